Source: an optimization exercise on an open RTL-to-GDS flow (aim: small area). Production flows keep margins and buffers that such runs may drop. Where RTL was checked, it was by simulation tests only, not by an equivalence proof against the original. The runs stand in the order in which they began. Some may have run side by side, so a run need not build on the results above it, and the first need not be the original design. Not every run is shown, and edits may drop behaviour that the tests do not exercise. Function not checked in run 2: the RTL went through the layout flow alone. Power and IR drop assume default switching activity.

==> flow/design.v <==
module button_conditioner (
    input wire clk,
    input wire raw_button,
    output reg conditioned_button,
    output wire conditioned_button_edge
);
    parameter integer DEBOUNCE_THRESHOLD = 50000;
    parameter integer COUNTER_WIDTH = 16;
    reg sync_ff1;
    reg sync_ff2;
    reg debounced_state;
    reg [COUNTER_WIDTH-1:0] debounce_counter;
    reg conditioned_button_prev;
    always @(posedge clk) begin
        sync_ff1 <= raw_button;
        sync_ff2 <= sync_ff1;
    end
    always @(posedge clk) begin
        if (sync_ff2 != debounced_state) begin
            if (debounce_counter < DEBOUNCE_THRESHOLD) begin
                debounce_counter <= debounce_counter + 1;
            end else begin
                debounced_state <= sync_ff2;
                debounce_counter <= 0;
            end
        end else begin
            debounce_counter <= 0;
        end
        conditioned_button <= debounced_state;
    end
    always @(posedge clk) begin
        conditioned_button_prev <= conditioned_button;
    end
    assign conditioned_button_edge = conditioned_button && ~conditioned_button_prev;
endmodule
module clock_divider #(
    parameter DIV_FACTOR = 50_000_000
) (
    input   wire    reset,
    input   wire    clk_in,
    output  reg    clk_out,
    output  wire   rise_next     
);
    reg [25:0] counter;
    assign rise_next = (counter == DIV_FACTOR - 1) && !clk_out;
    always @(posedge clk_in or posedge reset) begin
        if (reset) begin
            counter <= 0;
            clk_out <= 0;
        end else begin
            counter <= counter + 1;
            if(counter == DIV_FACTOR - 1) begin
                clk_out <= ~clk_out;
                counter <= 0;
            end
        end
    end
endmodule
module digit_to_7seg (
    input [3:0] digit,
    output reg [6:0] seg7
);
    always @(*) begin
        case (digit)
            4'b0000: seg7 = 7'b1000000;  
            4'b0001: seg7 = 7'b1111001;  
            4'b0010: seg7 = 7'b0100100;  
            4'b0011: seg7 = 7'b0110000;  
            4'b0100: seg7 = 7'b0011001;  
            4'b0101: seg7 = 7'b0010010;  
            4'b0110: seg7 = 7'b0000010;  
            4'b0111: seg7 = 7'b1111000;  
            4'b1000: seg7 = 7'b0000000;  
            4'b1001: seg7 = 7'b0010000;  
            default: seg7 = 7'b1111111;  
        endcase
    end
endmodule
module seg7_display (
    input clk,
    input reset,
    input [7:0] number,
    output reg [6:0] seg7,
    output reg [3:0] select
);
    reg[3:0] hundreds, tens, ones;
    wire [6:0] seg_ones, seg_tens, seg_hundreds;
    reg [1:0] mux_counter;
    digit_to_7seg u_ones (
        .digit(ones),
        .seg7(seg_ones)
    );
    digit_to_7seg u_tens (
        .digit(tens),
        .seg7(seg_tens)
    );
    digit_to_7seg u_hundreds (
        .digit(hundreds),
        .seg7(seg_hundreds)
    );
    wire slow_clk;
    wire slow_tick;
    clock_divider #(
        .DIV_FACTOR(500)
    ) clk_div (
        .reset(reset),
        .clk_in(clk),
        .clk_out(slow_clk),
        .rise_next(slow_tick)
    );
    always @(*) begin
        hundreds = number / 100;
        tens = (number - hundreds * 100) / 10;
        ones = number - hundreds * 100 - tens * 10;    
    end
    always @(posedge clk or posedge reset) begin
        if (reset) begin
            mux_counter <= 2'b00;
        end else if (slow_tick) begin
            if (mux_counter == 2'b10) begin
                mux_counter <= 2'b00;
            end else begin
                mux_counter <= mux_counter + 1;
            end
        end
    end
    always @(*) begin
        case (mux_counter) 
            2'b00: begin
                select = ~4'b0001;
                seg7 = seg_ones;
            end
            2'b01: begin
                select = ~4'b0010;
                seg7 = seg_tens;
            end
            2'b10: begin
                select = ~4'b0100;
                seg7 = seg_hundreds;
            end
            default: begin
                select = 4'b1111;
                seg7 = 7'b1111111;
            end
        endcase
    end
endmodule
module midi_uart_tx #(
    parameter integer CLK_FREQ = 100_000_000,                  
    parameter BAUD_RATE = 115200            
) (
    input clk,                              
    input reset,                            
    input send,                             
    input [7:0] data,                       
    output reg tx,                          
    output reg busy                         
);
    localparam integer CLKS_PER_BIT = CLK_FREQ / BAUD_RATE;      
    reg [9:0] shift_reg;               
    reg [3:0] bit_index;               
    reg [15:0] clk_count;              
    always @(posedge clk or posedge reset) begin
        if (reset) begin
            tx <= 1;                   
            busy <= 0;                 
            clk_count <= 0;            
            bit_index <= 0;            
        end else begin
            if (!busy) begin            
                if (send) begin         
                    shift_reg <= {1'b1, data, 1'b0};
                    busy <= 1;           
                    bit_index <= 0;      
                    clk_count <= 0;      
                end
            end else begin                
                clk_count <= clk_count + 1;  
                if (clk_count == CLKS_PER_BIT - 1) begin
                    tx <= shift_reg[bit_index];   
                    bit_index <= bit_index + 1;    
                    clk_count <= 0;                 
                    if (bit_index == 9) begin      
                        busy <= 0;                  
                        tx <= 1;                    
                    end
                end
            end
        end
    end
endmodule
module midi_note_sender (
    input clk,
    input reset,
    input trigger,
    input [3:0] channel,
    input [6:0] note,
    input [6:0] velocity,
    output tx,
    output busy
);
    localparam  IDLE = 2'd0,
                SEND_STATUS = 2'd1,
                SEND_NOTE = 2'd2,
                SEND_VELOCITY = 2'd3;    
    reg [1:0] state;
    reg uart_send;
    reg uart_send_d;  
    reg [7:0] uart_data;
    midi_uart_tx #(
        .CLK_FREQ(1_000_000),
        .BAUD_RATE(31_250)
    ) uart (
        .clk(clk),
        .reset(reset),
        .send(uart_send),
        .data(uart_data),
        .tx(tx),
        .busy(busy)
    );
    always @(posedge clk or posedge reset) begin
        if(reset) begin
            uart_send <= 0;
            uart_send_d <= 0;
            uart_data <= 0;
            state <= IDLE;
        end else begin
            uart_send_d <= 0;   
            uart_send <= uart_send_d;
            case (state) 
                IDLE: begin
                    if(trigger) begin
                        state <= SEND_STATUS;
                    end
                end
                SEND_STATUS: begin
                    if(!busy && !uart_send_d && !uart_send) begin
                        uart_data <= { 4'h9, channel[3:0] };  
                        uart_send_d <= 1;
                        state <= SEND_NOTE;
                    end
                end 
                SEND_NOTE: begin
                    if(!busy && !uart_send_d && !uart_send) begin
                        uart_data <= { 1'b0, note[6:0] };
                        uart_send_d <= 1;
                        state <= SEND_VELOCITY;
                    end
                end
                SEND_VELOCITY: begin
                    if(!busy && !uart_send_d && !uart_send) begin
                        uart_data <= { 1'b0, velocity[6:0] };
                        uart_send_d <= 1;
                        state <= IDLE;
                    end
                end
            endcase
        end
    end
endmodule
module note_counter #(
    parameter COUNT_IDX = 3'b011,
    parameter MAX = 4'b1000
)(
    input  wire clk,
    input  wire rst,
    input  wire enable,        
    output reg [COUNT_IDX-1:0] count
);
    always @(posedge clk) begin
        if (rst) begin
            count <= 0;
        end else begin
            if (enable) begin
                if (count == MAX - 1)
                    count <=0;      
                else 
                    count <= count + 1;
            end
        end
    end
endmodule
module note_sequence #(
    parameter INDEX_WIDTH = 3'b011   
)(
    input  wire         clk,
    input  wire [INDEX_WIDTH-1:0] index,
    output reg  [6:0]   note,
    output reg  [6:0]  velocity
);
    always @(*) begin
    case (index)
            3'b000: begin
                note <= 7'd60;  
                velocity <= 7'd100;
            end
            3'b001: begin
                note <= 7'd62;  
                velocity <= 7'd80;
            end
            3'b010:  begin
                note <= 7'd63;  
                velocity <= 7'd70;
                end
            3'b011:  begin
                note <= 7'd65;  
                velocity <= 7'd100;
            end
            3'b100:  begin
                note <= 7'd67;  
                velocity <= 7'd100;
            end
            3'b101:  begin
                note <= 7'd68;  
                velocity <= 7'd80;
            end
            3'b110:  begin
                note <= 7'd70;  
                velocity <= 7'd70;
            end
            3'b111:  begin
                note <= 7'd72;  
                velocity <= 7'd100;
            end
            default: begin
                note <= 7'd0;
                velocity <= 7'd100;
            end
        endcase
    end
endmodule
module seq_player #(
    parameter STEP_IDX_WIDTH = 3'b011
)(
    input clk,
    input rst,
    input pulse_choose_note,
    input busy,
    output reg pulse_send_note,
    output [6:0] midi_note,
    output [6:0] midi_velocity,
    output [STEP_IDX_WIDTH-1:0] step_idx  
);
    localparam WAIT_FOR_TICK = 2'd0,
               SEND_NOTE = 2'd1;
    reg [1:0] state;
    note_counter u_note_counter (
        .clk(clk),
        .rst(rst),
        .enable(pulse_choose_note),
        .count(step_idx)
    );
    note_sequence #( .INDEX_WIDTH(STEP_IDX_WIDTH) ) u_note_sequence (
        .clk(clk),
        .index(step_idx),
        .note(midi_note),
        .velocity(midi_velocity)
    );
    always @(posedge clk or posedge rst) begin
        if(rst) begin
            pulse_send_note <=0;
            state <= WAIT_FOR_TICK;
        end else begin
            case (state)
                WAIT_FOR_TICK: begin
                    pulse_send_note <= 0;  
                    if (!busy && pulse_choose_note)
                        state <= SEND_NOTE;
                end
                SEND_NOTE: begin
                    pulse_send_note <= 1;  
                    state <= WAIT_FOR_TICK;
                end
            endcase
        end
    end
endmodule
module bpm_clock #(
    parameter BPM = 120,
    parameter CLOCK_FREQ = 1_000_000  
) (
    input clk,
    input reset,
    input bpm_inc, 
    input bpm_dec,
    output reg [4:0] beats,
    output reg [4:0] beat_triggers,
    output reg [7:0] o_bpm
);
    localparam MIN_BPM = 40;
    localparam MAX_BPM = 200;
    localparam BPM_RANGE_SIZE = MAX_BPM - MIN_BPM + 1;
    localparam QN_WIDTH = $clog2( (CLOCK_FREQ * 60 ) / MIN_BPM );
    localparam EN_WIDTH = $clog2( ((CLOCK_FREQ * 60 ) / MIN_BPM ) / 2);
    localparam SN_WIDTH = $clog2( ((CLOCK_FREQ * 60 ) / MIN_BPM ) / 4);
    reg [7:0] bpm_current;
    reg [QN_WIDTH - 1:0] qn_counter;
    reg [EN_WIDTH - 1:0] en_counter;
    reg [SN_WIDTH - 1:0] sn_counter;
    function [QN_WIDTH-1:0] quarter_cycles_LUT;
        input [7:0] idx;
        begin
            case (idx)
                8'd0: quarter_cycles_LUT = 1500000;
                8'd1: quarter_cycles_LUT = 1463414;
                8'd2: quarter_cycles_LUT = 1428571;
                8'd3: quarter_cycles_LUT = 1395348;
                8'd4: quarter_cycles_LUT = 1363636;
                8'd5: quarter_cycles_LUT = 1333333;
                8'd6: quarter_cycles_LUT = 1304347;
                8'd7: quarter_cycles_LUT = 1276595;
                8'd8: quarter_cycles_LUT = 1250000;
                8'd9: quarter_cycles_LUT = 1224489;
                8'd10: quarter_cycles_LUT = 1200000;
                8'd11: quarter_cycles_LUT = 1176470;
                8'd12: quarter_cycles_LUT = 1153846;
                8'd13: quarter_cycles_LUT = 1132075;
                8'd14: quarter_cycles_LUT = 1111111;
                8'd15: quarter_cycles_LUT = 1090909;
                8'd16: quarter_cycles_LUT = 1071428;
                8'd17: quarter_cycles_LUT = 1052631;
                8'd18: quarter_cycles_LUT = 1034482;
                8'd19: quarter_cycles_LUT = 1016949;
                8'd20: quarter_cycles_LUT = 1000000;
                8'd21: quarter_cycles_LUT = 983606;
                8'd22: quarter_cycles_LUT = 967741;
                8'd23: quarter_cycles_LUT = 952380;
                8'd24: quarter_cycles_LUT = 937500;
                8'd25: quarter_cycles_LUT = 923076;
                8'd26: quarter_cycles_LUT = 909090;
                8'd27: quarter_cycles_LUT = 895522;
                8'd28: quarter_cycles_LUT = 882352;
                8'd29: quarter_cycles_LUT = 869565;
                8'd30: quarter_cycles_LUT = 857142;
                8'd31: quarter_cycles_LUT = 845070;
                8'd32: quarter_cycles_LUT = 833333;
                8'd33: quarter_cycles_LUT = 821917;
                8'd34: quarter_cycles_LUT = 810810;
                8'd35: quarter_cycles_LUT = 800000;
                8'd36: quarter_cycles_LUT = 789473;
                8'd37: quarter_cycles_LUT = 779220;
                8'd38: quarter_cycles_LUT = 769230;
                8'd39: quarter_cycles_LUT = 759493;
                8'd40: quarter_cycles_LUT = 750000;
                8'd41: quarter_cycles_LUT = 740740;
                8'd42: quarter_cycles_LUT = 731707;
                8'd43: quarter_cycles_LUT = 722891;
                8'd44: quarter_cycles_LUT = 714285;
                8'd45: quarter_cycles_LUT = 705882;
                8'd46: quarter_cycles_LUT = 697674;
                8'd47: quarter_cycles_LUT = 689655;
                8'd48: quarter_cycles_LUT = 681818;
                8'd49: quarter_cycles_LUT = 674157;
                8'd50: quarter_cycles_LUT = 666666;
                8'd51: quarter_cycles_LUT = 659340;
                8'd52: quarter_cycles_LUT = 652173;
                8'd53: quarter_cycles_LUT = 645161;
                8'd54: quarter_cycles_LUT = 638297;
                8'd55: quarter_cycles_LUT = 631578;
                8'd56: quarter_cycles_LUT = 625000;
                8'd57: quarter_cycles_LUT = 618556;
                8'd58: quarter_cycles_LUT = 612244;
                8'd59: quarter_cycles_LUT = 606060;
                8'd60: quarter_cycles_LUT = 600000;
                8'd61: quarter_cycles_LUT = 594059;
                8'd62: quarter_cycles_LUT = 588235;
                8'd63: quarter_cycles_LUT = 582524;
                8'd64: quarter_cycles_LUT = 576923;
                8'd65: quarter_cycles_LUT = 571428;
                8'd66: quarter_cycles_LUT = 566037;
                8'd67: quarter_cycles_LUT = 560747;
                8'd68: quarter_cycles_LUT = 555555;
                8'd69: quarter_cycles_LUT = 550458;
                8'd70: quarter_cycles_LUT = 545454;
                8'd71: quarter_cycles_LUT = 540540;
                8'd72: quarter_cycles_LUT = 535714;
                8'd73: quarter_cycles_LUT = 530973;
                8'd74: quarter_cycles_LUT = 526315;
                8'd75: quarter_cycles_LUT = 521739;
                8'd76: quarter_cycles_LUT = 517241;
                8'd77: quarter_cycles_LUT = 512820;
                8'd78: quarter_cycles_LUT = 508474;
                8'd79: quarter_cycles_LUT = 504201;
                8'd80: quarter_cycles_LUT = 500000;
                8'd81: quarter_cycles_LUT = 495867;
                8'd82: quarter_cycles_LUT = 491803;
                8'd83: quarter_cycles_LUT = 487804;
                8'd84: quarter_cycles_LUT = 483870;
                8'd85: quarter_cycles_LUT = 480000;
                8'd86: quarter_cycles_LUT = 476190;
                8'd87: quarter_cycles_LUT = 472440;
                8'd88: quarter_cycles_LUT = 468750;
                8'd89: quarter_cycles_LUT = 465116;
                8'd90: quarter_cycles_LUT = 461538;
                8'd91: quarter_cycles_LUT = 458015;
                8'd92: quarter_cycles_LUT = 454545;
                8'd93: quarter_cycles_LUT = 451127;
                8'd94: quarter_cycles_LUT = 447761;
                8'd95: quarter_cycles_LUT = 444444;
                8'd96: quarter_cycles_LUT = 441176;
                8'd97: quarter_cycles_LUT = 437956;
                8'd98: quarter_cycles_LUT = 434782;
                8'd99: quarter_cycles_LUT = 431654;
                8'd100: quarter_cycles_LUT = 428571;
                8'd101: quarter_cycles_LUT = 425531;
                8'd102: quarter_cycles_LUT = 422535;
                8'd103: quarter_cycles_LUT = 419580;
                8'd104: quarter_cycles_LUT = 416666;
                8'd105: quarter_cycles_LUT = 413793;
                8'd106: quarter_cycles_LUT = 410958;
                8'd107: quarter_cycles_LUT = 408163;
                8'd108: quarter_cycles_LUT = 405405;
                8'd109: quarter_cycles_LUT = 402684;
                8'd110: quarter_cycles_LUT = 400000;
                8'd111: quarter_cycles_LUT = 397350;
                8'd112: quarter_cycles_LUT = 394736;
                8'd113: quarter_cycles_LUT = 392156;
                8'd114: quarter_cycles_LUT = 389610;
                8'd115: quarter_cycles_LUT = 387096;
                8'd116: quarter_cycles_LUT = 384615;
                8'd117: quarter_cycles_LUT = 382165;
                8'd118: quarter_cycles_LUT = 379746;
                8'd119: quarter_cycles_LUT = 377358;
                8'd120: quarter_cycles_LUT = 375000;
                8'd121: quarter_cycles_LUT = 372670;
                8'd122: quarter_cycles_LUT = 370370;
                8'd123: quarter_cycles_LUT = 368098;
                8'd124: quarter_cycles_LUT = 365853;
                8'd125: quarter_cycles_LUT = 363636;
                8'd126: quarter_cycles_LUT = 361445;
                8'd127: quarter_cycles_LUT = 359281;
                8'd128: quarter_cycles_LUT = 357142;
                8'd129: quarter_cycles_LUT = 355029;
                8'd130: quarter_cycles_LUT = 352941;
                8'd131: quarter_cycles_LUT = 350877;
                8'd132: quarter_cycles_LUT = 348837;
                8'd133: quarter_cycles_LUT = 346820;
                8'd134: quarter_cycles_LUT = 344827;
                8'd135: quarter_cycles_LUT = 342857;
                8'd136: quarter_cycles_LUT = 340909;
                8'd137: quarter_cycles_LUT = 338983;
                8'd138: quarter_cycles_LUT = 337078;
                8'd139: quarter_cycles_LUT = 335195;
                8'd140: quarter_cycles_LUT = 333333;
                8'd141: quarter_cycles_LUT = 331491;
                8'd142: quarter_cycles_LUT = 329670;
                8'd143: quarter_cycles_LUT = 327868;
                8'd144: quarter_cycles_LUT = 326086;
                8'd145: quarter_cycles_LUT = 324324;
                8'd146: quarter_cycles_LUT = 322580;
                8'd147: quarter_cycles_LUT = 320855;
                8'd148: quarter_cycles_LUT = 319148;
                8'd149: quarter_cycles_LUT = 317460;
                8'd150: quarter_cycles_LUT = 315789;
                8'd151: quarter_cycles_LUT = 314136;
                8'd152: quarter_cycles_LUT = 312500;
                8'd153: quarter_cycles_LUT = 310880;
                8'd154: quarter_cycles_LUT = 309278;
                8'd155: quarter_cycles_LUT = 307692;
                8'd156: quarter_cycles_LUT = 306122;
                8'd157: quarter_cycles_LUT = 304568;
                8'd158: quarter_cycles_LUT = 303030;
                8'd159: quarter_cycles_LUT = 301507;
                8'd160: quarter_cycles_LUT = 300000;
                default: quarter_cycles_LUT = 0;
            endcase
        end
    endfunction
    function [EN_WIDTH-1:0] eighth_cycles_LUT;
        input [7:0] idx;
        begin
            case (idx)
                8'd0: eighth_cycles_LUT = 750000;
                8'd1: eighth_cycles_LUT = 731707;
                8'd2: eighth_cycles_LUT = 714285;
                8'd3: eighth_cycles_LUT = 697674;
                8'd4: eighth_cycles_LUT = 681818;
                8'd5: eighth_cycles_LUT = 666666;
                8'd6: eighth_cycles_LUT = 652173;
                8'd7: eighth_cycles_LUT = 638297;
                8'd8: eighth_cycles_LUT = 625000;
                8'd9: eighth_cycles_LUT = 612244;
                8'd10: eighth_cycles_LUT = 600000;
                8'd11: eighth_cycles_LUT = 588235;
                8'd12: eighth_cycles_LUT = 576923;
                8'd13: eighth_cycles_LUT = 566037;
                8'd14: eighth_cycles_LUT = 555555;
                8'd15: eighth_cycles_LUT = 545454;
                8'd16: eighth_cycles_LUT = 535714;
                8'd17: eighth_cycles_LUT = 526315;
                8'd18: eighth_cycles_LUT = 517241;
                8'd19: eighth_cycles_LUT = 508474;
                8'd20: eighth_cycles_LUT = 500000;
                8'd21: eighth_cycles_LUT = 491803;
                8'd22: eighth_cycles_LUT = 483870;
                8'd23: eighth_cycles_LUT = 476190;
                8'd24: eighth_cycles_LUT = 468750;
                8'd25: eighth_cycles_LUT = 461538;
                8'd26: eighth_cycles_LUT = 454545;
                8'd27: eighth_cycles_LUT = 447761;
                8'd28: eighth_cycles_LUT = 441176;
                8'd29: eighth_cycles_LUT = 434782;
                8'd30: eighth_cycles_LUT = 428571;
                8'd31: eighth_cycles_LUT = 422535;
                8'd32: eighth_cycles_LUT = 416666;
                8'd33: eighth_cycles_LUT = 410958;
                8'd34: eighth_cycles_LUT = 405405;
                8'd35: eighth_cycles_LUT = 400000;
                8'd36: eighth_cycles_LUT = 394736;
                8'd37: eighth_cycles_LUT = 389610;
                8'd38: eighth_cycles_LUT = 384615;
                8'd39: eighth_cycles_LUT = 379746;
                8'd40: eighth_cycles_LUT = 375000;
                8'd41: eighth_cycles_LUT = 370370;
                8'd42: eighth_cycles_LUT = 365853;
                8'd43: eighth_cycles_LUT = 361445;
                8'd44: eighth_cycles_LUT = 357142;
                8'd45: eighth_cycles_LUT = 352941;
                8'd46: eighth_cycles_LUT = 348837;
                8'd47: eighth_cycles_LUT = 344827;
                8'd48: eighth_cycles_LUT = 340909;
                8'd49: eighth_cycles_LUT = 337078;
                8'd50: eighth_cycles_LUT = 333333;
                8'd51: eighth_cycles_LUT = 329670;
                8'd52: eighth_cycles_LUT = 326086;
                8'd53: eighth_cycles_LUT = 322580;
                8'd54: eighth_cycles_LUT = 319148;
                8'd55: eighth_cycles_LUT = 315789;
                8'd56: eighth_cycles_LUT = 312500;
                8'd57: eighth_cycles_LUT = 309278;
                8'd58: eighth_cycles_LUT = 306122;
                8'd59: eighth_cycles_LUT = 303030;
                8'd60: eighth_cycles_LUT = 300000;
                8'd61: eighth_cycles_LUT = 297029;
                8'd62: eighth_cycles_LUT = 294117;
                8'd63: eighth_cycles_LUT = 291262;
                8'd64: eighth_cycles_LUT = 288461;
                8'd65: eighth_cycles_LUT = 285714;
                8'd66: eighth_cycles_LUT = 283018;
                8'd67: eighth_cycles_LUT = 280373;
                8'd68: eighth_cycles_LUT = 277777;
                8'd69: eighth_cycles_LUT = 275229;
                8'd70: eighth_cycles_LUT = 272727;
                8'd71: eighth_cycles_LUT = 270270;
                8'd72: eighth_cycles_LUT = 267857;
                8'd73: eighth_cycles_LUT = 265486;
                8'd74: eighth_cycles_LUT = 263157;
                8'd75: eighth_cycles_LUT = 260869;
                8'd76: eighth_cycles_LUT = 258620;
                8'd77: eighth_cycles_LUT = 256410;
                8'd78: eighth_cycles_LUT = 254237;
                8'd79: eighth_cycles_LUT = 252100;
                8'd80: eighth_cycles_LUT = 250000;
                8'd81: eighth_cycles_LUT = 247933;
                8'd82: eighth_cycles_LUT = 245901;
                8'd83: eighth_cycles_LUT = 243902;
                8'd84: eighth_cycles_LUT = 241935;
                8'd85: eighth_cycles_LUT = 240000;
                8'd86: eighth_cycles_LUT = 238095;
                8'd87: eighth_cycles_LUT = 236220;
                8'd88: eighth_cycles_LUT = 234375;
                8'd89: eighth_cycles_LUT = 232558;
                8'd90: eighth_cycles_LUT = 230769;
                8'd91: eighth_cycles_LUT = 229007;
                8'd92: eighth_cycles_LUT = 227272;
                8'd93: eighth_cycles_LUT = 225563;
                8'd94: eighth_cycles_LUT = 223880;
                8'd95: eighth_cycles_LUT = 222222;
                8'd96: eighth_cycles_LUT = 220588;
                8'd97: eighth_cycles_LUT = 218978;
                8'd98: eighth_cycles_LUT = 217391;
                8'd99: eighth_cycles_LUT = 215827;
                8'd100: eighth_cycles_LUT = 214285;
                8'd101: eighth_cycles_LUT = 212765;
                8'd102: eighth_cycles_LUT = 211267;
                8'd103: eighth_cycles_LUT = 209790;
                8'd104: eighth_cycles_LUT = 208333;
                8'd105: eighth_cycles_LUT = 206896;
                8'd106: eighth_cycles_LUT = 205479;
                8'd107: eighth_cycles_LUT = 204081;
                8'd108: eighth_cycles_LUT = 202702;
                8'd109: eighth_cycles_LUT = 201342;
                8'd110: eighth_cycles_LUT = 200000;
                8'd111: eighth_cycles_LUT = 198675;
                8'd112: eighth_cycles_LUT = 197368;
                8'd113: eighth_cycles_LUT = 196078;
                8'd114: eighth_cycles_LUT = 194805;
                8'd115: eighth_cycles_LUT = 193548;
                8'd116: eighth_cycles_LUT = 192307;
                8'd117: eighth_cycles_LUT = 191082;
                8'd118: eighth_cycles_LUT = 189873;
                8'd119: eighth_cycles_LUT = 188679;
                8'd120: eighth_cycles_LUT = 187500;
                8'd121: eighth_cycles_LUT = 186335;
                8'd122: eighth_cycles_LUT = 185185;
                8'd123: eighth_cycles_LUT = 184049;
                8'd124: eighth_cycles_LUT = 182926;
                8'd125: eighth_cycles_LUT = 181818;
                8'd126: eighth_cycles_LUT = 180722;
                8'd127: eighth_cycles_LUT = 179640;
                8'd128: eighth_cycles_LUT = 178571;
                8'd129: eighth_cycles_LUT = 177514;
                8'd130: eighth_cycles_LUT = 176470;
                8'd131: eighth_cycles_LUT = 175438;
                8'd132: eighth_cycles_LUT = 174418;
                8'd133: eighth_cycles_LUT = 173410;
                8'd134: eighth_cycles_LUT = 172413;
                8'd135: eighth_cycles_LUT = 171428;
                8'd136: eighth_cycles_LUT = 170454;
                8'd137: eighth_cycles_LUT = 169491;
                8'd138: eighth_cycles_LUT = 168539;
                8'd139: eighth_cycles_LUT = 167597;
                8'd140: eighth_cycles_LUT = 166666;
                8'd141: eighth_cycles_LUT = 165745;
                8'd142: eighth_cycles_LUT = 164835;
                8'd143: eighth_cycles_LUT = 163934;
                8'd144: eighth_cycles_LUT = 163043;
                8'd145: eighth_cycles_LUT = 162162;
                8'd146: eighth_cycles_LUT = 161290;
                8'd147: eighth_cycles_LUT = 160427;
                8'd148: eighth_cycles_LUT = 159574;
                8'd149: eighth_cycles_LUT = 158730;
                8'd150: eighth_cycles_LUT = 157894;
                8'd151: eighth_cycles_LUT = 157068;
                8'd152: eighth_cycles_LUT = 156250;
                8'd153: eighth_cycles_LUT = 155440;
                8'd154: eighth_cycles_LUT = 154639;
                8'd155: eighth_cycles_LUT = 153846;
                8'd156: eighth_cycles_LUT = 153061;
                8'd157: eighth_cycles_LUT = 152284;
                8'd158: eighth_cycles_LUT = 151515;
                8'd159: eighth_cycles_LUT = 150753;
                8'd160: eighth_cycles_LUT = 150000;
                default: eighth_cycles_LUT = 0;
            endcase
        end
    endfunction
    function [SN_WIDTH-1:0] sixteenth_cycles_LUT;
        input [7:0] idx;
        begin
            case (idx)
                8'd0: sixteenth_cycles_LUT = 375000;
                8'd1: sixteenth_cycles_LUT = 365853;
                8'd2: sixteenth_cycles_LUT = 357142;
                8'd3: sixteenth_cycles_LUT = 348837;
                8'd4: sixteenth_cycles_LUT = 340909;
                8'd5: sixteenth_cycles_LUT = 333333;
                8'd6: sixteenth_cycles_LUT = 326086;
                8'd7: sixteenth_cycles_LUT = 319148;
                8'd8: sixteenth_cycles_LUT = 312500;
                8'd9: sixteenth_cycles_LUT = 306122;
                8'd10: sixteenth_cycles_LUT = 300000;
                8'd11: sixteenth_cycles_LUT = 294117;
                8'd12: sixteenth_cycles_LUT = 288461;
                8'd13: sixteenth_cycles_LUT = 283018;
                8'd14: sixteenth_cycles_LUT = 277777;
                8'd15: sixteenth_cycles_LUT = 272727;
                8'd16: sixteenth_cycles_LUT = 267857;
                8'd17: sixteenth_cycles_LUT = 263157;
                8'd18: sixteenth_cycles_LUT = 258620;
                8'd19: sixteenth_cycles_LUT = 254237;
                8'd20: sixteenth_cycles_LUT = 250000;
                8'd21: sixteenth_cycles_LUT = 245901;
                8'd22: sixteenth_cycles_LUT = 241935;
                8'd23: sixteenth_cycles_LUT = 238095;
                8'd24: sixteenth_cycles_LUT = 234375;
                8'd25: sixteenth_cycles_LUT = 230769;
                8'd26: sixteenth_cycles_LUT = 227272;
                8'd27: sixteenth_cycles_LUT = 223880;
                8'd28: sixteenth_cycles_LUT = 220588;
                8'd29: sixteenth_cycles_LUT = 217391;
                8'd30: sixteenth_cycles_LUT = 214285;
                8'd31: sixteenth_cycles_LUT = 211267;
                8'd32: sixteenth_cycles_LUT = 208333;
                8'd33: sixteenth_cycles_LUT = 205479;
                8'd34: sixteenth_cycles_LUT = 202702;
                8'd35: sixteenth_cycles_LUT = 200000;
                8'd36: sixteenth_cycles_LUT = 197368;
                8'd37: sixteenth_cycles_LUT = 194805;
                8'd38: sixteenth_cycles_LUT = 192307;
                8'd39: sixteenth_cycles_LUT = 189873;
                8'd40: sixteenth_cycles_LUT = 187500;
                8'd41: sixteenth_cycles_LUT = 185185;
                8'd42: sixteenth_cycles_LUT = 182926;
                8'd43: sixteenth_cycles_LUT = 180722;
                8'd44: sixteenth_cycles_LUT = 178571;
                8'd45: sixteenth_cycles_LUT = 176470;
                8'd46: sixteenth_cycles_LUT = 174418;
                8'd47: sixteenth_cycles_LUT = 172413;
                8'd48: sixteenth_cycles_LUT = 170454;
                8'd49: sixteenth_cycles_LUT = 168539;
                8'd50: sixteenth_cycles_LUT = 166666;
                8'd51: sixteenth_cycles_LUT = 164835;
                8'd52: sixteenth_cycles_LUT = 163043;
                8'd53: sixteenth_cycles_LUT = 161290;
                8'd54: sixteenth_cycles_LUT = 159574;
                8'd55: sixteenth_cycles_LUT = 157894;
                8'd56: sixteenth_cycles_LUT = 156250;
                8'd57: sixteenth_cycles_LUT = 154639;
                8'd58: sixteenth_cycles_LUT = 153061;
                8'd59: sixteenth_cycles_LUT = 151515;
                8'd60: sixteenth_cycles_LUT = 150000;
                8'd61: sixteenth_cycles_LUT = 148514;
                8'd62: sixteenth_cycles_LUT = 147058;
                8'd63: sixteenth_cycles_LUT = 145631;
                8'd64: sixteenth_cycles_LUT = 144230;
                8'd65: sixteenth_cycles_LUT = 142857;
                8'd66: sixteenth_cycles_LUT = 141509;
                8'd67: sixteenth_cycles_LUT = 140186;
                8'd68: sixteenth_cycles_LUT = 138888;
                8'd69: sixteenth_cycles_LUT = 137614;
                8'd70: sixteenth_cycles_LUT = 136363;
                8'd71: sixteenth_cycles_LUT = 135135;
                8'd72: sixteenth_cycles_LUT = 133928;
                8'd73: sixteenth_cycles_LUT = 132743;
                8'd74: sixteenth_cycles_LUT = 131578;
                8'd75: sixteenth_cycles_LUT = 130434;
                8'd76: sixteenth_cycles_LUT = 129310;
                8'd77: sixteenth_cycles_LUT = 128205;
                8'd78: sixteenth_cycles_LUT = 127118;
                8'd79: sixteenth_cycles_LUT = 126050;
                8'd80: sixteenth_cycles_LUT = 125000;
                8'd81: sixteenth_cycles_LUT = 123966;
                8'd82: sixteenth_cycles_LUT = 122950;
                8'd83: sixteenth_cycles_LUT = 121951;
                8'd84: sixteenth_cycles_LUT = 120967;
                8'd85: sixteenth_cycles_LUT = 120000;
                8'd86: sixteenth_cycles_LUT = 119047;
                8'd87: sixteenth_cycles_LUT = 118110;
                8'd88: sixteenth_cycles_LUT = 117187;
                8'd89: sixteenth_cycles_LUT = 116279;
                8'd90: sixteenth_cycles_LUT = 115384;
                8'd91: sixteenth_cycles_LUT = 114503;
                8'd92: sixteenth_cycles_LUT = 113636;
                8'd93: sixteenth_cycles_LUT = 112781;
                8'd94: sixteenth_cycles_LUT = 111940;
                8'd95: sixteenth_cycles_LUT = 111111;
                8'd96: sixteenth_cycles_LUT = 110294;
                8'd97: sixteenth_cycles_LUT = 109489;
                8'd98: sixteenth_cycles_LUT = 108695;
                8'd99: sixteenth_cycles_LUT = 107913;
                8'd100: sixteenth_cycles_LUT = 107142;
                8'd101: sixteenth_cycles_LUT = 106382;
                8'd102: sixteenth_cycles_LUT = 105633;
                8'd103: sixteenth_cycles_LUT = 104895;
                8'd104: sixteenth_cycles_LUT = 104166;
                8'd105: sixteenth_cycles_LUT = 103448;
                8'd106: sixteenth_cycles_LUT = 102739;
                8'd107: sixteenth_cycles_LUT = 102040;
                8'd108: sixteenth_cycles_LUT = 101351;
                8'd109: sixteenth_cycles_LUT = 100671;
                8'd110: sixteenth_cycles_LUT = 100000;
                8'd111: sixteenth_cycles_LUT = 99337;
                8'd112: sixteenth_cycles_LUT = 98684;
                8'd113: sixteenth_cycles_LUT = 98039;
                8'd114: sixteenth_cycles_LUT = 97402;
                8'd115: sixteenth_cycles_LUT = 96774;
                8'd116: sixteenth_cycles_LUT = 96153;
                8'd117: sixteenth_cycles_LUT = 95541;
                8'd118: sixteenth_cycles_LUT = 94936;
                8'd119: sixteenth_cycles_LUT = 94339;
                8'd120: sixteenth_cycles_LUT = 93750;
                8'd121: sixteenth_cycles_LUT = 93167;
                8'd122: sixteenth_cycles_LUT = 92592;
                8'd123: sixteenth_cycles_LUT = 92024;
                8'd124: sixteenth_cycles_LUT = 91463;
                8'd125: sixteenth_cycles_LUT = 90909;
                8'd126: sixteenth_cycles_LUT = 90361;
                8'd127: sixteenth_cycles_LUT = 89820;
                8'd128: sixteenth_cycles_LUT = 89285;
                8'd129: sixteenth_cycles_LUT = 88757;
                8'd130: sixteenth_cycles_LUT = 88235;
                8'd131: sixteenth_cycles_LUT = 87719;
                8'd132: sixteenth_cycles_LUT = 87209;
                8'd133: sixteenth_cycles_LUT = 86705;
                8'd134: sixteenth_cycles_LUT = 86206;
                8'd135: sixteenth_cycles_LUT = 85714;
                8'd136: sixteenth_cycles_LUT = 85227;
                8'd137: sixteenth_cycles_LUT = 84745;
                8'd138: sixteenth_cycles_LUT = 84269;
                8'd139: sixteenth_cycles_LUT = 83798;
                8'd140: sixteenth_cycles_LUT = 83333;
                8'd141: sixteenth_cycles_LUT = 82872;
                8'd142: sixteenth_cycles_LUT = 82417;
                8'd143: sixteenth_cycles_LUT = 81967;
                8'd144: sixteenth_cycles_LUT = 81521;
                8'd145: sixteenth_cycles_LUT = 81081;
                8'd146: sixteenth_cycles_LUT = 80645;
                8'd147: sixteenth_cycles_LUT = 80213;
                8'd148: sixteenth_cycles_LUT = 79787;
                8'd149: sixteenth_cycles_LUT = 79365;
                8'd150: sixteenth_cycles_LUT = 78947;
                8'd151: sixteenth_cycles_LUT = 78534;
                8'd152: sixteenth_cycles_LUT = 78125;
                8'd153: sixteenth_cycles_LUT = 77720;
                8'd154: sixteenth_cycles_LUT = 77319;
                8'd155: sixteenth_cycles_LUT = 76923;
                8'd156: sixteenth_cycles_LUT = 76530;
                8'd157: sixteenth_cycles_LUT = 76142;
                8'd158: sixteenth_cycles_LUT = 75757;
                8'd159: sixteenth_cycles_LUT = 75376;
                8'd160: sixteenth_cycles_LUT = 75000;
                default: sixteenth_cycles_LUT = 0;
            endcase
        end
    endfunction
    always @(posedge clk or posedge reset) begin
        if(reset) begin
            qn_counter <= 0;
            en_counter <= 0;
            sn_counter <= 0;
            bpm_current <= BPM;
            o_bpm <= 0;
            beats <= 5'b00000;
            beat_triggers <= 5'b00000;
        end else begin
            if (qn_counter < quarter_cycles_LUT(bpm_current - MIN_BPM) - 1) begin
                qn_counter <= qn_counter + 1;
                beat_triggers[0] <= 0;
            end else begin
                qn_counter <= 0;
                beats[0] <= ~beats[0];  
                beat_triggers[0] <= 1;
            end 
            if(en_counter < eighth_cycles_LUT(bpm_current - MIN_BPM) - 1) begin
                en_counter <= en_counter + 1;
                beat_triggers[1] <= 0;
            end else begin
                en_counter <= 0;
                beats[1] <= ~beats[1];  
                beat_triggers[1] <= 1;
            end
            if(sn_counter < sixteenth_cycles_LUT(bpm_current - MIN_BPM) - 1) begin
                sn_counter <= sn_counter + 1;
                beat_triggers[2] <= 0;
            end else begin
                sn_counter <= 0;
                beats[2] <= ~beats[2];  
                beat_triggers[2] <= 1;
            end 
            if ( bpm_inc  && bpm_current < MAX_BPM ) begin
                bpm_current <= bpm_current + 10;
            end else if( bpm_dec && bpm_current > MIN_BPM ) begin
                bpm_current <= bpm_current - 10;
            end  
            o_bpm <= bpm_current;  
        end
    end
endmodule
module sequencer #(
    parameter MIDI_CHANNEL = 4'd0
) (
    input   wire clk,                 
    input   wire rst,                 
    input   wire btn_inc_bpm,         
    input   wire btn_dec_bpm,         
    output  wire [7:0] leds,
    output  wire [23:0] io_leds,         
    output  wire [6:0] seg_display,  
    output  wire [3:0] seg_select,
    output  wire tx  
);
    wire [7:0] bpm;
    wire [4:0] beats;
    wire [4:0] beat_triggers;
    bpm_clock #(
        .CLOCK_FREQ(1_000_000)
    ) u_bpm_clock (
        .clk(clk),
        .reset(rst),
        .bpm_inc(btn_inc_bpm),
        .bpm_dec(btn_dec_bpm),
        .beats(beats),
        .beat_triggers(beat_triggers),
        .o_bpm(bpm)
    );
    wire busy;
    wire trigger_send_note;
    wire [6:0] midi_note;
    wire [6:0] midi_velocity;
    wire pulse_8th = beat_triggers[1];
    wire [2:0] step_idx;
    seq_player u_seq_player(
        .clk(clk),
        .rst(rst),
        .pulse_choose_note(pulse_8th),
        .busy(busy),
        .pulse_send_note(trigger_send_note),
        .midi_note(midi_note),
        .midi_velocity(midi_velocity),
        .step_idx(step_idx)
    );
    midi_note_sender u_midi_note_sender(
        .clk(clk),
        .reset(rst),
        .trigger(trigger_send_note),
        .channel(MIDI_CHANNEL),
        .note(midi_note),
        .velocity(midi_velocity),
        .tx(tx),
        .busy(busy)
    );
    assign io_leds = { 21'b0, step_idx };
    assign leds[4:0] = beats;
    assign leds[7:5] = 3'b000;
    seg7_display u_seg7_display (
        .clk(clk),
        .reset(rst),
        .number(bpm),
        .seg7(seg_display),
        .select(seg_select)
    );
endmodule
module sequencer_top (
    input clk,
    input rst_n,
    output [7:0] led,
    output usb_tx,
    output [23:0] io_led,
    output [7:0] io_segment,
    output [3:0] io_select,
    input wire [4:0] io_button
);
    localparam BTN_INC = 0;
    localparam BTN_DEC = 2;
    wire conditioned_button_edge_inc;
    wire conditioned_button_edge_dec;
    wire [7:0] seq_leds;
    button_conditioner #(
        .DEBOUNCE_THRESHOLD(500)
    ) b_inc (
        .clk(clk),
        .raw_button(io_button[BTN_INC]),
        .conditioned_button(),
        .conditioned_button_edge(conditioned_button_edge_inc)
    );
    button_conditioner #(
        .DEBOUNCE_THRESHOLD(500)
    ) b_dec (
        .clk(clk),
        .raw_button(io_button[BTN_DEC]),
        .conditioned_button(),
        .conditioned_button_edge(conditioned_button_edge_dec)
    );
    assign led[5:0] = seq_leds[5:0];
    assign led[6] = io_button[BTN_DEC];
    assign led[7] = io_button[BTN_INC];
    assign io_segment[7] = 1'b1;
    sequencer u_sequencer (
        .clk(clk),
        .rst(~rst_n),
        .btn_inc_bpm(conditioned_button_edge_inc),
        .btn_dec_bpm(conditioned_button_edge_dec),
        .leds(seq_leds),
        .io_leds(io_led),
        .seg_display(io_segment[6:0]),
        .seg_select(io_select),
        .tx(usb_tx)
    );
endmodule
==> flow/run.sh <==
#!/bin/bash
# synth_recipe.tcl (not shown) runs the flow's synth.tcl, then flattens the netlist and writes it again
# the make line also repeats each setting of config.mk as NAME=value (left out here)
make -C /OpenROAD-flow-scripts/flow DESIGN_CONFIG=/design/flow/config.mk WORK_HOME=/design/flow/orfs CLKGATE_MAP_FILE= SYNTH_SCRIPT=/design/flow/synth_recipe.tcl finish
==> flow/config.mk <==
export PLATFORM = sky130hd
export DESIGN_NAME = sequencer_top
export DESIGN_NICKNAME = sequencer_top
export VERILOG_FILES = /design/flow/design.v
export SDC_FILE = /design/flow/constraint.sdc
export NUM_CORES = 4
export LEC_CHECK = 0
export CAP_MARGIN = 20
export CORE_MARGIN = 2
export CORE_UTILIZATION = 40
export SLEW_MARGIN = 20
export SYNTH_MEMORY_MAX_BITS = 16384
==> flow/constraint.sdc <==
create_clock -name core_clock -period 12.0 [get_ports {clk}]
set_input_delay 2.4000 -clock core_clock [delete_from_list [all_inputs] [get_ports {clk}]]
set_output_delay 2.4000 -clock core_clock [all_outputs]
set_load 0.01 [all_outputs]
==> results of run 1 <==
-- per-layer routing --
metal / vias up / global-route usage, % / routed length, um
li1: 6053 / - / -
met1: 5868 / 24.37 / 16090
met2: 333 / 30.24 / 16410
met3: 68 / 2.323 / 1841
met4: 0 / 5.445 / 861
met5: - / 0 / 0
-- worst max-delay path by stage --
stage                          to                              from  cells after the start
floorplan           io_segment[4]  u_sequencer.u_bpm_clock.o_bpm[4]                     33
global placement    io_segment[4]  u_sequencer.u_bpm_clock.o_bpm[4]                     32
detailed placement  io_segment[4]  u_sequencer.u_bpm_clock.o_bpm[4]                     32
CTS                 io_segment[4]  u_sequencer.u_bpm_clock.o_bpm[4]                     32
global route        io_segment[4]  u_sequencer.u_bpm_clock.o_bpm[4]                     32
finish              io_segment[4]  u_sequencer.u_bpm_clock.o_bpm[4]                     32
-- logic make-up (layout without fill, tap and decap cells) --
kind of cell / count (synthesis) / in the layout / synth area share (%)
xor gates and xnor gates: 150 / 150 / 8.967
DFF: 206 / 206 / 32.70
AOI/OAI and AO/OA: 394 / 394 / 18.65
other: 2 / 40 / 0.04965
and+or+nand+nor: 648 / 648 / 21.52
adders and majority gates: 124 / 124 / 10.41
buffers and inverters: 164 / 142 / 5.766
muxes: 22 / 22 / 1.952
-- worst max-delay path, delay by kind of cell (launching register included) --
family          cells  cell delay, ps
fa+ha+maj           7            2070
simple gates        8            1800
flops               1             490
compound gates     11            3000
xor+xnor            1             240
buf+inv             5             870
-- layout make-up --
class	instances	area, um^2
Clock buffer	30	633.1
Clock inverter	14	128.9
Fill cell	3719	21070
Inverter	59	234.0
Multi-Input combinational cell	1378	9489
Sequential cell	206	4947
Tap cell	511	639.4
Timing Repair Buffer	39	349.1
-- cells in the final DEF, fill, tap and decap left out, types with 21 or more instances in the layout --
master,n
nand2_1,107
xor2_1,71
nand2b_1,25
o21ai_0,88
clkbuf_16,24
dfxtp_1,53
clkdlybuf4s50_1,21
conb_1,40
a21oi_1,76
and3_1,47
xnor2_1,72
nor2b_1,33
nand4_1,30
a21o_1,26
nor3_1,37
nor2_1,215
inv_1,56
ha_1,120
nand3_1,67
dfrtp_1,137
-- timing repair --
action | CTS | global route
resized for setup | 0 | 3
buffers inserted | 0 | 0
setup endpoints to repair | 0 | 7
-- metrics by stage --
stage	hold WS [ps]	cells	utilization (%)	instance area (um^2)	setup slack [ps]
after global placement	333.7	2193	41.75	15650	1114
final	344.2	2237	43.80	16420	565.3
after detailed placement	340.5	2193	41.75	15650	1006
after CTS	355.4	2237	43.78	16410	380.2
after global routing	354.8	2237	43.80	16420	33.74
after floorplan	309.6	1748	-	15270	2193
==> run_results.csv, run 1 <==
group,metric,value,unit
yosys,synth_edf_count,10,
critical_path,critPathRequiredTime,9600,ps
yosys,synthArstFlopShare,69.42,%
timing,final-hold-violation-count,0,
floorplanning,die_area,0.03939,mm^2
critical_path,arrival,9030,ps
placement,numPortBuffers,22,
global_routing,gr-usage-all-layers,18.07,%
route,drt_wl_total,35200,um
hold_path,holdPathEnd,"b_dec.sync_ff2",
clock_network,clock_latency,550,ps
status,status,"complete, no violations",
placement,dp_hpwl,24580,um
timing,setup_violations,0,
floorplanning,rows,71,
floorplanning,coreArea,0.03749,mm^2
yosys,synth_top_cell_by_area,"dfrtp_1",
global_routing,grt_pass1_wl,58860,um
critical_path,slowest_delay,690,ps
final_layout,largest_reg_flops,26,
final_layout,drive_above_1_share,8.111,%
floorplanning,fp.dieH,198.5,um
yosys,synth_top_area_share,22.83,%
route,dr_total_vias,12322,
critical_path,crit_type,"register to output pin",
final_layout,nNetsFinal,1839,
final_layout,syn_to_final_growth,8.561,%
clock_network,clkTransAtPathRegs,70,ps
yosys,synth_most_common_cell,"nor2_1",
clock_network,htree_num_levels,1,
yosys,avgSynthCellArea,8.845,um^2
yosys,synth-seq-cells,206,
yosys,seq_area_frac_synth,32.70,%
final_layout,top_register,"u_sequencer.u_seg7_display.clk_div.counter",
hold_path,hold_depth,0,
timing,fin_skew,25.04,ps
timing,tns,0,ps
route,ant_nets,0,
clock_network,cts_tree,"built",
critical_path,end_kind,"output pin",
global_routing,overflow,0,
timing,fin_crit_sh,95.29,%
job,maxCapViolations,0,
placement,gp_congestion,0.9116,
clock_network,cts_num_sinks,206,
yosys,syn-cell-area,0.01513,mm^2
yosys,ys_types,124,
hold_path,hp-class,"register to register",
yosys,ys_warn_count,10,
clock_network,ctsHoldBuffers,0,
timing,period_minus_slack,11430,ps
floorplanning,die_w,198.5,um
route,drt_iter0_markers,979,
global_routing,grt_max_degree,87,
floorplanning,io_pins,52,
critical_path,rr_startpoint,"u_sequencer.u_bpm_clock.bpm_current[3]",
critical_path,cpMostUsedCell,"ha_1",
critical_path,reg2reg_depth,26,
yosys,yosys-top-cells-count,"nor2_1, dfrtp_1, ha_1",
yosys,ys_top_cells_by_area,"dfrtp_1, ha_1, dfxtp_1",
timing,rsz0062_at_grt,"no",
hold_path,hp-start,"b_dec.sync_ff1",
clock_network,numCtsBuffers,24,
critical_path,cp_max_fo,10,
timing,slew_headroom,24.46,%
final_layout,reg.largest.list,"u_sequencer.u_seg7_display.clk_div.counter x26, u_sequencer.u_bpm_clock.qn_counter x21, u_sequencer.u_bpm_clock.en_counter x20",
floorplanning,start_util,40.35,%
global_routing,antenna_found_initial,0,
route,wl_per_cell,15.74,um
route,dr.pass1.iters,5,
critical_path,reg2reg_to,"u_sequencer.u_bpm_clock.beats[1]",
critical_path,cp_slowest_cell,"a2111oi_0",
timing,maxSlewViolCount,0,
global_routing,grt_pass1_vias,11697,
final_layout,n_antenna_cell,0,
clock_network,cts_max_path_buffers,3,
timing,clock.fmax,87.45,MHz
critical_path,reg2reg_slack,2810,ps
route,drt-vias-per-instance,5.508,
timing,worst_slew_pin_slew,1130,ps
route,drc,0,
yosys,synth_flop_cell,"dfrtp_1",
critical_path,cp-start-kind,"register",
clock_network,cts-root-buf,"clkbuf_16",
yosys,syn_inst,1710,
Power of run 1 is left out: the tool's default activity adds up to more than one toggle a clock period on the data nets, which glitch-free logic cannot reach.
==> run 2, diff against run 1 <==
==> flow/design.v (replaced) <==
module button_conditioner (
    input  wire clk,
    input  wire raw_button,
    output wire conditioned_button_edge
);
    reg sync_ff1, sync_ff2;
    reg debounced_state;
    reg [8:0] debounce_counter;
    reg conditioned_button, conditioned_button_prev;
    wire mismatch = sync_ff2 ^ debounced_state;
    wire done = debounce_counter >= 9'd500;
    always @(posedge clk) begin
        sync_ff1 <= raw_button;
        sync_ff2 <= sync_ff1;
        if (mismatch && done)
            debounced_state <= sync_ff2;
        debounce_counter <= (mismatch && !done) ? debounce_counter + 9'd1 : 9'd0;
        conditioned_button <= debounced_state;
        conditioned_button_prev <= conditioned_button;
    end
    assign conditioned_button_edge = conditioned_button & ~conditioned_button_prev;
endmodule
module seg7_display (
    input  wire clk,
    input  wire reset,
    input  wire [4:0] number,    
    output reg  [6:0] seg7,
    output reg  [3:0] select
);
    reg [8:0] div;
    reg half;
    reg [1:0] mux;
    wire div_end = div == 9'd499;
    always @(posedge clk or posedge reset) begin
        if (reset) begin
            div <= 0; half <= 0; mux <= 0;
        end else begin
            div <= div_end ? 9'd0 : div + 9'd1;
            if (div_end) half <= ~half;
            if (div_end && !half) mux <= mux[1] ? 2'd0 : mux + 2'd1;
        end
    end
    function [6:0] seg;
        input [3:0] d;
        case (d)
            4'd0: seg = 7'b1000000;
            4'd1: seg = 7'b1111001;
            4'd2: seg = 7'b0100100;
            4'd3: seg = 7'b0110000;
            4'd4: seg = 7'b0011001;
            4'd5: seg = 7'b0010010;
            4'd6: seg = 7'b0000010;
            4'd7: seg = 7'b1111000;
            4'd8: seg = 7'b0000000;
            default: seg = 7'b0010000;
        endcase
    endfunction
    reg [3:0] tens, hundreds;
    always @(*) begin
        if (number == 5'd31) begin
            tens = 4'd0; hundreds = 4'd0;
        end else if (number < 5'd6) begin
            tens = number + 4'd4; hundreds = 4'd0;
        end else if (number < 5'd16) begin
            tens = number - 4'd6; hundreds = 4'd1;
        end else begin
            tens = 4'd0; hundreds = 4'd2;
        end
    end
    always @(*) begin
        case (mux)
            2'd0: begin select = 4'b1110; seg7 = 7'b1000000; end
            2'd1: begin select = 4'b1101; seg7 = seg(tens); end
            default: begin select = 4'b1011; seg7 = seg(hundreds); end
        endcase
    end
endmodule
module midi_note_sender (
    input  wire clk,
    input  wire reset,
    input  wire trigger,
    input  wire [2:0] step,
    output reg  tx,
    output wire busy
);
    localparam IDLE = 2'd0, SEND_STATUS = 2'd1, SEND_NOTE = 2'd2, SEND_VELOCITY = 2'd3;
    reg [1:0] state;
    reg [8:0] u;
    reg [2:0] data_step;
    wire u_idle = u[8] & ~u[7] & u[6];
    assign busy = ~u[8] | (~u[7] & ~u[6]);
    wire load = u_idle & (state != IDLE);
    reg [6:0] note, velocity;
    always @(*) begin
        case (data_step)
            3'd0: begin note = 7'd60; velocity = 7'd100; end
            3'd1: begin note = 7'd62; velocity = 7'd80;  end
            3'd2: begin note = 7'd63; velocity = 7'd70;  end
            3'd3: begin note = 7'd65; velocity = 7'd100; end
            3'd4: begin note = 7'd67; velocity = 7'd100; end
            3'd5: begin note = 7'd68; velocity = 7'd80;  end
            3'd6: begin note = 7'd70; velocity = 7'd70;  end
            default: begin note = 7'd72; velocity = 7'd100; end
        endcase
    end
    reg [7:0] data;
    always @(*) begin
        case (state)
            SEND_NOTE:     data = 8'h90;
            SEND_VELOCITY: data = {1'b0, note};
            default:       data = {1'b0, velocity};
        endcase
    end
    wire [9:0] frame = {1'b1, data, 1'b0};
    always @(*) begin
        case (u[8:5])
            4'd1, 4'd2, 4'd3, 4'd4, 4'd5, 4'd6, 4'd7, 4'd8, 4'd9:
                tx = frame[u[8:5] - 4'd1];
            default: tx = 1'b1;
        endcase
    end
    always @(posedge clk or posedge reset) begin
        if (reset) begin
            state <= IDLE;
            u <= 9'd320;
            data_step <= 3'd0;
        end else begin
            if (u_idle)
                u <= load ? 9'd510 : 9'd320;
            else
                u <= u + 9'd1;
            if (load)
                data_step <= step;
            case (state)
                IDLE: if (trigger) state <= SEND_STATUS;
                SEND_STATUS: if (load) state <= SEND_NOTE;
                SEND_NOTE: if (load) state <= SEND_VELOCITY;
                SEND_VELOCITY: if (load) state <= IDLE;
            endcase
        end
    end
endmodule
module seq_player (
    input  wire clk,
    input  wire rst,
    input  wire pulse_choose_note,
    input  wire busy,
    output reg  pulse_send_note,
    output reg  [2:0] step_idx
);
    reg send_state;
    always @(posedge clk)
        if (rst)
            step_idx <= 3'd0;
        else if (pulse_choose_note)
            step_idx <= step_idx + 3'd1;
    always @(posedge clk or posedge rst)
        if (rst) begin
            send_state <= 1'b0;
            pulse_send_note <= 1'b0;
        end else begin
            send_state <= pulse_choose_note & ~busy;
            pulse_send_note <= send_state;
        end
endmodule
module bpm_clock (
    input  wire clk,
    input  wire reset,
    input  wire bpm_inc,
    input  wire bpm_dec,
    output reg  [2:0] beats,
    output reg  pulse_8th,
    output reg  [4:0] o_bpm       
);
    reg [4:0] k;
    reg [20:0] qn;
    reg [19:0] en;
    reg [18:0] sn;
    reg [20:0] q;    
    always @(*) begin
        case (k)
            5'd0:  q = 21'd1500000;
            5'd1:  q = 21'd1200000;
            5'd2:  q = 21'd1000000;
            5'd3:  q = 21'd857142;
            5'd4:  q = 21'd750000;
            5'd5:  q = 21'd666666;
            5'd6:  q = 21'd600000;
            5'd7:  q = 21'd545454;
            5'd8:  q = 21'd500000;
            5'd9:  q = 21'd461538;
            5'd10: q = 21'd428571;
            5'd11: q = 21'd400000;
            5'd12: q = 21'd375000;
            5'd13: q = 21'd352941;
            5'd14: q = 21'd333333;
            5'd15: q = 21'd315789;
            5'd16: q = 21'd300000;
            default: q = 21'bx;
        endcase
    end
    wire [20:0] qn_inc = qn + 21'd1;
    wire [19:0] en_inc = en + 20'd1;
    wire [18:0] sn_inc = sn + 19'd1;
    wire q_wrap = qn_inc >= q;
    wire e_wrap = en_inc >= q[20:1];
    wire s_wrap = sn_inc >= q[20:2];
    always @(posedge clk or posedge reset) begin
        if (reset) begin
            qn <= 0; en <= 0; sn <= 0;
            beats <= 3'b000;
            pulse_8th <= 1'b0;
            k <= 5'd8;
            o_bpm <= 5'd31;
        end else begin
            qn <= q_wrap ? 21'd0 : qn_inc;
            en <= e_wrap ? 20'd0 : en_inc;
            sn <= s_wrap ? 19'd0 : sn_inc;
            beats <= beats ^ {s_wrap, e_wrap, q_wrap};
            pulse_8th <= e_wrap;
            if (bpm_inc && k != 5'd16)
                k <= k + 5'd1;
            else if (bpm_dec && k != 5'd0)
                k <= k - 5'd1;
            o_bpm <= k;
        end
    end
endmodule
module sequencer_top (
    input clk,
    input rst_n,
    output [7:0] led,
    output usb_tx,
    output [23:0] io_led,
    output [7:0] io_segment,
    output [3:0] io_select,
    input wire [4:0] io_button
);
    wire rst = ~rst_n;
    wire inc, dec;
    wire [2:0] beats;
    wire pulse_8th;
    wire [4:0] bpm;
    wire busy, send;
    wire [2:0] step;
    button_conditioner b_inc (.clk(clk), .raw_button(io_button[0]), .conditioned_button_edge(inc));
    button_conditioner b_dec (.clk(clk), .raw_button(io_button[2]), .conditioned_button_edge(dec));
    bpm_clock u_bpm_clock (
        .clk(clk), .reset(rst), .bpm_inc(inc), .bpm_dec(dec),
        .beats(beats), .pulse_8th(pulse_8th), .o_bpm(bpm)
    );
    seq_player u_seq_player (
        .clk(clk), .rst(rst), .pulse_choose_note(pulse_8th), .busy(busy),
        .pulse_send_note(send), .step_idx(step)
    );
    midi_note_sender u_midi_note_sender (
        .clk(clk), .reset(rst), .trigger(send), .step(step),
        .tx(usb_tx), .busy(busy)
    );
    seg7_display u_seg7_display (
        .clk(clk), .reset(rst), .number(bpm),
        .seg7(io_segment[6:0]), .select(io_select)
    );
    assign led = {io_button[0], io_button[2], 3'b000, beats};
    assign io_led = {21'b0, step};
    assign io_segment[7] = 1'b1;
endmodule
==> run 2 against run 1 <==
  * Synthesized area down 43%
  * Non-clock buffer count down 13
  * Clock skew down 15 ps
  * Via count down 50%
  * Register-to-register slack better by 4600 ps
  * First-iteration DRC count down 58%
  * Flip-flop and latch count down 73
  * Worst hold slack worse by 18 ps
  * Sequential share of layout area up 3.2 points
  * Maximum frequency up 97%
  * Worst setup slack better by 5600 ps
  * Critical endpoint is now led[7]
  * Largest cell class unchanged
==> run_results.csv, run 2 <==
group,metric,value,unit
yosys,synthArstFlopShare,76.69,%
global_routing,antenna_found_initial,0,
hold_path,hp-class,"register to register",
route,wl_per_cell,13.67,um
timing,worst_slew_pin_slew,960.3,ps
power_and_ir_drop,switching_share,37.69,%
global_routing,grt_pass1_wl,28830,um
final_layout,utilization,45.69,%
floorplanning,fp.dieH,150.6,um
critical_path,critPathRequiredTime,9600,ps
critical_path,reg2reg_to,"u_bpm_clock.beats[1]",
timing,fin_crit_sh,48.36,%
power_and_ir_drop,p_leak,4.510,nW
critical_path,cpMostUsedCell,"clkdlybuf4s50_1",
placement,dpl.cell_count,1191,
clock_network,post-cts-setup-buffers,0,
hold_path,hold_depth,0,
status,status,"complete, no violations",
final_layout,final_common_cell,"ha_1",
power_and_ir_drop,power_switching,652.4,uW
placement,pre_cts_ws,6195,ps
global_routing,grt_max_degree,64,
route,dr.pass1.iters,4,
final_layout,syn_to_final_growth,11.78,%
critical_path,rr_startpoint,"u_bpm_clock.k[1]",
route,drt-vias-per-instance,5.020,
placement,numPortBuffers,22,
critical_path,cp-start-kind,"input pin",
floorplanning,die_w,150.6,um
timing,slew_headroom,35.44,%
route,ant_nets,0,
hold_path,hp-start,"b_inc.sync_ff1",
clock_network,htree_num_levels,4,
placement,dp_hpwl,12050,um
clock_network,ctsHoldBuffers,0,
critical_path,cp_num_buf_inv,2,
clock_network,clock_latency,420,ps
power_and_ir_drop,intPower,1.078,mW
critical_path,crit_chain,"clkdlybuf4s50_1 > clkdlybuf4s50_1",
timing,tns,0,ps
clock_network,numCtsBuffers,17,
floorplanning,die_area,0.02267,mm^2
power_and_ir_drop,p_seq_share,33.1,%
yosys,synth_flop_cell,"dfrtp_1",
clock_network,cts_num_sinks,133,
critical_path,reg2reg_depth,12,
timing,period_minus_slack,5804,ps
yosys,synth-seq-cells,133,
route,drt_wl_total,16720,um
critical_path,cp_slowest_cell,"clkdlybuf4s50_1",
yosys,seq_area_frac_synth,37.28,%
global_routing,overflow,0,
power_and_ir_drop,ir_worst_vdd,106.5,uV
yosys,yosys-top-cells-count,"ha_1, dfrtp_1, nor2_1",
floorplanning,start_util,40.87,%
yosys,synth_most_common_cell,"ha_1",
floorplanning,coreArea,0.02102,mm^2
floorplanning,io_pins,52,
final_layout,finalNonFillerCells,1223,
critical_path,cp_max_fo,2,
final_layout,top_register,"u_bpm_clock.qn",
placement,gp_congestion,0.8309,
power_and_ir_drop,powerDensity,180.2,mW/mm^2
final_layout,nNetsFinal,1046,
floorplanning,rows,53,
power_and_ir_drop,finalPower,1.731,mW
route,dr_total_vias,6140,
critical_path,arrival,3400,ps
power_and_ir_drop,clock_power_share,31.6,%
final_layout,drive_above_1_share,7.173,%
critical_path,crit_family,"buffers and inverters",
hold_path,holdPathEnd,"b_inc.sync_ff2",
critical_path,slowest_delay,530,ps
timing,fin_ws,6196,ps
global_routing,gr-usage-all-layers,15.98,%
route,drc,0,
yosys,avgSynthCellArea,9.421,um^2
yosys,syn_inst,912,
yosys,synth_edf_count,2,
critical_path,end_kind,"output pin",
power_and_ir_drop,p_comb_share,35.4,%
critical_path,startpoint,"io_button[0]",
timing,setup_violations,0,
final_layout,nFillCells,1995,
yosys,ys_warn_count,5,
clock_network,clkTransAtPathRegs,60,ps
critical_path,reg2reg_slack,7430,ps
clock_network,cts_max_path_buffers,2,
clock_network,cts_resized,0,
yosys,syn-cell-area,0.008592,mm^2
yosys,ys_types,66,
yosys,synth_top_area_share,27.38,%
timing,fin_skew,9.559,ps
yosys,ys_top_cells_by_area,"dfrtp_1, ha_1, dfxtp_1",
global_routing,grt_pass1_vias,6072,
timing,maxSlewViolCount,0,
clock_network,cts_tree,"built",
timing,rsz0062_at_grt,"no",
timing,clock.fmax,172.3,MHz
final_layout,largest_reg_flops,21,
job,maxCapViolations,0,
timing,final-hold-violation-count,0,
final_layout,n_antenna_cell,0,
final_layout,layout_common_cells,"ha_1, dfrtp_1, nor2_1, nand2_1, xnor2_1",
yosys,synth_top_cell_by_area,"dfrtp_1",
route,drt_iter0_markers,410,
clock_network,cts-root-buf,"clkbuf_16",
critical_path,crit_type,"input pin to output pin",
final_layout,reg.largest.list,"u_bpm_clock.qn x21, u_bpm_clock.en x20, u_bpm_clock.sn x19",
## run 2: changes by cell type after synthesis, moves of 24 or more
cell,before,now
nor2_1,215,72
o21ai_0,88,35
dfrtp_1,138,94
xor2_1,72,35
nand2_1,107,71
a21oi_1,76,45
nor3_1,37,8
nand3_1,67,39
dfxtp_1,53,29
## run 2: cell families (layout without fill, tap and decap cells)
family | after synthesis | in the layout | synth area share, %
and+or+nand+nor | 340 | 340 | 20.64
AOI/OAI and AO/OA | 152 | 152 | 11.33
DFF | 133 | 133 | 37.28
adders and majority gates | 104 | 104 | 15.23
xor gates and xnor gates | 93 | 93 | 9.480
buffers and inverters | 80 | 92 | 4.995
muxes | 8 | 8 | 0.9611
other | 2 | 26 | 0.08741
## run 2: how the worst max path moves through the flow
stage,to,slack [ps],cells past startpoint
6_report,led[7],6200,2
5_1_grt,led[6],6160,2
4_1_cts,led[7],6190,2
3_5_place_dp,led[7],6190,2
3_3_place_gp,led[6],6200,2
2_1_floorplan,led[6],7080,1
## run 2: layer usage
layer	GRT usage, %	share of wire [%]	up-vias
li1	-	-	3176
met1	21.38	50	2882
met2	25.95	46	65
met3	3.152	2.9	17
met4	5.236	1.5	0
met5	0	0	-
## run 2: power by group through the flow
| stage | Clock, mW | Sequential [mW] | Combinational, mW |
|---|---|---|---|
| global placement | 0 | 0.580 | 0.598 |
| global route | 0.581 | 0.582 | 0.700 |
| detailed placement | 0 | 0.579 | 0.608 |
| finish | 0.547 | 0.572 | 0.612 |
| floorplan | 0 | 0.534 | 0.493 |
| CTS | 0.561 | 0.571 | 0.614 |
## run 2: final cells by class
type / instances / area (um^2) / share of cell area, %
Clock buffer: 22 / 529.3 / 5.511
Clock inverter: 10 / 102.6 / 1.068
Inverter: 34 / 127.6 / 1.329
Multi-Input combinational cell: 723 / 5050 / 52.58
Sequential cell: 133 / 3203 / 33.35
Tap cell: 275 / 344.1 / 3.583
Timing Repair Buffer: 26 / 247.7 / 2.579
## run 2: stage by stage
step | cell area, um^2 | hold slack (ps)
global placement | 8972 | 311.0
CTS | 9604 | 327.4
floorplan | 8682 | 309.6
global route | 9604 | 335.5
finish | 9604 | 326.1
detailed placement | 8972 | 312.1
==> run 3, diff against run 2 <==
==> flow/design.v (replaced) <==
module button_conditioner (
    input  wire clk,
    input  wire raw_button,
    output wire conditioned_button_edge
);
    reg sync_ff1, sync_ff2;
    reg debounced_state;
    reg [8:0] debounce_counter;
    reg conditioned_button, conditioned_button_prev;
    wire mismatch = sync_ff2 ^ debounced_state;
    wire done = ~|{debounce_counter[7:5], debounce_counter[3:0]};
    always @(posedge clk) begin
        sync_ff1 <= raw_button;
        sync_ff2 <= sync_ff1;
        if (mismatch && done)
            debounced_state <= sync_ff2;
        debounce_counter <= (mismatch && !done)
            ? {debounce_counter[7:0], debounce_counter[3] ^ debounce_counter[8]}
            : 9'd2;
        conditioned_button <= debounced_state;
        conditioned_button_prev <= conditioned_button;
    end
    assign conditioned_button_edge = conditioned_button & ~conditioned_button_prev;
endmodule
module seg7_display (
    input  wire clk,
    input  wire reset,
    input  wire [4:0] number,    
    output reg  [6:0] seg7,
    output reg  [3:0] select
);
    reg [9:0] div;
    reg [1:0] mux;
    wire tick = ~|{div[8:7], div[5:0]};
    always @(posedge clk)
        if (reset)
            div <= 10'd265;
        else
            div <= tick ? 10'd154 : {div[8:0], div[2] ^ div[9]};
    always @(posedge clk or posedge reset)
        if (reset)
            mux <= 2'd0;
        else if (tick)
            mux <= mux[1] ? 2'd0 : mux + 2'd1;
    reg [6:0] seg_t, seg_h;
    always @(*) begin
        case (number)
            5'd0: begin seg_t = 7'b0011001; seg_h = 7'b1000000; end
            5'd1: begin seg_t = 7'b0010010; seg_h = 7'b1000000; end
            5'd2: begin seg_t = 7'b0000010; seg_h = 7'b1000000; end
            5'd3: begin seg_t = 7'b1111000; seg_h = 7'b1000000; end
            5'd4: begin seg_t = 7'b0000000; seg_h = 7'b1000000; end
            5'd5: begin seg_t = 7'b0010000; seg_h = 7'b1000000; end
            5'd6: begin seg_t = 7'b1000000; seg_h = 7'b1111001; end
            5'd7: begin seg_t = 7'b1111001; seg_h = 7'b1111001; end
            5'd8: begin seg_t = 7'b0100100; seg_h = 7'b1111001; end
            5'd9: begin seg_t = 7'b0110000; seg_h = 7'b1111001; end
            5'd10: begin seg_t = 7'b0011001; seg_h = 7'b1111001; end
            5'd11: begin seg_t = 7'b0010010; seg_h = 7'b1111001; end
            5'd12: begin seg_t = 7'b0000010; seg_h = 7'b1111001; end
            5'd13: begin seg_t = 7'b1111000; seg_h = 7'b1111001; end
            5'd14: begin seg_t = 7'b0000000; seg_h = 7'b1111001; end
            5'd15: begin seg_t = 7'b0010000; seg_h = 7'b1111001; end
            5'd16: begin seg_t = 7'b1000000; seg_h = 7'b0100100; end
            default: begin seg_t = 7'b1000000; seg_h = 7'b1000000; end
        endcase
    end
    always @(*) begin
        case (mux)
            2'd0: begin select = 4'b1110; seg7 = 7'b1000000; end
            2'd1: begin select = 4'b1101; seg7 = seg_t; end
            default: begin select = 4'b1011; seg7 = seg_h; end
        endcase
    end
endmodule
module midi_note_sender (
    input  wire clk,
    input  wire reset,
    input  wire trigger,         
    input  wire [19:0] j,        
    input  wire [2:0] step,
    output wire tx
);
    reg active;                  
    always @(posedge clk or posedge reset)
        if (reset)
            active <= 1'b0;
        else if (trigger)
            active <= 1'b1;
    reg [6:0] note, velocity;
    always @(*) begin
        case (step)
            3'd0: begin note = 7'd60; velocity = 7'd100; end
            3'd1: begin note = 7'd62; velocity = 7'd80;  end
            3'd2: begin note = 7'd63; velocity = 7'd70;  end
            3'd3: begin note = 7'd65; velocity = 7'd100; end
            3'd4: begin note = 7'd67; velocity = 7'd100; end
            3'd5: begin note = 7'd68; velocity = 7'd80;  end
            3'd6: begin note = 7'd70; velocity = 7'd70;  end
            default: begin note = 7'd72; velocity = 7'd100; end
        endcase
    end
    wire [4:0] J = j[9:5];
    wire [4:0] L = j[4:0];
    wire lt6 = L < 5'd6, lt9 = L < 5'd9, lt12 = L < 5'd12;
    wire borrow = (J < 5'd10 || (J == 5'd10 && lt9)) ? lt6 :
                  (J < 5'd20 || (J == 5'd20 && lt12)) ? lt9 : lt12;
    wire [4:0] m = J - {4'd0, borrow};
    reg bit_out;
    always @(*) begin
        case (m)
            5'd1, 5'd11, 5'd21: bit_out = 1'b0;      
            5'd2: bit_out = 1'b0; 5'd3: bit_out = 1'b0;    
            5'd4: bit_out = 1'b0; 5'd5: bit_out = 1'b0;
            5'd6: bit_out = 1'b1; 5'd7: bit_out = 1'b0;
            5'd8: bit_out = 1'b0; 5'd9: bit_out = 1'b1;
            5'd12: bit_out = note[0];     5'd13: bit_out = note[1];
            5'd14: bit_out = note[2];     5'd15: bit_out = note[3];
            5'd16: bit_out = note[4];     5'd17: bit_out = note[5];
            5'd18: bit_out = note[6];     5'd19: bit_out = 1'b0;
            5'd22: bit_out = velocity[0]; 5'd23: bit_out = velocity[1];
            5'd24: bit_out = velocity[2]; 5'd25: bit_out = velocity[3];
            5'd26: bit_out = velocity[4]; 5'd27: bit_out = velocity[5];
            5'd28: bit_out = velocity[6]; 5'd29: bit_out = 1'b0;
            default: bit_out = 1'b1;
        endcase
    end
    assign tx = bit_out | ~active | (|j[19:10]);
endmodule
module seq_player (
    input  wire clk,
    input  wire rst,
    input  wire pulse_choose_note,
    output reg  [2:0] step_idx
);
    always @(posedge clk)
        if (rst)
            step_idx <= 3'd0;
        else if (pulse_choose_note)
            step_idx <= step_idx + 3'd1;
endmodule
module bpm_clock (
    input  wire clk,
    input  wire reset,
    input  wire bpm_inc,
    input  wire bpm_dec,
    output reg  [2:0] beats,
    output reg  pulse_8th,
    output reg  [4:0] o_bpm,      
    output reg  [19:0] en         
);
    reg [4:0] k;
    reg [20:0] qn;
    reg [18:0] sn;
    wire [16:0] kd;
    genvar gi;
    generate for (gi = 0; gi < 17; gi = gi + 1) begin : dec
        assign kd[gi] = k == gi;
    end endgenerate
    wire [20:0] q;
    assign q[0] = kd[10] | kd[13] | kd[14] | kd[15];
    assign q[1] = kd[3] | kd[5] | kd[7] | kd[9] | kd[10];
    assign q[2] = kd[3] | kd[7] | kd[13] | kd[14] | kd[15];
    assign q[3] = kd[5] | kd[7] | kd[10] | kd[12] | kd[13] | kd[15];
    assign q[4] = kd[3] | kd[4] | kd[10] | kd[12] | kd[14];
    assign q[5] = kd[0] | kd[3] | kd[4] | kd[5] | kd[7] | kd[8] | kd[9] | kd[13] | kd[16];
    assign q[6] = kd[0] | kd[2] | kd[6] | kd[9] | kd[12] | kd[16];
    assign q[7] = kd[1] | kd[4] | kd[6] | kd[7] | kd[9] | kd[11] | kd[12] | kd[13] | kd[15] | kd[16];
    assign q[8] = kd[0] | kd[1] | kd[4] | kd[6] | kd[8] | kd[15] | kd[16];
    assign q[9] = kd[0] | kd[1] | kd[2] | kd[6] | kd[7] | kd[9] | kd[10] | kd[11] | kd[13] | kd[14] | kd[16];
    assign q[10] = kd[1] | kd[3] | kd[5] | kd[6] | kd[14];
    assign q[11] = kd[1] | kd[5] | kd[9] | kd[10] | kd[11] | kd[12];
    assign q[12] = kd[3] | kd[4] | kd[7] | kd[11] | kd[12] | kd[14] | kd[15] | kd[16];
    assign q[13] = kd[0] | kd[4] | kd[5] | kd[6] | kd[8] | kd[12] | kd[13];
    assign q[14] = kd[0] | kd[1] | kd[2] | kd[4] | kd[7] | kd[13] | kd[15];
    assign q[15] = kd[0] | kd[8] | kd[10] | kd[12] | kd[15] | kd[16];
    assign q[16] = kd[2] | kd[3] | kd[4] | kd[6] | kd[8] | kd[9] | kd[12] | kd[13] | kd[14];
    assign q[17] = kd[0] | kd[1] | kd[2] | kd[4] | kd[5] | kd[8] | kd[9] | kd[10] | kd[11];
    assign q[18] = kd[0] | kd[2] | kd[3] | kd[8] | kd[9] | kd[10] | kd[11] | kd[12] | kd[13] | kd[14] | kd[15] | kd[16];
    assign q[19] = kd[2] | kd[3] | kd[4] | kd[5] | kd[6] | kd[7];
    assign q[20] = kd[0] | kd[1];
    wire [20:0] qn_inc = qn + 21'd1;
    wire [19:0] en_inc = en + 20'd1;
    wire [18:0] sn_inc = sn + 19'd1;
    function ge;   
        input [20:0] a, b;
        input integer n;
        integer i;
        reg g;
        begin
            g = 1'b1;
            for (i = 0; i < n; i = i + 1)
                g = (a[i] & ~b[i]) | (a[i] & g) | (~b[i] & g);
            ge = g;
        end
    endfunction
    wire q_wrap = ge(qn_inc, q, 21);
    wire e_wrap = ge({1'b0, en_inc}, {1'b0, q[20:1]}, 20);
    wire s_wrap = ge({2'b0, sn_inc}, {2'b0, q[20:2]}, 19);
    always @(posedge clk) begin
        if (reset) begin
            qn <= 0; en <= 0; sn <= 0;
            pulse_8th <= 1'b0;
            k <= 5'd8;
        end else begin
            qn <= q_wrap ? 21'd0 : qn_inc;
            en <= e_wrap ? 20'd0 : en_inc;
            sn <= s_wrap ? 19'd0 : sn_inc;
            pulse_8th <= e_wrap;
            if (bpm_inc && k != 5'd16)
                k <= k + 5'd1;
            else if (bpm_dec && k != 5'd0)
                k <= k - 5'd1;
        end
    end
    always @(posedge clk or posedge reset) begin
        if (reset) begin
            beats <= 3'b000;
            o_bpm <= 5'd31;
        end else begin
            beats <= beats ^ {s_wrap, e_wrap, q_wrap};
            o_bpm <= k;
        end
    end
endmodule
module sequencer_top (
    input clk,
    input rst_n,
    output [7:0] led,
    output usb_tx,
    output [23:0] io_led,
    output [7:0] io_segment,
    output [3:0] io_select,
    input wire [4:0] io_button
);
    wire rst = ~rst_n;
    wire inc, dec;
    wire [2:0] beats;
    wire pulse_8th;
    wire [4:0] bpm;
    wire [19:0] en;
    wire [2:0] step;
    button_conditioner b_inc (.clk(clk), .raw_button(io_button[0]), .conditioned_button_edge(inc));
    button_conditioner b_dec (.clk(clk), .raw_button(io_button[2]), .conditioned_button_edge(dec));
    bpm_clock u_bpm_clock (
        .clk(clk), .reset(rst), .bpm_inc(inc), .bpm_dec(dec),
        .beats(beats), .pulse_8th(pulse_8th), .o_bpm(bpm), .en(en)
    );
    seq_player u_seq_player (
        .clk(clk), .rst(rst), .pulse_choose_note(pulse_8th), .step_idx(step)
    );
    midi_note_sender u_midi_note_sender (
        .clk(clk), .reset(rst), .trigger(pulse_8th), .j(en), .step(step), .tx(usb_tx)
    );
    seg7_display u_seg7_display (
        .clk(clk), .reset(rst), .number(bpm),
        .seg7(io_segment[6:0]), .select(io_select)
    );
    assign led = {io_button[0], io_button[2], 3'b000, beats};
    assign io_led = {21'b0, step};
    assign io_segment[7] = 1'b1;
endmodule
==> flow/flow/run.sh (new file) <==
#!/bin/bash
# Own layout flow: the standard ORFS flow (same make targets and
# scripts) with these changes:
#  - clock tree built from clkbuf_4 cells, without dummy loads;
#  - port buffers are buf_1 cells;
#  - the tie cells are not duplicated per constant output.
# make's output goes to make.log and write_def.log in this folder, and
# each ORFS step keeps its own log under orfs/logs.
set -euo pipefail
W=$(pwd)
export MY_FLOW_DIR=$W/flow
KNOBS=(
  CORE_UTILIZATION=40 CORE_MARGIN=2 CAP_MARGIN=20 SLEW_MARGIN=20
  SYNTH_MEMORY_MAX_BITS=16384
  "CTS_ARGS=-sink_clustering_enable -repair_clock_nets -buf_list sky130_fd_sc_hd__clkbuf_4 -dont_use_dummy_load"
  "BUFFER_PORTS_ARGS=-buffer_cell sky130_fd_sc_hd__buf_1"
  SKIP_REPAIR_TIE_FANOUT=1
)
make -C "$FLOW_HOME" DESIGN_CONFIG="$W/config.mk" WORK_HOME="$W/orfs" CLKGATE_MAP_FILE= \
  SYNTH_SCRIPT="$W/flow/synth.tcl" "${KNOBS[@]}" finish > "$W/make.log" 2>&1
R=$W/orfs/results/$FLOW_PLATFORM/sequencer_top/base
: # left out here: write the final layout as DEF
==> flow/flow/abc1.script (new file) <==
strash
dc2
resub
dc2
dch
amap -F 3 -A 8
==> flow/flow/abc2.script (new file) <==
strash
&get -n
&dc2
&put
dch
amap -F 3 -A 8
==> flow/flow/abc3.script (new file) <==
strash
dc2
resub
dc2
dch -f
amap
==> flow/flow/abc4.script (new file) <==
strash
dc2
resub
dc2
dch
amap -F 4 -A 20
==> flow/flow/abc5.script (new file) <==
strash
dc2
resub
dc2
&get -n
&dch -f
&nf -R 1000 -p
&put
==> flow/flow/abc6.script (new file) <==
strash
dc2
resub
dc2
&get -n
&dch
&nf -R 1000 -p
&put
==> flow/flow/abc7.script (new file) <==
strash
&get -n
&dc2
&put
dch
amap -F 4 -A 20
==> flow/flow/abc8.script (new file) <==
strash
&get -n
&dc2
&put
dch -f
amap
==> flow/flow/abc9.script (new file) <==
strash
dc2
&get -n
&dch -f
&nf -R 1000 -p
&put
==> flow/flow/abcA.script (new file) <==
strash
&get -n
&dc2
&put
&get -n
&dch -f
&nf -R 1000 -p
&put
==> flow/flow/synth.tcl (new file) <==
proc synth {args} { yosys synth -nofsm -noshare {*}$args }
proc extract_fa {args} { puts "flow: adder extraction skipped" }
proc abc {args} {
  set keep {}
  set lib ""
  for {set i 0} {$i < [llength $args]} {incr i} {
    set a [lindex $args $i]
    if {$a in {-script -constr -D}} { incr i; continue }
    if {$a eq "-liberty" && $lib eq ""} { set lib [lindex $args [expr {$i + 1}]] }
    lappend keep $a
  }
  set scripts [lsort [glob $::env(MY_FLOW_DIR)/abc*.script]]
  yosys design -save flow_pre_abc
  set best_area 0
  set best ""
  foreach s $scripts {
    yosys design -load flow_pre_abc
    yosys abc -script $s {*}$keep
    set st [tee -q -s result.string stat -liberty $lib]
    if {[regexp {Chip area for module '[^']*':\s+([0-9.]+)} $st -> area]} {
      puts "flow: $s gives area $area"
      if {$best eq "" || $area < $best_area} {
        set best_area $area
        set best $s
        yosys design -save flow_best_abc
      }
    }
  }
  puts "flow: keeping $best ($best_area)"
  yosys design -load flow_best_abc
}
source $::env(SCRIPTS_DIR)/synth.tcl
# left out here: clear keep_hierarchy, flatten, clean up, hide names made inside functions, write 1_2_yosys.v
==> flow/standard.sh (new file) <==
#!/bin/bash
# synth_recipe.tcl (not shown) runs the flow's synth.tcl, then flattens the netlist and writes it again
# the make line also repeats each setting of config.mk as NAME=value (left out here)
make -C /OpenROAD-flow-scripts/flow DESIGN_CONFIG=/design/flow/config.mk WORK_HOME=/design/flow/orfs CLKGATE_MAP_FILE= SYNTH_SCRIPT=/design/flow/synth_recipe.tcl "${@:-finish}"
removed: flow/run.sh
==> run 3 against run 2 <==
  * Largest cell class unchanged
  * Routed wire length shrank 28%
  * Flip-flop and latch count fell by 15
  * Sequential share of layout area increased by 7.8 points
  * First-iteration DRC count decreased by 22%
  * Via count down 17%
  * Synthesized cell count fell by 17%
  * Sequential power decreased by 18%
  * Utilization fell by 2.9 points
  * Critical endpoint is now usb_tx
==> run_results.csv, run 3 <==
group,metric,value,unit
yosys,syn_inst,760,
clock_network,htree_num_levels,4,
final_layout,top_register,"u_bpm_clock.qn",
final_layout,drive_above_1_share,3.105,%
clock_network,numCtsBuffers,17,
clock_network,ctsHoldBuffers,0,
power_and_ir_drop,ir_worst_vdd,74.05,uV
critical_path,end_kind,"output pin",
global_routing,gr-usage-all-layers,16.99,%
yosys,ys_top_cells_by_area,"dfxtp_1, nor2_1, o21ai_0",
power_and_ir_drop,p_leak,2.132,nW
clock_network,cts_max_path_buffers,2,
timing,maxSlewViolCount,0,
floorplanning,coreArea,0.01388,mm^2
global_routing,grt_max_degree,25,
yosys,synth_top_cell_by_area,"dfxtp_1",
clock_network,cts_num_sinks,118,
global_routing,grt_pass1_wl,20560,um
critical_path,critPathRequiredTime,9600,ps
final_layout,n_antenna_cell,0,
yosys,synth_top_area_share,36.91,%
yosys,synth-seq-cells,118,
yosys,synth_top_family_by_area,"simple AND/OR/NAND/NOR gates",
floorplanning,start_util,41.02,%
power_and_ir_drop,powerDensity,183.9,mW/mm^2
final_layout,seq_area,0.002444,mm^2
final_layout,reg.largest.list,"u_bpm_clock.qn x21, u_bpm_clock.en x20, u_bpm_clock.sn x19",
final_layout,layout_common_cells,"nor2_1, dfxtp_1, nand2_1, clkinv_1, o21ai_0",
route,drt_wl_total,12010,um
global_routing,overflow,0,
timing,setup_violations,0,
final_layout,nFillCells,1407,
yosys,avgSynthCellArea,7.492,um^2
global_routing,antenna_found_initial,0,
clock_network,post-cts-setup-buffers,0,
floorplanning,io_pins,52,
placement,gp_congestion,0.8618,
timing,period_minus_slack,6085,ps
yosys,ys_warn_count,5,
yosys,synth_edf_count,2,
timing,worst_slew_pin_slew,782.6,ps
timing,final-hold-violation-count,0,
timing,rsz0062_at_grt,"no",
timing,clock.fmax,164.3,MHz
yosys,yosys-top-cells-count,"nor2_1, dfxtp_1, nand2_1",
hold_path,hp-class,"register to register",
critical_path,slowest_delay,530,ps
yosys,synthArstFlopShare,9.322,%
route,wl_per_cell,12.60,um
timing,fin_skew,37.46,ps
placement,dp_hpwl,9110,um
status,status,"complete, no violations",
final_layout,syn_to_final_growth,4.219,%
yosys,yosys.area_share.simple,24.32,%
job,maxCapViolations,0,
clock_network,cts_tree,"built",
global_routing,grt_pass1_vias,4583,
yosys,seq_area_frac_synth,42.91,%
yosys,synth_most_common_cell,"nor2_1",
critical_path,reg2reg_slack,6440,ps
yosys,muxShareOfSynthArea,0,%
yosys,synth_fa_ha_area_share,0,%
timing,fin_ws,5915,ps
placement,numPortBuffers,22,
route,drt-vias-per-instance,5.316,
floorplanning,rows,43,
route,drt_iter0_markers,320,
yosys,syn-cell-area,0.005694,mm^2
timing,tns,0,ps
route,dr.pass1.iters,5,
route,ant_nets,0,
final_layout,nNetsFinal,782,
yosys,synth_xor_area_share,0.1538,%
critical_path,crit_chain,"clkinv_1 > a21oi_1 > nor3_1 > o21ai_0 > nand3b_1 > nor2_1 > nand2_1 > a21oi_1 > clkinv_1 > nor2_1 > a22oi_1 > o221a_1 > or4_1 > buf_1",
clock_network,clkTransAtPathRegs,80,ps
critical_path,arrival,3690,ps
placement,dpl.cell_count,936,
route,dr_total_vias,5066,
floorplanning,die_w,123.3,um
clock_network,clock_latency,540,ps
final_layout,largest_reg_flops,21,
critical_path,cp_max_fo,8,
yosys,ys_types,47,
floorplanning,fp.dieH,123.3,um
timing,slew_headroom,47.28,%
route,drc,0,
final_layout,final_common_cell,"nor2_1",
final_layout,finalNonFillerCells,953,
critical_path,cp_slowest_cell,"a21oi_1",
final_layout,multi_input_area,0.002695,mm^2
yosys,synth_flop_cell,"dfxtp_1",
yosys,synth-compound-area-share,22.72,%
critical_path,cp-start-kind,"register",
floorplanning,die_area,0.01521,mm^2
critical_path,crit_type,"register to output pin",
placement,pre_cts_ws,6396,ps
timing,fin_crit_sh,50.71,%
clock_network,cts_resized,0,
clock_network,cts-root-buf,"clkbuf_4",
[run 3: final timing paths]
check / start / end / depth (start not counted)
worst min-delay path: u_bpm_clock.k[4] / u_bpm_clock.o_bpm[4] / 0
min in group asynchronous: rst_n / u_seg7_display.mux[1] / 2
max in group asynchronous: rst_n / u_bpm_clock.o_bpm[2] / 2
worst min register to register: u_bpm_clock.k[4] / u_bpm_clock.o_bpm[4] / 0
worst max-delay path: u_bpm_clock.en[6] / usb_tx / 14
worst max register to register: u_bpm_clock.k[0] / u_bpm_clock.sn[9] / 28
[run 3: layer usage]
metal / vias to the layer above / global-route usage [%] / share of wire [%] / wire [um]
li1: 2636 / - / - / -
met2: 125 / 26.61 / 45 / 5368
met3: 31 / 5.258 / 5.4 / 653
met5: - / 0 / 0 / 0
met4: 0 / 6.392 / 2.4 / 286
met1: 2274 / 21.95 / 47 / 5699
[run 3: layout make-up]
class	instances	area share, %
clock buffers	17	2.151
flip-flops and latches	118	41.18
well taps	180	3.795
inverters	92	5.819
repair buffers	24	1.645
multi-input cells	522	45.41
[run 3: per-stage QoR]
stage / power (mW) / area (um^2) / utilization, % / hold WS, ps
finish: 1.091 / 5934 / 42.75 / 316.2
global route: 1.179 / 5934 / 42.75 / 326.1
CTS: 1.099 / 5934 / 42.75 / 317.3
detailed placement: 0.9127 / 5807 / 41.83 / 305.9
global placement: 0.9084 / 5807 / 41.83 / 306.0
floorplan: 0.7970 / 5694 / - / 300.8
[run 3: cells by family after synthesis]
family                    count (synthesis)
and+or+nand+nor                         321
buffers and inverters                   120
other                                     2
DFF                                     118
xor gates and xnor gates                  1
AOI/OAI and AO/OA                       198
[run 3: where the power goes]
group,total (mW),internal [mW],switching [mW],leakage (nW)
clock network,0.182,0.0644,0.117,0.0782
registers,0.470,0.437,0.0334,0.996
logic,0.440,0.149,0.291,1.06
total,1.09,0.650,0.442,2.13
[run 3: worst max-delay path, delay by kind of cell, from the launching register on]
family | cells | cell delay, ps
buffers and inverters | 3 | 490
DFF | 1 | 440
AOI/OAI and AO/OA | 5 | 1220
and+or+nand+nor | 6 | 1040
==> run 4, diff against run 3 <==
==> flow/flow/abcB.script (new file) <==
strash
&get -n
&deepsyn -I 3 -J 50
&put
dc2
dch -f
amap -F 4 -A 20
==> flow/flow/abcC.script (new file) <==
strash
&get -n
&deepsyn -I 3 -J 50
&put
&get -n
&dch -f
&nf -R 1000 -p
&put
==> run 4 against run 3 <==
  * Still clean on timing, DRC and antenna
  * Sequential share of layout area grew 0.48 points
  * Synthesized cell count fell by 2.2%
  * Non-clock buffer count increased by 1
  * Via count decreased by 1.1%
  * Final cell count shrank 1.7%
  * Critical path type is now register to register
  * Critical endpoint is now u_bpm_clock.en[17]
==> run_results.csv, run 4 <==
group,metric,value,unit
yosys,syn-cell-area,0.005618,mm^2
yosys,syn_inst,743,
global_routing,grt_max_degree,25,
yosys,synth_top_area_share,37.42,%
global_routing,antenna_found_initial,0,
yosys,synth_most_common_cell,"nor2_1",
yosys,synthArstFlopShare,9.322,%
floorplanning,io_pins,52,
clock_network,clock_latency,540,ps
critical_path,cp_slowest_cell,"o21ai_0",
clock_network,cts_max_path_buffers,2,
clock_network,clkTransAtPathRegs,110,ps
timing,maxSlewViolCount,0,
timing,hold_slack,338.9,ps
final_layout,largest_reg_flops,21,
global_routing,overflow,0,
final_layout,n_antenna_cell,0,
power_and_ir_drop,powerDensity,164.5,mW/mm^2
power_and_ir_drop,p_seq_share,47.7,%
route,drt-vias-per-instance,5.347,
power_and_ir_drop,switching_share,38.44,%
route,dr_total_vias,5010,
final_layout,top_register,"u_bpm_clock.qn",
floorplanning,die_w,122.5,um
clock_network,ctsHoldBuffers,0,
placement,gp_congestion,0.9102,
yosys,ys_types,43,
final_layout,layout_common_cells,"nor2_1, dfxtp_1, clkinv_1, o21ai_0, nand2_1",
final_layout,reg.largest.list,"u_bpm_clock.qn x21, u_bpm_clock.en x20, u_bpm_clock.sn x19",
route,dr.pass1.iters,5,
final_layout,syn_to_final_growth,4.410,%
critical_path,crit_type,"register to register",
yosys,yosys-top-cells-count,"nor2_1, dfxtp_1, clkinv_1",
timing,slew_headroom,29.50,%
clock_network,cts_tree,"built",
final_layout,drive_above_1_share,3.303,%
critical_path,cpMostUsedCell,"o21ai_0",
power_and_ir_drop,intPower,594.1,uW
critical_path,arrival,6960,ps
clock_network,post-cts-setup-buffers,0,
clock_network,cts_num_sinks,118,
final_layout,nNetsFinal,766,
floorplanning,rows,43,
yosys,synth-seq-cells,118,
yosys,synth_top_cell_by_area,"dfxtp_1",
critical_path,critPathRequiredTime,12430,ps
global_routing,grt_pass1_vias,4745,
power_and_ir_drop,clock_power_share,19.7,%
placement,dp_hpwl,9277,um
route,drt_iter0_markers,299,
clock_network,cts-root-buf,"clkbuf_4",
clock_network,cts_resized,0,
timing,clock.fmax,153.2,MHz
job,maxCapViolations,0,
power_and_ir_drop,p_comb_share,32.6,%
clock_network,numCtsBuffers,17,
timing,period_minus_slack,6527,ps
yosys,synth_flop_cell,"dfxtp_1",
global_routing,gr-usage-all-layers,17.97,%
yosys,seq_area_frac_synth,43.50,%
timing,final-hold-violation-count,0,
yosys,avgSynthCellArea,7.561,um^2
timing,rsz0062_at_grt,"no",
route,ant_nets,0,
yosys,ys_warn_count,5,
timing,tns,0,ps
critical_path,cp-start-kind,"register",
clock_network,htree_num_levels,4,
floorplanning,coreArea,0.01377,mm^2
route,wl_per_cell,13.13,um
timing,fin_crit_sh,54.39,%
timing,worst_slew_pin_slew,1057,ps
power_and_ir_drop,ir_worst_vdd,84.57,uV
critical_path,reg2reg_slack,5470,ps
hold_path,hp-class,"register to register",
critical_path,cp_max_fo,20,
placement,numPortBuffers,22,
final_layout,final_common_cell,"nor2_1",
critical_path,end_kind,"register",
power_and_ir_drop,p_leak,1.989,nW
route,drc,0,
power_and_ir_drop,power_switching,371.0,uW
floorplanning,die_area,0.01501,mm^2
timing,setup_violations,0,
floorplanning,fp.dieH,122.5,um
route,drt_wl_total,12310,um
floorplanning,start_util,40.79,%
critical_path,slowest_delay,570,ps
global_routing,grt_pass1_wl,21400,um
status,status,"complete, no violations",
yosys,ys_top_cells_by_area,"dfxtp_1, nor2_1, o21ai_0",
yosys,synth_edf_count,2,
timing,fin_skew,41.41,ps
## run 4: path summary, 6_finish.rpt
| check | from | endpoint | cells after the start |
|---|---|---|---|
| max | u_bpm_clock.k[2] | u_bpm_clock.en[17] | 35 |
| min | b_dec.sync_ff1 | b_dec.sync_ff2 | 0 |
| max reg2reg | u_bpm_clock.k[2] | u_bpm_clock.en[17] | 35 |
| min reg2reg | b_dec.sync_ff1 | b_dec.sync_ff2 | 0 |
| max in group asynchronous | rst_n | u_bpm_clock.o_bpm[3] | 2 |
| min in group asynchronous | rst_n | u_bpm_clock.beats[0] | 2 |
## run 4: power groups by stage
stage	clock network (mW)	registers (mW)	logic, mW
after floorplan	0	0.459	0.233
after global placement	0	0.467	0.311
after detailed placement	0	0.468	0.314
after CTS	0.198	0.460	0.315
after global routing	0.212	0.466	0.355
final	0.190	0.460	0.315
## run 4: layer usage
metal | track usage (%) | routed length, um | part of all wire (%) | vias up
li1 | - | - | - | 2588
met1 | 22.07 | 5880 | 48 | 2300
met2 | 29.65 | 5689 | 46 | 101
met3 | 4.879 | 534 | 4.3 | 21
met4 | 7.543 | 200 | 1.6 | 0
met5 | 0 | 0 | 0 | -
## run 4: cell families (layout without fill, tap and decap cells)
group                  count (synthesis)  in the layout  share of synthesized area (%)
AOI/OAI and AO/OA                    210            210                          24.32
and+or+nand+nor                      285            285                          21.63
buffers and inverters                128            142                          10.42
other                                  2              2                         0.1337
DFF                                  118            118                          43.50
## run 4: critical path, delay by kind of cell, from the launching register on
family | cells | cell delay [ps]
compound gates | 24 | 4070
flops | 1 | 440
buf+inv | 3 | 740
simple gates | 8 | 1220
## run 4: final cells by class
type,instances,area [um^2]
Fill cell,1437,7908
Multi-Input combinational cell,497,2589
Sequential cell,118,2444
Inverter,100,375.4
Tap cell,180,225.2
Clock buffer,17,127.6
Timing Repair Buffer,25,105.1
## run 4: per-stage QoR
stage                     cells  worst slack [ps]  utilization (%)  instance area (um^2)  power [mW]
after global placement      920              5462            41.66                  5738      0.7782
after floorplan             743              6613                -                  5618      0.6922
after detailed placement    920              5494            41.66                  5738      0.7819
after CTS                   937              5483            42.59                  5866      0.9736
after global routing        937              4667            42.59                  5866       1.033
final                       937              5473            42.59                  5866      0.9652

## port drivers added, routing unchanged
The results above use ideal ports. As a check the final layouts listed here were re-extracted and re-timed, cells and wires unchanged.
Step 1 sets driving cells, clkbuf_16 on the clock port and buf_2 on the other inputs (assumed; they add their load-dependent delay and slew).
Step 2, shift: input delay + t, output delay - t, t = (earliest + latest rising clock arrival at the registers) / 2. This alone moves slack from input paths to output paths.
Three values: no drivers, after step 1, after step 2; two values: the first two.
| run | shift t [ns] | setup slack, ns | worst setup path after step 2 | latest minus earliest clock arrival (ns) | worst data-port slew with drivers (ns) |
|---|---|---|---|---|---|
| run 1 | 0.591 | 0.565 / 0.513 / 1.104 | register to output | 0.025 / 0.025 | 0.05 |
| run 2 | 0.462 | 6.196 / 6.175 / 6.175 | input to output | 0.010 / 0.009 | 0.03 |
| run 3 | 0.545 | 5.915 / 5.882 / 6.428 | register to output | 0.048 / 0.047 | 0.03 |
| run 4 | 0.558 | 5.473 / 5.473 / 5.473 | register to register | 0.045 / 0.045 | 0.03 |
After both steps setup and hold are still met in every run listed. The setup slack of run 2, which loses most, moves by -0.021 ns with the drivers and by -0.021 ns with both steps.
